Source: an optimization exercise on an open RTL-to-GDS flow (aim: small area). Production flows keep margins and buffers that such runs may drop. RTL that was checked went through simulation tests only; none was proved equivalent to the original. Order is by start time. A run may have started before the one above it ended, and the first run may already hold edits. Some runs may be left out. An edit can pass the tests and still lose a function that they never use. For runs 2 to 5 and 7, only the layout was checked, not whether the RTL still works. In runs 7 to 11 the design's own scripts or RTL, not TritonCTS, make the clock network. The clock input has no modelled driver; a real chip could not lean on it and would need a root buffer or a full tree. Power is estimated from default activity; no workload was simulated.

**flow/run.sh**
```bash
#!/bin/bash
# synth_recipe.tcl (not shown) runs the flow's synth.tcl, then flattens the netlist and writes it again
# the make line also repeats each setting of config.mk as NAME=value (left out here)
make -C /OpenROAD-flow-scripts/flow DESIGN_CONFIG=/design/flow/config.mk WORK_HOME=/design/flow/orfs CLKGATE_MAP_FILE= SYNTH_SCRIPT=/design/flow/synth_recipe.tcl finish
```
**flow/config.mk**
```make
export PLATFORM = sky130hd
export DESIGN_NAME = parking_system
export DESIGN_NICKNAME = parking_system
export VERILOG_FILES = /design/flow/design.v
export SDC_FILE = /design/flow/constraint.sdc
export NUM_CORES = 4
export LEC_CHECK = 0
export CAP_MARGIN = 20
export CORE_MARGIN = 2
export CORE_UTILIZATION = 40
export SLEW_MARGIN = 20
```
**flow/constraint.sdc**
```tcl
create_clock -name core_clock -period 10.0 [get_ports {clk}]
set_input_delay 2.0000 -clock core_clock [delete_from_list [all_inputs] [get_ports {clk}]]
set_output_delay 2.0000 -clock core_clock [all_outputs]
set_load 0.01 [all_outputs]
```
**flow/design.v**
```verilog
`timescale 1ns / 1ps
module parking_system( 
  input clk,reset_n,
  input sensor_entrance, sensor_exit, 
  input pushbutton_0,input pushbutton_1,
  output reg [3:0] digit_out,
  output reg GREEN_LED,output reg RED_LED,output reg IDLE_LED
);
parameter IDLE = 3'b000, WAIT_PASSWORD = 3'b001, WRONG_PASS = 3'b010, RIGHT_PASS = 3'b011,STOP = 3'b100;
parameter WAIT_EXIT_PASSWORD = 3'b101, RIGHT_EXIT_PASS = 3'b111;
parameter pass1=4'b1100, pass2=4'b1001, pass3=4'b1010, pass4=4'b0101;  
parameter CAPACITY=4;
parameter GATE_DELAY=11'd1935, SHOW_DELAY=15'd1935;
parameter TICK_01=15'd8079, TICK_23=15'd1935;
reg[2:0] current_state;
reg red_tmp,green_tmp,idle_temp;
reg[4:0] num_cars;
reg [3:0] password_temp;
reg button_old_0;
reg button_old_1;
reg [3:0] temp_counter;
reg [10:0] delay;
reg [3:0] flag;
reg [3:0] change_flag;
reg [3:0]counter[0:3];
reg [14:0]delays[0:3];
reg [14:0]show_delay;
always @(posedge clk)
begin
  if(reset_n==1)
  begin
    current_state<=IDLE;
    red_tmp<=1'b0;
    green_tmp<=1'b0;
    idle_temp<=1'b0;
    RED_LED<=1'b0;
    GREEN_LED<=1'b0;
    IDLE_LED<=1'b0;
    num_cars<=0;
    password_temp<=0;
    button_old_0<=0;
    button_old_1<=0;
    temp_counter<=0;
    delay<=0;
    flag<=0;
    change_flag<=0;
    counter[0]<=0; counter[1]<=0; counter[2]<=0; counter[3]<=0;
    delays[0]<=0; delays[1]<=0; delays[2]<=0; delays[3]<=0;
    show_delay<=0;
    digit_out<=0;
  end
  else
  begin
    if(current_state==WAIT_PASSWORD || current_state==WAIT_EXIT_PASSWORD)
    begin
        if (pushbutton_0 == 1'b1 && button_old_0 == 0)
        begin
            password_temp<=password_temp*2;
            temp_counter<=temp_counter+1;  
            button_old_0<=1;
        end
        else if (pushbutton_0 == 1'b0 && button_old_0 == 1)
        begin
          button_old_0<=0;
        end   
      if (pushbutton_1 == 1'b1 && button_old_1 == 0)
        begin
            password_temp<=password_temp*2+1;  
            temp_counter<=temp_counter+1;
            button_old_1<=1;
        end
      else if (pushbutton_1 == 1'b0 && button_old_1 == 1)
        begin
          button_old_1<=0;
        end
    end
    case(current_state)
    IDLE: 
      begin
          temp_counter <= 3'b000;
          password_temp <= 4'b0000;
          if(sensor_entrance == 1 && num_cars < CAPACITY)
              current_state <= WAIT_PASSWORD;
          else if(sensor_exit == 1 && num_cars > 0)
              current_state <= WAIT_EXIT_PASSWORD;
          else
              current_state <= IDLE;
      end
    WAIT_PASSWORD: 
      begin
        if((temp_counter==4)&&((password_temp==pass1)||(password_temp==pass2)||(password_temp==pass3)||(password_temp==pass4)))
        begin
             if(password_temp==pass1)
                flag[0]<=1;
             else if(password_temp==pass2)
                flag[1]<=1;
             else if(password_temp==pass3)
                flag[2]<=1;
             else if(password_temp==pass4)
                flag[3]<=1;   
             current_state <= RIGHT_PASS;
             temp_counter<=0;
             password_temp<=4'b0000;
             num_cars<=num_cars+1;
        end
        else if((temp_counter==4)&&(password_temp!=pass1)&&(password_temp!=pass2)&&(password_temp!=pass3)&&(password_temp!=pass4))
        begin
            current_state <= IDLE;
            temp_counter<=0;
            password_temp<=4'b0000;
        end
        else
            current_state<=WAIT_PASSWORD;
      end
    WAIT_EXIT_PASSWORD: 
      begin
        if((temp_counter==4)&&((password_temp==pass1)||(password_temp==pass2)||(password_temp==pass3)||(password_temp==pass4)))
        begin
             if(password_temp==pass1)
             begin
                flag[0]<=0;
                change_flag[0]<=1;
             end   
             else if(password_temp==pass2)
             begin
                flag[1]<=0;
                change_flag[1]<=1;
             end   
             else if(password_temp==pass3)
             begin
                flag[2]<=0;
                change_flag[2]<=1;
             end   
             else if(password_temp==pass4)
             begin
                flag[3]<=0;
                change_flag[3]<=1;
             end      
             current_state <= RIGHT_EXIT_PASS;
             temp_counter<=0;
             password_temp<=4'b0000;
             num_cars<=num_cars-1;
        end
        else if((temp_counter==4)&&(password_temp!=pass1)&&(password_temp!=pass2)&&(password_temp!=pass3)&&(password_temp!=pass4))
        begin
            current_state <= IDLE;
            temp_counter<=0;
            password_temp<=4'b0000;
        end
        else
            current_state<=WAIT_EXIT_PASSWORD;
      end
    RIGHT_PASS: 
    begin
      delay <= delay+1;
      if(delay==GATE_DELAY)  
      begin
          delay <= 0;
          current_state <= IDLE;
      end
      else
        current_state<=RIGHT_PASS;
    end
    RIGHT_EXIT_PASS: 
    begin
      delay <= delay+1;
      if(delay==GATE_DELAY)
      begin
          delay <= 0;
          current_state <= IDLE;
      end
      else
        current_state<=RIGHT_EXIT_PASS;
    end
    default: 
      current_state <= IDLE;
    endcase
    case(current_state)
       IDLE: 
       begin
         idle_temp<=1'b1;
         red_tmp <= 1'b0;
         green_tmp <= 1'b0;
       end
       WAIT_PASSWORD: 
       begin
         idle_temp<=1'b0;
         red_tmp <= 1'b1;
         green_tmp <= 1'b1;
       end
       WAIT_EXIT_PASSWORD: 
       begin
         idle_temp<=1'b1;
         red_tmp <= 1'b1;
         green_tmp <= 1'b1;
       end
       RIGHT_EXIT_PASS: 
       begin
         idle_temp<=1'b1;
         red_tmp <= 1'b0;
         green_tmp <= 1'b1;
       end
       RIGHT_PASS: 
       begin
         idle_temp<=1'b0;
         red_tmp <= 1'b0;
         green_tmp <= 1'b1;
       end
       default: ;
    endcase
    RED_LED <=red_tmp;
    GREEN_LED <= green_tmp;
    IDLE_LED <= idle_temp;
    if(flag[0]==1)
    begin
      delays[0]<=delays[0]+1;
      if(delays[0]==TICK_01)
      begin
        delays[0]<=0;
        counter[0]<=counter[0]+1;
      end
    end
    if(flag[1]==1)
    begin
      delays[1]<=delays[1]+1;
      if(delays[1]==TICK_01)
      begin
        delays[1]<=0;
        counter[1]<=counter[1]+1;
      end
    end
    if(flag[2]==1)
    begin
      delays[2]<=delays[2]+1;
      if(delays[2]==TICK_23)
      begin
        delays[2]<=0;
        counter[2]<=counter[2]+1;
      end
    end
    if(flag[3]==1)
    begin
      delays[3]<=delays[3]+1;
      if(delays[3]==TICK_23)
      begin
        delays[3]<=0;
        counter[3]<=counter[3]+1;
      end
    end 
    if(change_flag[0]==1)
    begin
      if(show_delay==SHOW_DELAY)
      begin
        digit_out<=num_cars;
        show_delay<=0;
        change_flag[0]<=0;
        delays[0]<=0;
        counter[0]<=0;
      end  
      else
      begin
        digit_out<=(counter[0]/5);
        show_delay<=show_delay+1;      
      end
    end
    else if(change_flag[1]==1)
    begin
      if(show_delay==SHOW_DELAY)
      begin
        digit_out<=num_cars;
        show_delay<=0;
        change_flag[1]<=0;
        delays[1]<=0;
        counter[1]<=0;
      end  
      else
      begin
        digit_out<=(counter[1]/5);
        show_delay<=show_delay+1;      
      end
    end  
    else if(change_flag[2]==1)
    begin
      if(show_delay==SHOW_DELAY)
      begin
        digit_out<=num_cars;
        show_delay<=0;
        change_flag[2]<=0;
        delays[2]<=0;
        counter[2]<=0;
      end  
      else
      begin
        digit_out<=(counter[2]/5);
        show_delay<=show_delay+1;      
      end
    end  
    else if(change_flag[3]==1)
    begin
      if(show_delay==SHOW_DELAY)
      begin
        digit_out<=num_cars;
        show_delay<=0;
        change_flag[3]<=0;
        delays[3]<=0;
        counter[3]<=0;
      end  
      else
      begin
        digit_out<=counter[3]/5;
        show_delay<=show_delay+1;      
      end
    end    
    else
        digit_out<=num_cars;
  end
end
endmodule
```
==> results of run 1 <==
[layout make-up]
class | count | area [um2]
fill | 1640 | 8910
inverter | 33 | 124
clock inverter | 12 | 198
sequential | 138 | 2760
clock buffer | 19 | 443
multi-input combinational | 605 | 3860
tap | 220 | 275
timing repair buffer | 13 | 128
[worst register-to-register path: stages (launching register included)]
cell      delay, ps
dfxtp_1         590
nand2b_1        390
nor2_1          370
inv_1           140
fa_1            410
nor2b_1         110
o21ai_0         100
a21o_1          190
nand3_1          80
mux2_2          330
[flip-flops by register name, summed over array words and instances (netlist names), 3 cells and up]
signal         cells
digit_out          4
current_state      3
show_delay        15
flag               4
counter           16
num_cars           5
temp_counter       4
delays            60
delay             11
password_temp      4
change_flag        4
[final timing paths]
path	startpoint	slack (ps)	depth (start not counted)	end
setup / recovery	reset_n	6630	5	delays[0][7]
setup reg to reg	current_state[0]	7150	9	num_cars[4]
hold reg to reg	green_tmp	460	1	GREEN_LED
hold / removal	green_tmp	460	1	GREEN_LED
[cell families (layout without fill, tap and decap cells)]
| kind of cell | count (synthesis) | count (layout) |
|---|---|---|
| fa+ha+maj | 38 | 38 |
| mux | 6 | 6 |
| xor+xnor | 86 | 86 |
| compound gates | 101 | 101 |
| buf+inv | 58 | 77 |
| flops | 138 | 138 |
| simple gates | 374 | 374 |
[synth_stat cells (5+ instances only)]
cell       number
nand2b_1       12
nor2_1        139
or3_1           9
a31oi_1         5
and3_1         16
a211oi_1        8
ha_1           37
dfxtp_1       138
xnor2_1        41
o21ai_0        19
nor2b_1         8
inv_1          33
a21o_1          6
mux2i_1         5
nand4_1        33
clkbuf_1       11
nand3_1        25
nand2_1        65
nor3_1         16
nor4_1          6
nor3b_1         6
nand4bb_1       5
xor2_1         45
o21a_1          5
nand3b_1        6
a21oi_1        40
[per-layer routing]
metal,part of all wire,wire [um],GRT usage
met4,0.012,148,0.0590
met3,0.020,253,0.0382
met5,0,0,0
met2,0.43,5520,0.231
met1,0.53,6770,0.202
[through the flow]
stage / setup WS (ps) / utilization / power, mW / instances / hold slack, ps
4_1_cts: 6620 / 0.466 / 1.28 / 1040 / 466
2_1_floorplan: 6910 / - / 0.585 / 801 / 438
3_5_place_dp: 6180 / 0.428 / 0.591 / 1009 / 457
5_1_grt: 6490 / 0.466 / 1.31 / 1040 / 475
6_report: 6630 / 0.466 / 1.26 / 1040 / 463
3_3_place_gp: 6220 / 0.428 / 0.591 / 1009 / 458
[where the power goes]
| group | total, mW | internal (mW) | switching, mW |
|---|---|---|---|
| Sequential | 0.554 | 0.552 | 0.00214 |
| Clock | 0.681 | 0.447 | 0.235 |
| Combinational | 0.0241 | 0.00841 | 0.0157 |
==> reports/results.txt, run 1 <==
Initial antenna violation count - 0
Crit path cell chain - clkdlybuf4s50_1, buf_4, a21o_1, or2_1, nor2_1
IR Drop Worst-Case VDD - 0.121 mV
Synthesis Warnings - 3
Total CTS buffers - 17
Post-synthesis adder-cell area fraction - 0.0702
Resized cells post-CTS - 0
Tmin final - 3370 ps
Final hold violations - 0
WP data arrival - 3660 ps
Multiplexer share of the synthesized area - 0.00891
Layout Nets - 852
Die boundary width - 135 um
Final setup skew - 5.85 ps
Layout cells sized above 1 - 0.0598
Core Region - 16700 um2
DRT antenna net count - 0
IO Port Bufs - 12
Iteration-0 DRC count of the detailed router - 197
Least-Margin Pin Slew - 927 ps
Yosys top cell area share - 0.401
CP delay by family, top - buffers and inverters
CTS sink cnt - 138
Hpwl dp - 8690 um
Clock root buffer - clkbuf_16
Hold_buf cts - 0
Clk latency of the worst-skew pair - 420 ps
Die area - 18300 um2
Critical path class - in -> reg
Design Area, Final - 7790 um2
Crit path max-delay cell type - clkdlybuf4s50_1
GR Util All Layers - 0.150
Distinct cells, synth - 57
CTS tree - built
Largest net degree at the start of global routing - 40
Final GP Congestion - 0.739
Top_reg_cell synth - dfxtp_1
Seq cells post-synth - 138
Vias - 5177
Syn Area/Cell - 8.59 um2
Slowest stage delay, CP - 470 ps
Initial Util - 0.412
XOR/XNOR Fraction of Synth Area - 0.109
Final setup fails - 0
Vias in the first global route - 4900
Pre-Repair DR Iteration Count - 4
Max-slew violations - 0
Top Ports - 13
Ranking of synthesized cells by area - dfxtp_1 40%, nor2_1 7.6%, ha_1 6.7%, xor2_1 5.7%, xnor2_1 5.2%
WP buf/inv - 2
Worst Path Required - 10290 ps
RSZ-0062 raised after global routing - no
Pleak - 2.80 nW
Max Freq - 297 MHz
Antenna diode count - 0
Post-Synth Simple-Gate Area - 0.278
CP Capture Type - register
Max Cap Violations - 0
Post-Syn Area - 6880 um2
First-pass GRT wire length - 22500 um
DR vias/cell - 4.98
Setup TNS - 0 ps
Post-CTS Setup Bufs - 0
Tcrit/Tclk final - 0.337
H-Tree Level Count - 4
Total power per unit cell area - 162 nW/um2
Post-synthesis async set-or-reset flop share - 0
Commonest cells after routing, fill and taps aside - 139 x nor2_1, 138 x dfxtp_1, 65 x nand2_1, 45 x xor2_1, 41 x xnor2_1
Post-synth EDFFs - 0
Crit Path Max Fanout - 39
Routed WL - 12700 um
Die height - 135 um
DR WL/cell - 12.2 um
P&R area growth vs syn - 13.2%
Clk slew on worst S/H paths - 60 ps
Max clock buf depth - 2
Register area share after synthesis - 0.401
Overflow after GRT - 0
Most common cell after layout, fill and taps aside - nor2_1
Max_slew headroom - 0.380
Post-synth top area cell - dfxtp_1
Outcome - finished clean
Synth Area in Compound Gates - 0.0933
Number of remaining DRC errors - 0
Syn nets - 845
CP Launch Type - input port
Placement-stage cell area - 7150 um2
Post-synthesis cell count - 801
Worst min-delay path category - reg -> reg
Site row count - 47
Largest family of logic cells by synthesized area - simple AND/OR/NAND/NOR gates
==> run 2, diff against run 1 <==
==> flow/design.v (replaced) <==
`timescale 1ns / 1ps
module parking_system(
  input clk,reset_n,
  input sensor_entrance, sensor_exit,
  input pushbutton_0,input pushbutton_1,
  output [3:0] digit_out,
  output reg GREEN_LED,output reg RED_LED,output reg IDLE_LED
);
localparam [2:0] S_IDLE = 3'b100, S_WP = 3'b011, S_WEP = 3'b111,
                 S_RP = 3'b001, S_REP = 3'b101;
localparam [10:0] L11_END = 11'd1837;
localparam [12:0] L13_END = 13'd2280;
localparam [10:0] G_END = L11_END;
function [10:0] l11;   
  input [10:0] s;
  l11 = {s[9:0], ~(s[10] ^ s[8])};
endfunction
function [12:0] l13;   
  input [12:0] s;
  l13 = {s[11:0], ~(s[12] ^ s[1] ^ s[0])};
endfunction
reg [2:0] st;
reg [2:0] led_tmp;
reg [2:0] num_cars;
reg [4:0] sh;             
reg old0, old1;
reg [3:0] flag;
reg [3:0] cflag;
reg [3:0] cnt0, cnt1, cnt2, cnt3;
reg [12:0] d0, d1;
reg [10:0] d2, d3;
reg [10:0] show;
reg [10:0] gate;
reg [2:0] dig;
assign digit_out = {1'b0, dig};
wire is_idle  = ~st[0];
wire is_wait  = st[1];
wire is_right = st[0] & ~st[1];
wire exit_dir = st[2];
wire r0 = is_wait & pushbutton_0 & ~old0;
wire r1 = is_wait & pushbutton_1 & ~old1;
wire [3:0] pw = sh[3:0];
wire check = is_wait & sh[4];
wire v0 = pw == 4'b1100;
wire v1 = pw == 4'b1001;
wire v2 = pw == 4'b1010;
wire v3 = pw == 4'b0101;
wire valid = v0 | v1 | v2 | v3;
wire ok = check & valid;
wire [3:0] vs = {v3, v2, v1, v0};
wire gate_end = gate == G_END;
wire show_end = show == G_END;
wire pending = |cflag;
wire [3:0] sel = cflag[0] ? 4'b0001 : cflag[1] ? 4'b0010 : cflag[2] ? 4'b0100 :
                 cflag[3] ? 4'b1000 : 4'b0000;
wire [3:0] csel = cflag[0] ? cnt0 : cflag[1] ? cnt1 : cflag[2] ? cnt2 : cnt3;
wire [3:0] dclr = sel & {4{show_end}};
wire e0 = d0 == L13_END;
wire e1 = d1 == L13_END;
wire e2 = d2 == L11_END;
wire e3 = d3 == L11_END;
always @(posedge clk) begin
  if (reset_n) begin
    st <= S_IDLE;
    led_tmp <= 3'b000;
    {IDLE_LED, RED_LED, GREEN_LED} <= 3'b000;
    num_cars <= 0;
    old0 <= 0; old1 <= 0;
    flag <= 0; cflag <= 0;
    cnt0 <= 0; cnt1 <= 0; cnt2 <= 0; cnt3 <= 0;
    d0 <= 0; d1 <= 0; d2 <= 0; d3 <= 0;
    dig <= 0;
  end else begin
    led_tmp <= st;
    {IDLE_LED, RED_LED, GREEN_LED} <= led_tmp;
    if (is_wait) begin
      old0 <= pushbutton_0;
      old1 <= pushbutton_1;
    end
    if (is_idle) begin
      if (sensor_entrance && !num_cars[2]) st <= S_WP;
      else if (sensor_exit && num_cars != 0) st <= S_WEP;
    end else if (is_wait) begin
      if (check) st <= valid ? {exit_dir, 2'b01} : S_IDLE;
    end else begin
      if (gate_end) st <= S_IDLE;
    end
    if (ok) begin
      if (exit_dir) begin
        num_cars <= num_cars - 1'b1;
        flag <= flag & ~vs;
      end else begin
        num_cars <= num_cars + 1'b1;
        flag <= flag | vs;
      end
    end
    cflag <= (cflag | (vs & {4{ok & exit_dir}})) & ~dclr;
    if (flag[0]) begin d0 <= e0 ? 13'd0 : l13(d0); if (e0) cnt0 <= cnt0 + 1'b1; end
    if (flag[1]) begin d1 <= e1 ? 13'd0 : l13(d1); if (e1) cnt1 <= cnt1 + 1'b1; end
    if (flag[2]) begin d2 <= e2 ? 11'd0 : l11(d2); if (e2) cnt2 <= cnt2 + 1'b1; end
    if (flag[3]) begin d3 <= e3 ? 11'd0 : l11(d3); if (e3) cnt3 <= cnt3 + 1'b1; end
    if (dclr[0]) begin d0 <= 0; cnt0 <= 0; end
    if (dclr[1]) begin d1 <= 0; cnt1 <= 0; end
    if (dclr[2]) begin d2 <= 0; cnt2 <= 0; end
    if (dclr[3]) begin d3 <= 0; cnt3 <= 0; end
    if (pending && !show_end) dig <= csel / 3'd5;
    else dig <= num_cars;
  end
end
always @(posedge clk) begin
  if (!is_wait || sh[4]) sh <= 5'b00001;
  else if (r1) sh <= {sh[3:0], 1'b1};
  else if (r0) sh <= {sh[3:0], 1'b0};
  gate <= (is_right && !gate_end) ? l11(gate) : 11'd0;
  show <= (pending && !show_end) ? l11(show) : 11'd0;
end
endmodule
==> run 2 against run 1 <==
  * Die area shrank 29%
  * Global-route usage shrank 0.58 points
  * Register-to-register slack gained 590 ps
  * Worst setup slack lost 75 ps
  * Final cell count shrank 34%
  * Design area shrank 28%
  * Still clean
  * Critical path depth shrank 2
==> reports/results.txt, run 2 <==
Max_slew headroom - 0.389
Distinct cells, synth - 62
Most frequent cell after synthesis - dfxtp_1
Clk slew on worst S/H paths - 50 ps
Site row count - 40
Clock root buffer - clkbuf_16
Internal power - 875 uW
Most common cell after layout, fill and taps aside - dfxtp_1
R2R setup slack - 7740 ps
CTS sink cnt - 116
Vias - 3408
Register area share after synthesis - 0.482
Ranking of synthesized cells by area - dfxtp_1 48%, mux2i_1 6.2%, nor2_1 6.1%, nor2b_1 4.7%, a21oi_1 4.2%
Final hold slack - 432 ps
Layout Nets - 535
Max clock buf depth - 2
Max Cap Violations - 0
Hpwl dp - 5590 um
Resized cells post-CTS - 0
DRT antenna net count - 0
Layout cells sized above 1 - 0.0935
Hold-critical path endpoint - RED_LED
Yosys top cell area share - 0.482
DR vias/cell - 5.00
Pre-Repair DR Iteration Count - 5
Clk latency of the worst-skew pair - 410 ps
IR Drop Worst-Case VDD - 0.0990 mV
Critical path class - in -> reg
Syn Area/Cell - 9.38 um2
Reg2reg start - cflag[0]
Largest net degree at the start of global routing - 26
Post-synthesis async set-or-reset flop share - 0
Least-Margin Pin Slew - 916 ps
DR WL/cell - 12.2 um
Post-Syn Area - 4820 um2
Die boundary width - 114 um
Post-synth top area cell - dfxtp_1
Post-synth EDFFs - 0
Pleak - 2.06 nW
Clock share of power - 0.559
Initial antenna violation count - 0
Total CTS buffers - 17
Antenna diode count - 0
Outcome - finished clean
H-Tree Level Count - 4
Crit Path Max Fanout - 25
Tmin final - 3440 ps
Worst Path Required - 10270 ps
Hold_buf cts - 0
Initial Util - 0.405
Logic pwr share - 0.018
WHS Path Cells - 1
P_sw - 235 uW
Highest metal used - met4
GR Util All Layers - 0.144
Setup TNS - 0 ps
Total power per unit cell area - 198 nW/um2
Routed WL - 8310 um
Number of remaining DRC errors - 0
Tcrit/Tclk final - 0.344
Routed wire length on met2 - 3650 um
Seq cells post-synth - 116
Max-slew violations - 0
CTS tree - built
WL met1 - 4190 um
Met3 WL - 282 um
P&R area growth vs syn - 16.5%
RSZ-0062 raised after global routing - no
Top Ports - 13
Final setup skew - 7.40 ps
Largest registers - d0 (13), d1 (13)
Synthesis Warnings - 1
IO Port Bufs - 11
Post-synthesis cell count - 514
Commonest cells in the netlist - 116 x dfxtp_1, 79 x nor2_1, 40 x a21oi_1, 36 x nor2b_1, 30 x mux2i_1
CP Capture Type - register
CP Launch Type - input port
Vias in the first global route - 3297
Top_reg_cell synth - dfxtp_1
R2R depth - 6
Final setup fails - 0
Die height - 114 um
Max Freq - 290 MHz
RR Endpoint - dig[0]
Syn nets - 527
First-pass GRT wire length - 14900 um
WP data arrival - 3710 ps
Iteration-0 DRC count of the detailed router - 188
Worst min-delay path category - reg -> reg
Commonest cells after routing, fill and taps aside - 116 x dfxtp_1, 79 x nor2_1, 40 x a21oi_1, 36 x nor2b_1, 30 x mux2i_1
Final GP Congestion - 0.738
Core Region - 11900 um2
Overflow after GRT - 0
Overall power - 1.11 mW
Die area - 12900 um2
Switching share of power - 0.212
Post-CTS Setup Bufs - 0
Seq pwr share - 0.423
Worst hold start - led_tmp[1]
Final hold violations - 0
-- run 2: changes by cell type after synthesis, moves of 18 or more --
cell,delta
dfxtp_1,-22
ha_1,-31
inv_1,-18
mux2i_1,+25
nand2_1,-43
nand4_1,-30
nor2_1,-60
nor2b_1,+28
xnor2_1,-32
xor2_1,-33
-- run 2: final cells by class --
| class | instances | area (um2) |
|---|---|---|
| Inverter | 15 | 56.3 |
| Timing Repair Buffer | 11 | 110 |
| Clock inverter | 14 | 178 |
| Tap cell | 147 | 184 |
| Multi-Input combinational cell | 361 | 2330 |
| Fill cell | 1143 | 6290 |
| Clock buffer | 18 | 439 |
| Sequential cell | 116 | 2320 |
-- run 2: per-stage QoR --
stage / util / setup slack (ps) / instance area [um2] / cells
2_1_floorplan: - / 7200 / 4820 / 514
3_3_place_gp: 0.420 / 6180 / 5000 / 650
3_5_place_dp: 0.420 / 6150 / 5000 / 650
4_1_cts: 0.472 / 6560 / 5620 / 682
5_1_grt: 0.472 / 6340 / 5620 / 682
6_report: 0.472 / 6560 / 5620 / 682
-- run 2: how the worst max path moves through the flow --
stage | startpoint | end | slack [ps]
finish | reset_n | d0[6] | 6560
global route | reset_n | d0[6] | 6340
global placement | reset_n | cnt0[1] | 6180
floorplan | pushbutton_1 | sh[2] | 7200
CTS | reset_n | d0[6] | 6560
detailed placement | reset_n | d0[6] | 6150
-- run 2: kinds of logic (layout without fill, tap and decap cells) --
group	after synthesis	in the layout	share of synthesized area
xor+xnor	21	21	0.0381
mux	31	31	0.0646
simple gates	231	231	0.268
other cells	1	1	0.000778
fa+ha+maj	7	7	0.0197
compound gates	70	70	0.0919
flops	116	116	0.482
buf+inv	37	58	0.0355
-- run 2: power groups by stage --
stage | sequential, mW | combinational, mW | clock, mW
2_1_floorplan | 0.478 | 0.0167 | 0
3_3_place_gp | 0.480 | 0.0194 | 0
5_1_grt | 0.471 | 0.0226 | 0.657
3_5_place_dp | 0.480 | 0.0198 | 0
4_1_cts | 0.470 | 0.0199 | 0.635
6_report | 0.470 | 0.0196 | 0.621
-- run 2: routing by layer --
metal	global-route usage	up-vias
met3	0.0558	16
met4	0.0618	0
li1	-	1771
met2	0.212	36
met1	0.189	1585
met5	0	-
-- run 2: worst max-delay path, stage by stage --
cell and delay [ps]:
clkdlybuf4s50_1 1060, a21o_1 520, nor2_1 130
==> run 3, diff against run 2 <==
--- a/flow/config.mk
+++ b/flow/config.mk
@@ -8,4 +8,7 @@
 export CAP_MARGIN = 20
 export CORE_MARGIN = 2
 export CORE_UTILIZATION = 40
+export CTS_BUF_LIST = sky130_fd_sc_hd__clkbuf_4
+export CTS_CLUSTER_DIAMETER = 150
+export CTS_CLUSTER_SIZE = 40
 export SLEW_MARGIN = 20
==> run 3 against run 2 <==
  * First-iteration DRC count down 6.4%
  * Design area down 5.4%
  * Highest routed layer unchanged
  * Sequential share of layout area up 2.4 points
  * Clock-buffer cell count down 1
  * Fmax up 1.6%
  * Critical path type is now reg -> out
  * Critical path depth down 2
  * Synthesized cell count unchanged
  * Final cell count up 0.15%
  * Utilization down 2.6 points
  * Register-to-register slack worse by 20 ps
  * Area after synthesis unchanged
==> reports/results.txt, run 3 <==
CP Capture Point - digit_out[1]
Ranking of synthesized cells by area - dfxtp_1 48%, mux2i_1 6.2%, nor2_1 6.1%, nor2b_1 4.7%, a21oi_1 4.2%
Pleak - 1.92 nW
DRT antenna net count - 0
Yosys top cell area share - 0.482
Commonest cells after routing, fill and taps aside - 116 x dfxtp_1, 79 x nor2_1, 40 x a21oi_1, 36 x nor2b_1, 30 x mux2i_1
GR Util All Layers - 0.143
Post-synth EDFFs - 0
Routed WL - 8290 um
Number of remaining DRC errors - 0
Least-Margin Pin Slew - 922 ps
CP delay by family, top - buffers and inverters
Crit path max-delay cell type - clkdlybuf4s50_1
WHS Path Cells - 1
P&R area growth vs syn - 10.2%
RR Endpoint - dig[0]
Syn Area/Cell - 9.38 um2
Tmin final - 3390 ps
Register area share after synthesis - 0.482
Vias - 3399
Most frequent cell after synthesis - dfxtp_1
Hpwl dp - 5590 um
Post-Syn Area - 4820 um2
Register area - 2320 um2
Final GP Congestion - 0.738
Most common cell after layout, fill and taps aside - dfxtp_1
RSZ-0062 raised after global routing - no
# fillers - 1186
Max-slew violations - 0
Max Cap Violations - 0
CP Capture Type - primary output
Site row count - 40
Syn nets - 527
Iteration-0 DRC count of the detailed router - 176
Outcome - finished clean
Worst Path Required - 8000 ps
Hold_buf cts - 0
Crit path cell chain - clkdlybuf4s50_1
Largest registers - d0 (13), d1 (13)
CTS sink cnt - 116
Final setup fails - 0
Synthesis Warnings - 1
Die area - 12900 um2
Clk slew on worst S/H paths - 110 ps
WP buf/inv - 1
Overall power - 852 uW
Seq cells post-synth - 116
Top_reg_cell synth - dfxtp_1
Reg2reg start - cflag[0]
Vias in the first global route - 3278
Overflow after GRT - 0
Crit Path Max Fanout - 1
Slowest stage delay, CP - 530 ps
Max_slew headroom - 0.383
Post-synth top area cell - dfxtp_1
Total power per unit cell area - 160 nW/um2
Total CTS buffers - 17
Final hold violations - 0
Initial antenna violation count - 1
Max Freq - 295 MHz
Worst min-delay path category - reg -> reg
Clk latency of the worst-skew pair - 520 ps
Distinct cells, synth - 62
Launch point of the worst path - dig[1]
DR WL/cell - 12.1 um
Top Ports - 13
Core Region - 11900 um2
WP data arrival - 1390 ps
Pre-Repair DR Iteration Count - 4
Resized cells post-CTS - 0
Die boundary width - 114 um
Layout Nets - 535
Worst hold start - led_tmp[1]
R2R setup slack - 7720 ps
Die height - 114 um
Post-synthesis async set-or-reset flop share - 0
Clock root buffer - clkbuf_4
R2R depth - 6
Crit path depth - 1
Max clock buf depth - 2
Largest net degree at the start of global routing - 26
Post-CTS Setup Bufs - 0
Setup TNS - 0 ps
Layout cells sized above 1 - 0.0916
Initial Util - 0.405
DR vias/cell - 4.98
Final setup skew - 17.0 ps
H-Tree Level Count - 4
First-pass GRT wire length - 14900 um
Commonest cells in the netlist - 116 x dfxtp_1, 79 x nor2_1, 40 x a21oi_1, 36 x nor2b_1, 30 x mux2i_1
Tcrit/Tclk final - 0.339
Critical path class - reg -> out
CTS tree - built
Post-synthesis cell count - 514
IR Drop Worst-Case VDD - 0.102 mV
Multi-input combinational cell area - 2330 um2
IO Port Bufs - 11
CP Launch Type - register
run 3: changes by cell type in the layout (fill, tap and decap cells not counted), sizes merged:
cell	change
diode	+1
clkbuf	-1
clkinv	+1
run 3: logic make-up after synthesis:
| group | share of synthesized area |
|---|---|
| compound gates | 0.0919 |
| xor+xnor | 0.0381 |
| buf+inv | 0.0355 |
| flops | 0.482 |
| simple gates | 0.268 |
| fa+ha+maj | 0.0197 |
| mux | 0.0646 |
| other cells | 0.000778 |
run 3: report_power, final:
group	total (mW)	leakage [nW]	internal [mW]	switching, mW
registers	0.470	0.937	0.466	0.00390
logic	0.0196	0.830	0.00775	0.0119
clock network	0.363	0.158	0.175	0.187
total	0.852	1.92	0.649	0.203
run 3: area by class of cell:
class                           count  share of cell area
Inverter                           15              0.0106
Antenna cell                        1            0.000471
Tap cell                          147              0.0346
Multi-Input combinational cell    361               0.438
Clock inverter                     15              0.0341
Timing Repair Buffer               11              0.0207
Clock buffer                       17              0.0240
Sequential cell                   116               0.437
run 3: metal layers:
layer,part of all wire,GRT usage,vias up
met5,0,0,-
met4,0.0094,0.0602,0
met3,0.029,0.0542,6
met2,0.46,0.214,26
met1,0.51,0.187,1593
li1,-,-,1774
run 3: through the flow:
step	util	setup slack (ps)	instances	instance area, um2	hold WS [ps]
after floorplan	-	7200	514	4820	414
after global placement	0.420	6180	650	5000	420
after detailed placement	0.420	6150	650	5000	424
after CTS	0.446	6560	682	5310	452
after global routing	0.446	6500	683	5310	471
final	0.446	6610	683	5310	445
run 3: worst min path at each step:
stage | end | slack [ps]
3_5_place_dp | RED_LED | 420
4_1_cts | RED_LED | 450
6_report | RED_LED | 450
5_1_grt | GREEN_LED | 470
3_3_place_gp | RED_LED | 420
2_1_floorplan | GREEN_LED | 410
==> run 4, diff against run 3 <==
--- a/flow/config.mk
+++ b/flow/config.mk
@@ -7,8 +7,8 @@
 export LEC_CHECK = 0
 export CAP_MARGIN = 20
 export CORE_MARGIN = 2
-export CORE_UTILIZATION = 40
-export CTS_BUF_LIST = sky130_fd_sc_hd__clkbuf_4
-export CTS_CLUSTER_DIAMETER = 150
-export CTS_CLUSTER_SIZE = 40
+export CORE_UTILIZATION = 70
+export CTS_BUF_LIST = sky130_fd_sc_hd__clkbuf_8
+export CTS_CLUSTER_DIAMETER = 300
+export CTS_CLUSTER_SIZE = 60
 export SLEW_MARGIN = 20
==> run 4 against run 3 <==
  * Still clean
  * Combinational power about the same
  * Fmax decreased by 1.1%
  * Register-to-register slack got worse by 90 ps
  * Routed wire length increased by 1.1%
  * Sequential power about the same
  * Clock power increased by 28%
  * Hold slack got worse by 9.1 ps
  * Synthesized cell count unchanged
  * Flip-flop and latch count unchanged
  * Global-route usage increased by 9.5 points
  * Largest power group unchanged
==> reports/results.txt, run 4 <==
Outcome - finished clean
Site row count - 30
Tcrit/Tclk final - 0.343
Post-synth top area cell - dfxtp_1
Top_reg_cell synth - dfxtp_1
CP delay by family, top - buffers and inverters
Initial Util - 0.718
Routed wire length on met2 - 3990 um
Worst hold start - led_tmp[0]
Slowest stage delay, CP - 1040 ps
Final setup skew - 7.66 ps
Clk latency of the worst-skew pair - 420 ps
P_sw - 194 uW
IR Drop Worst-Case VDD - 0.124 mV
WL met1 - 4000 um
CTS tree - built
Max_slew headroom - 0.418
Placement-stage cell area - 4920 um2
Die boundary width - 87 um
WP buf/inv - 1
RSZ-0062 raised after global routing - no
Switching share of power - 0.203
Seq cells post-synth - 116
Highest metal used - met4
Total CTS buffers - 17
Resized cells post-CTS - 0
Final hold violations - 0
Design Area, Final - 5350 um2
Worst min-delay path category - reg -> reg
Antenna diode count - 0
Initial antenna violation count - 0
Critical path class - in -> reg
Number of remaining DRC errors - 0
Internal power - 761 uW
GR Util All Layers - 0.238
Vias - 3452
RR Endpoint - dig[0]
DRT antenna net count - 0
Hold_buf cts - 0
Commonest cells after routing, fill and taps aside - 116 x dfxtp_1, 79 x nor2_1, 40 x a21oi_1, 36 x nor2b_1, 30 x mux2i_1
CP Launch Type - input port
Max Freq - 292 MHz
# fillers - 446
Clock root buffer - clkbuf_8
Clk slew on worst S/H paths - 70 ps
Reg2reg start - cflag[0]
Least-Margin Pin Slew - 870 ps
Post-CTS Setup Bufs - 0
Routed WL - 8380 um
Register area share after synthesis - 0.482
Synthesis Warnings - 1
Met3 WL - 228 um
Worst Path Required - 10280 ps
CP Capture Type - register
Top Ports - 13
WP data arrival - 3710 ps
Hold-critical path endpoint - GREEN_LED
Ranking of synthesized cells by area - dfxtp_1 48%, mux2i_1 6.2%, nor2_1 6.1%, nor2b_1 4.7%, a21oi_1 4.2%
Most frequent cell after synthesis - dfxtp_1
Max Cap Violations - 0
Logic pwr share - 0.021
R2R setup slack - 7630 ps
Distinct cells, synth - 62
Clock share of power - 0.487
Post-Syn Area - 4820 um2
Post-synthesis cell count - 514
Crit path max-delay cell type - clkdlybuf4s50_1
Pleak - 1.99 nW
Final GP Congestion - 0.785
Max clock buf depth - 2
Overflow after GRT - 0
Die area - 7570 um2
Commonest cells in the netlist - 116 x dfxtp_1, 79 x nor2_1, 40 x a21oi_1, 36 x nor2b_1, 30 x mux2i_1
Pre-Repair DR Iteration Count - 5
H-Tree Level Count - 4
IO Port Bufs - 11
Layout Nets - 535
WHS Path Cells - 1
Layout cells sized above 1 - 0.0879
Total power per unit cell area - 178 nW/um2
Yosys top cell area share - 0.482
First-pass GRT wire length - 14200 um
R2R depth - 6
Vias in the first global route - 3188
Largest net degree at the start of global routing - 26
Post-synthesis async set-or-reset flop share - 0
Seq pwr share - 0.492
CTS sink cnt - 116
Setup TNS - 0 ps
Tmin final - 3430 ps
Die height - 87 um
P&R area growth vs syn - 11.0%
Final setup fails - 0
Largest registers - d0 (13), d1 (13)
Iteration-0 DRC count of the detailed router - 135
Post-synth EDFFs - 0
Crit path cell chain - clkdlybuf4s50_1, a21o_1, nor2_1
DR WL/cell - 13.6 um
DR vias/cell - 5.61
Hpwl dp - 5520 um
Syn Area/Cell - 9.38 um2
Core Region - 6720 um2
Final core utilization - 0.797
Crit Path Max Fanout - 25
Syn nets - 527
Most common cell after layout, fill and taps aside - dfxtp_1
Max-slew violations - 0
## run 4: cell counts after synthesis
Identical to the previous run, type by type.
## run 4: cells by family (layout without fill, tap and decap cells)
family / after synthesis / in the layout / share of synthesized area
AO/OA/AOI/OAI: 70 / 70 / 0.0919
XOR/XNOR: 21 / 21 / 0.0381
adder cells (fa/ha/maj): 7 / 7 / 0.0197
buffers and inverters: 37 / 58 / 0.0355
flip-flops: 116 / 116 / 0.482
multiplexers: 31 / 31 / 0.0646
other: 1 / 1 / 0.000778
AND/OR/NAND/NOR: 231 / 231 / 0.268
## run 4: power groups by stage
stage	clock network [mW]	logic, mW	registers [mW]
2_1_floorplan	0	0.0167	0.478
3_3_place_gp	0	0.0191	0.480
3_5_place_dp	0	0.0195	0.480
4_1_cts	0.472	0.0197	0.470
5_1_grt	0.491	0.0218	0.470
6_report	0.466	0.0197	0.470
## run 4: layer usage
| metal | vias to the layer above | GRT usage |
|---|---|---|
| li1 | 1771 | - |
| met1 | 1629 | 0.304 |
| met2 | 37 | 0.378 |
| met3 | 15 | 0.0768 |
| met4 | 0 | 0.0895 |
| met5 | - | 0 |
## run 4: area by class of cell
type / instances / area, um2 / area share
inverter: 15 / 56.3 / 0.0105
multi-input combinational: 361 / 2330 / 0.435
sequential: 116 / 2320 / 0.434
clock inverter: 12 / 161 / 0.0301
clock buffer: 20 / 275 / 0.0514
tap: 80 / 100 / 0.0187
timing repair buffer: 11 / 110 / 0.0206
## run 4: how the worst max path moves through the flow
stage	start	to	slack (ps)	cells past startpoint
floorplan	pushbutton_1	sh[2]	7200	4
global placement	reset_n	cnt0[2]	6220	3
detailed placement	reset_n	d0[3]	6170	3
CTS	reset_n	d0[8]	6610	3
global route	reset_n	d0[10]	6480	3
finish	reset_n	d0[3]	6570	3
## run 4: worst reg2reg max path: cells and delay by family, from the launching register on
family | cells | cell delay (ps)
and+or+nand+nor | 2 | 340
AOI/OAI and AO/OA | 3 | 1010
DFF | 1 | 640
adders and majority gates | 1 | 280
## run 4: metrics by stage
step                      setup slack, ps  power, mW  hold slack [ps]  instances
after floorplan                      7200      0.495              414        514
after global placement               6220      0.499              427        583
after detailed placement             6170      0.500              423        583
after CTS                            6610      0.962              438        615
after global routing                 6480      0.983              460        615
final                                6570      0.955              436        615
==> run 5, diff against run 4 <==
==> flow/design.v (replaced) <==
`timescale 1ns / 1ps
module parking_system(
  input clk,reset_n,
  input sensor_entrance, sensor_exit,
  input pushbutton_0,input pushbutton_1,
  output [3:0] digit_out,
  output reg GREEN_LED,output reg RED_LED,output reg IDLE_LED
);
localparam [2:0] S_IDLE = 3'b100, S_WP = 3'b011, S_WEP = 3'b111,
                 S_RP = 3'b001, S_REP = 3'b101;
localparam [10:0] G_START = 11'd1490;
localparam [12:0] A_START = 13'd1322;
localparam [10:0] B_START = 11'd1490;
function [10:0] lg;
  input [10:0] s;
  lg = {s[9:0], ~(s[10] ^ s[1])};
endfunction
function [12:0] la;
  input [12:0] s;
  la = {s[11:0], ~(s[12] ^ s[0] ^ s[1])};
endfunction
function [10:0] lb;
  input [10:0] s;
  lb = {s[9:0], ~(s[10] ^ s[1])};
endfunction
reg [2:0] st;
reg [2:0] led_tmp;       
reg [2:0] ncd;           
reg [4:0] sh;
reg old0, old1;
reg [3:0] flag;
reg [3:0] cnt0, cnt1, cnt2, cnt3;
reg [12:0] d0, d1;
reg [10:0] d2, d3;
reg [10:0] gate;
wire is_idle  = ~st[0];
wire is_wait  = st[1];
wire is_right = st[0] & ~st[1];
wire exit_dir = st[2];
wire is_rep   = is_right & exit_dir;
wire first    = is_right & led_tmp[1];    
wire r0 = is_wait & pushbutton_0 & ~old0;
wire r1 = is_wait & pushbutton_1 & ~old1;
wire [3:0] pw = sh[3:0];
wire check = is_wait & sh[4];
wire v0 = pw == 4'b1100;
wire v1 = pw == 4'b1001;
wire v2 = pw == 4'b1010;
wire v3 = pw == 4'b0101;
wire valid = v0 | v1 | v2 | v3;
wire ok = check & valid;
wire [3:0] vs = {v3, v2, v1, v0};
wire gate_end = &{gate[9], ~gate[8], ~gate[7], gate[6], ~gate[5], ~gate[4], gate[3], gate[1], ~gate[0]};
wire e0 = &{~d0[12], ~d0[11], d0[10], ~d0[9], d0[8], ~d0[7], d0[6], d0[5], d0[3], ~d0[2], d0[1], ~d0[0]};
wire e1 = &{~d1[12], ~d1[11], d1[10], ~d1[9], d1[8], ~d1[7], d1[6], d1[5], d1[3], ~d1[2], d1[1], ~d1[0]};
wire e2 = &{d2[9], ~d2[8], ~d2[7], d2[6], ~d2[5], ~d2[4], d2[3], d2[1], ~d2[0]};
wire e3 = &{d3[9], ~d3[8], ~d3[7], d3[6], ~d3[5], ~d3[4], d3[3], d3[1], ~d3[0]};
wire [3:0] tend = {e3, e2, e1, e0};
wire show = is_rep & ~first;
wire [3:0] csel = ({4{v0}} & cnt0) | ({4{v1}} & cnt1) | ({4{v2}} & cnt2) | ({4{v3}} & cnt3);
wire [1:0] q5 = csel / 3'd5;
assign digit_out = show ? {2'b00, q5} : {1'b0, ncd};
always @(posedge clk) begin
  if (reset_n) begin
    st <= S_IDLE;
    led_tmp <= 3'b000;
    {IDLE_LED, RED_LED, GREEN_LED} <= 3'b000;
    ncd <= 0;
    old0 <= 0; old1 <= 0;
    flag <= 0;
  end else begin
    led_tmp <= st;
    {IDLE_LED, RED_LED, GREEN_LED} <= led_tmp;
    if (is_wait) begin
      old0 <= pushbutton_0;
      old1 <= pushbutton_1;
    end
    if (is_idle) begin
      if (sensor_entrance && !ncd[2]) st <= S_WP;
      else if (sensor_exit && ncd != 0) st <= S_WEP;
    end else if (is_wait) begin
      if (check) st <= valid ? {exit_dir, 2'b01} : S_IDLE;
    end else begin
      if (gate_end) st <= S_IDLE;
    end
    if (first) ncd <= exit_dir ? ncd - 1'b1 : ncd + 1'b1;
    if (ok) flag <= exit_dir ? flag & ~vs : flag | vs;
  end
end
always @(posedge clk) begin
  if (is_idle) sh <= 5'b00001;
  else if (is_wait && !sh[4]) begin
    if (r1) sh <= {sh[3:0], 1'b1};
    else if (r0) sh <= {sh[3:0], 1'b0};
  end
  gate <= (is_right && !gate_end) ? lg(gate) : G_START;
  d0 <= (flag[0] && !e0) ? la(d0) : A_START;
  d1 <= (flag[1] && !e1) ? la(d1) : A_START;
  d2 <= (flag[2] && !e2) ? lb(d2) : B_START;
  d3 <= (flag[3] && !e3) ? lb(d3) : B_START;
  if (flag[0]) cnt0 <= cnt0 + e0; else if (!(is_rep && v0 && !gate_end)) cnt0 <= 0;
  if (flag[1]) cnt1 <= cnt1 + e1; else if (!(is_rep && v1 && !gate_end)) cnt1 <= 0;
  if (flag[2]) cnt2 <= cnt2 + e2; else if (!(is_rep && v2 && !gate_end)) cnt2 <= 0;
  if (flag[3]) cnt3 <= cnt3 + e3; else if (!(is_rep && v3 && !gate_end)) cnt3 <= 0;
end
endmodule
--- a/flow/config.mk
+++ b/flow/config.mk
@@ -7,8 +7,6 @@
 export LEC_CHECK = 0
 export CAP_MARGIN = 20
 export CORE_MARGIN = 2
-export CORE_UTILIZATION = 70
-export CTS_BUF_LIST = sky130_fd_sc_hd__clkbuf_8
-export CTS_CLUSTER_DIAMETER = 300
-export CTS_CLUSTER_SIZE = 60
+export CORE_UTILIZATION = 40
+export CTS_BUF_LIST = sky130_fd_sc_hd__clkbuf_4 sky130_fd_sc_hd__clkbuf_8
 export SLEW_MARGIN = 20
==> run 5 against run 4 <==
  * Sequential share of layout area grew 5.9 points
  * Via count shrank 29%
  * Clock power shrank 43%
  * Non-clock buffer count is the same
  * First-iteration DRC count shrank 43%
  * Register-to-register slack lost 190 ps
  * Final cell count shrank 17%
  * Highest routed layer unchanged
  * Utilization shrank 34 points
  * Critical path type is now reg -> out
==> reports/results.txt, run 5 <==
Logic pwr share - 0.043
Die area - 10500 um2
Placement-stage cell area - 4100 um2
Max Freq - 195 MHz
Seq cells post-synth - 98
Syn nets - 385
Post-synth EDFFs - 16
Resized cells post-CTS - 0
WP data arrival - 3120 ps
Max clock buf depth - 2
Initial antenna violation count - 0
Seq pwr share - 0.585
Final hold violations - 0
CP Capture Type - primary output
Least-Margin Pin Slew - 801 ps
P_sw - 168 uW
Fin worst setup slack - 4880 ps
Clk slew on worst S/H paths - 100 ps
Outcome - finished clean
Switching share of power - 0.236
Largest net degree at the start of global routing - 19
Overall power - 711 uW
Core Region - 9330 um2
Ranking of synthesized cells by area - dfxtp_1 42%, edfxtp_1 12%, and2_1 4.8%, nand2b_1 4.7%, and3_1 3.4%
Crit path max-delay cell type - nor2b_1
First-pass GRT wire length - 11300 um
Die boundary width - 103 um
CP Launch Type - register
Initial Util - 0.417
IO Port Bufs - 11
Total power per unit cell area - 165 nW/um2
Iteration-0 DRC count of the detailed router - 77
Multi-input combinational cell area - 1660 um2
Post-Syn Area - 3890 um2
Setup TNS - 0 ps
Tmin final - 5120 ps
Layout Nets - 393
Worst min-delay path category - reg -> reg
RSZ-0062 raised after global routing - no
DR vias/cell - 4.83
Register area share after synthesis - 0.546
Site row count - 35
Synthesis Warnings - 1
Total CTS buffers - 9
Critical path class - reg -> out
# fillers - 883
Commonest cells in the netlist - 82 x dfxtp_1, 30 x and2_1, 29 x nand2b_1, 21 x and3_1
Hold_buf cts - 0
Busiest grt layer - met2
Max_slew headroom - 0.465
Final setup skew - 12.6 ps
WP buf/inv - 1
Most frequent cell after synthesis - dfxtp_1
Most common cell after layout, fill and taps aside - dfxtp_1
Yosys top cell area share - 0.422
Final GP Congestion - 0.826
Clock root buffer - clkbuf_8
Design Area, Final - 4310 um2
Register area - 2120 um2
GR Layer Usage met2 - 0.218
Pre-CTS setup slack - 5270 ps
Vias - 2461
Post-synthesis cell count - 368
Routed WL - 6600 um
Pre-Repair DR Iteration Count - 6
Top Ports - 13
Tcrit/Tclk final - 0.512
P&R area growth vs syn - 10.8%
Top_reg_cell synth - dfxtp_1
Clk latency of the worst-skew pair - 370 ps
Antenna diode count - 0
DRT antenna net count - 0
Met1 Use GR - 0.181
Max-slew violations - 0
Internal power - 543 uW
CTS sink cnt - 98
Layout cells sized above 1 - 0.0919
Slowest stage delay, CP - 700 ps
GR Util All Layers - 0.141
Hpwl dp - 4600 um
Post-CTS Setup Bufs - 0
Overflow after GRT - 0
Largest registers - d0 (13), d1 (13)
CP delay by family, top - simple AND/OR/NAND/NOR gates
Crit path cell chain - nor2b_1, nand3b_1, and2_1, a311oi_2, a211o_1, clkdlybuf4s50_1
Post-synth top area cell - dfxtp_1
Die height - 103 um
CTS tree - built
Max Cap Violations - 0
Worst Path Required - 8000 ps
Grt met3 use - 0.0386
Post-synthesis async set-or-reset flop share - 0
H-Tree Level Count - 3
DR WL/cell - 12.9 um
Number of remaining DRC errors - 0
Distinct cells, synth - 51
Syn Area/Cell - 10.6 um2
IR Drop Worst-Case VDD - 0.0779 mV
Pleak - 1.72 nW
Vias in the first global route - 2425
Commonest cells after routing, fill and taps aside - 82 x dfxtp_1, 30 x and2_1, 29 x nand2b_1, 21 x and3_1
Final setup fails - 0
Crit Path Max Fanout - 14
Clock share of power - 0.372
run 5: changes by cell type after synthesis, moves of 6 or more:
cell / previous run / this run
dfxtp_1: 116 / 82
edfxtp_1: 0 / 16
inv_1: 15 / 9
nand3b_1: 1 / 12
and2_1: 18 / 30
nor2_1: 79 / 13
nand2b_1: 9 / 29
nand3_1: 17 / 6
a21oi_1: 40 / 16
nor2b_1: 36 / 11
and3_1: 4 / 21
mux2i_1: 30 / 5
nand2_1: 22 / 11
run 5: worst reg2reg max path, cell delays in order (launching register included):
cell and delay [ps]:
dfxtp_1 520, nor2b_1 700, and2_1 340, nand2_1 170
or4_1 550
run 5: worst paths after layout:
path              cells after the start            to  slack [ps]  startpoint
setup / recovery                      6  digit_out[0]        4880       st[0]
setup reg to reg                      4       cnt1[2]        7440       st[0]
hold reg to reg                       1         d0[5]         420       d0[4]
hold / removal                        1         d0[5]         420       d0[4]
run 5: area by class of cell:
| cell class | count | area share |
|---|---|---|
| clock buffers | 9 | 0.0288 |
| repair buffers | 11 | 0.0256 |
| well taps | 129 | 0.0375 |
| multi-input cells | 244 | 0.385 |
| flip-flops and latches | 98 | 0.493 |
| inverters | 12 | 0.0105 |
| clock inverters | 7 | 0.0198 |
run 5: logic make-up (layout without fill, tap and decap cells):
logic type	after synthesis	in the layout	share of synthesized area
AOI/OAI and AO/OA	42	42	0.0747
xor gates and xnor gates	18	18	0.0406
adders and majority gates	11	11	0.0373
buffers and inverters	26	39	0.0270
DFF	98	98	0.546
muxes	5	5	0.0129
other	1	1	0.000965
and+or+nand+nor	167	167	0.260
run 5: power groups by stage:
| stage | Combinational (mW) | Sequential [mW] | Clock [mW] |
|---|---|---|---|
| finish | 0.0303 | 0.416 | 0.265 |
| global route | 0.0334 | 0.418 | 0.295 |
| CTS | 0.0307 | 0.416 | 0.278 |
| detailed placement | 0.0306 | 0.425 | 0 |
| global placement | 0.0304 | 0.425 | 0 |
| floorplan | 0.0252 | 0.420 | 0 |
run 5: metal layers:
metal	vias up	wire length (um)
met3	11	138
met1	1157	3330
met4	0	138
met2	16	2990
met5	-	0
li1	1277	-
run 5: per-stage QoR:
step | hold WS, ps | cells | utilization
floorplan | 386 | 368 | -
global placement | 394 | 494 | 0.439
detailed placement | 401 | 494 | 0.439
CTS | 426 | 510 | 0.462
global route | 449 | 510 | 0.462
finish | 417 | 510 | 0.462
==> run 6, diff against run 5 <==
--- a/flow/design.v
+++ b/flow/design.v
@@ -8,20 +8,32 @@
 );
 localparam [2:0] S_IDLE = 3'b100, S_WP = 3'b011, S_WEP = 3'b111,
                  S_RP = 3'b001, S_REP = 3'b101;
-localparam [10:0] G_START = 11'd1490;
-localparam [12:0] A_START = 13'd1322;
-localparam [10:0] B_START = 11'd1490;
-function [10:0] lg;
+localparam [10:0] G_START = 11'd1912;
+localparam [12:0] A_START = 13'd3968;
+localparam [10:0] B_START = 11'd1912;
+function [10:0] lg;   
   input [10:0] s;
-  lg = {s[9:0], ~(s[10] ^ s[1])};
+  reg [10:0] v;
+  begin
+    v = s ^ 11'd682;
+    lg = {v[9:0], ~(v[10] ^ v[1])} ^ 11'd682;
+  end
 endfunction
-function [12:0] la;
+function [12:0] la;   
   input [12:0] s;
-  la = {s[11:0], ~(s[12] ^ s[0] ^ s[1])};
+  reg [12:0] v;
+  begin
+    v = s ^ 13'd2730;
+    la = {v[11:0], ~(v[12] ^ v[0] ^ v[1])} ^ 13'd2730;
+  end
 endfunction
-function [10:0] lb;
+function [10:0] lb;   
   input [10:0] s;
-  lb = {s[9:0], ~(s[10] ^ s[1])};
+  reg [10:0] v;
+  begin
+    v = s ^ 11'd682;
+    lb = {v[9:0], ~(v[10] ^ v[1])} ^ 11'd682;
+  end
 endfunction
 reg [2:0] st;
 reg [2:0] led_tmp;       
@@ -50,11 +62,11 @@
 wire valid = v0 | v1 | v2 | v3;
 wire ok = check & valid;
 wire [3:0] vs = {v3, v2, v1, v0};
-wire gate_end = &{gate[9], ~gate[8], ~gate[7], gate[6], ~gate[5], ~gate[4], gate[3], gate[1], ~gate[0]};
-wire e0 = &{~d0[12], ~d0[11], d0[10], ~d0[9], d0[8], ~d0[7], d0[6], d0[5], d0[3], ~d0[2], d0[1], ~d0[0]};
-wire e1 = &{~d1[12], ~d1[11], d1[10], ~d1[9], d1[8], ~d1[7], d1[6], d1[5], d1[3], ~d1[2], d1[1], ~d1[0]};
-wire e2 = &{d2[9], ~d2[8], ~d2[7], d2[6], ~d2[5], ~d2[4], d2[3], d2[1], ~d2[0]};
-wire e3 = &{d3[9], ~d3[8], ~d3[7], d3[6], ~d3[5], ~d3[4], d3[3], d3[1], ~d3[0]};
+wire gate_end = &{~gate[9], ~gate[8], gate[7], gate[6], gate[5], ~gate[4], ~gate[3], ~gate[1], ~gate[0]};
+wire e0 = &{~d0[12], d0[11], d0[10], d0[9], d0[8], d0[7], d0[6], ~d0[5], ~d0[3], ~d0[2], ~d0[1], ~d0[0]};
+wire e1 = &{~d1[12], d1[11], d1[10], d1[9], d1[8], d1[7], d1[6], ~d1[5], ~d1[3], ~d1[2], ~d1[1], ~d1[0]};
+wire e2 = &{~d2[9], ~d2[8], d2[7], d2[6], d2[5], ~d2[4], ~d2[3], ~d2[1], ~d2[0]};
+wire e3 = &{~d3[9], ~d3[8], d3[7], d3[6], d3[5], ~d3[4], ~d3[3], ~d3[1], ~d3[0]};
 wire [3:0] tend = {e3, e2, e1, e0};
 wire show = is_rep & ~first;
 wire [3:0] csel = ({4{v0}} & cnt0) | ({4{v1}} & cnt1) | ({4{v2}} & cnt2) | ({4{v3}} & cnt3);
==> flow/flow/run.sh (new file) <==
#!/bin/bash
set -e
export BUFFER_PORTS_ARGS="-buffer_cell sky130_fd_sc_hd__buf_1"
export CTS_ARGS="-sink_clustering_enable -repair_clock_nets -buf_list sky130_fd_sc_hd__clkbuf_8 -dont_use_dummy_load"
bash standard.sh > standard.log 2>&1
==> flow/standard.sh (new file) <==
#!/bin/bash
# synth_recipe.tcl (not shown) runs the flow's synth.tcl, then flattens the netlist and writes it again
# the make line also repeats each setting of config.mk as NAME=value (left out here)
make -C /OpenROAD-flow-scripts/flow DESIGN_CONFIG=/design/flow/config.mk WORK_HOME=/design/flow/orfs CLKGATE_MAP_FILE= SYNTH_SCRIPT=/design/flow/synth_recipe.tcl "${@:-finish}"
--- a/flow/config.mk
+++ b/flow/config.mk
@@ -8,5 +8,5 @@
 export CAP_MARGIN = 20
 export CORE_MARGIN = 2
 export CORE_UTILIZATION = 40
-export CTS_BUF_LIST = sky130_fd_sc_hd__clkbuf_4 sky130_fd_sc_hd__clkbuf_8
+export CTS_BUF_LIST = sky130_fd_sc_hd__clkbuf_8
 export SLEW_MARGIN = 20
removed: flow/run.sh
==> run 6 against run 5 <==
  * Still clean
  * Fmax up 0.23%
  * Clock skew up 11 ps
  * Clock-buffer cell count unchanged
  * Critical path depth up 3
  * Area after synthesis down 3.7%
  * First-iteration DRC count up 82%
  * Register-to-register slack better by 340 ps
  * Via count up 0.61%
  * Global-route usage down 0.27 points
  * Worst setup slack better by 12 ps
  * Non-clock buffer count unchanged
  * Critical endpoint unchanged
  * Largest power group unchanged
==> reports/results.txt, run 6 <==
Pre-Repair DR Iteration Count - 6
Vias in the first global route - 2387
Total power per unit cell area - 160 nW/um2
Routed WL - 6370 um
CP Launch Type - register
Total CTS buffers - 9
Clock share of power - 0.304
Ranking of synthesized cells by area - dfxtp_1 44%, edfxtp_1 13%, nand2_1 4.8%, nor2_1 4.2%, and2_1 3.5%
Die boundary width - 101 um
Setup TNS - 0 ps
Worst Path Required - 8000 ps
First-pass GRT wire length - 11100 um
Hold_buf cts - 0
Clk slew on worst S/H paths - 90 ps
Max-slew violations - 0
Largest net degree at the start of global routing - 19
Syn Area/Cell - 10.2 um2
Commonest cells in the netlist - 82 x dfxtp_1, 48 x nand2_1, 42 x nor2_1, 21 x and2_1, 16 x edfxtp_1
IO Port Bufs - 11
Critical path class - reg -> out
H-Tree Level Count - 3
CTS sink cnt - 98
Final setup skew - 23.4 ps
Final setup fails - 0
DR WL/cell - 13.1 um
Post-Syn Area - 3740 um2
Distinct cells, synth - 50
Layout cells sized above 1 - 0.0400
Iteration-0 DRC count of the detailed router - 140
Site row count - 35
Worst min-delay path category - reg -> reg
Outcome - finished clean
Largest registers - d0 (13), d1 (13)
Seq pwr share - 0.654
CTS tree - built
Final hold violations - 0
GR Util All Layers - 0.138
Switching share of power - 0.216
Post-synthesis cell count - 368
Final GP Congestion - 0.831
P_sw - 137 uW
Core Region - 9150 um2
Post-CTS Setup Bufs - 0
Syn nets - 385
Final core utilization - 0.436
DR vias/cell - 5.09
Post-synth EDFFs - 16
Design Area, Final - 3990 um2
Overflow after GRT - 0
Antenna diode count - 0
DRT antenna net count - 0
Max Cap Violations - 0
Top Ports - 13
Tcrit/Tclk final - 0.511
Number of remaining DRC errors - 0
Tmin final - 5110 ps
Initial Util - 0.409
Top_reg_cell synth - dfxtp_1
P&R area growth vs syn - 6.48%
Post-synthesis async set-or-reset flop share - 0
Resized cells post-CTS - 0
Logic pwr share - 0.042
Pleak - 1.59 nW
Post-synth top area cell - dfxtp_1
Vias - 2476
Max_slew headroom - 0.449
Clk latency of the worst-skew pair - 340 ps
IR Drop Worst-Case VDD - 0.101 mV
RSZ-0062 raised after global routing - no
Initial antenna violation count - 0
Least-Margin Pin Slew - 826 ps
Clock root buffer - clkbuf_8
Register area share after synthesis - 0.567
Most frequent cell after synthesis - dfxtp_1
Placement-stage cell area - 3860 um2
Synthesis Warnings - 1
Yosys top cell area share - 0.439
Hpwl dp - 4630 um
Commonest cells after routing, fill and taps aside - 82 x dfxtp_1, 48 x nand2_1, 42 x nor2_1, 21 x and2_1, 16 x edfxtp_1
Internal power - 499 uW
Most common cell after layout, fill and taps aside - dfxtp_1
Die area - 10100 um2
Die height - 101 um
Max clock buf depth - 2
Crit Path Max Fanout - 17
CP Capture Type - primary output
Layout Nets - 394
WP data arrival - 3110 ps
Seq cells post-synth - 98
Max Freq - 196 MHz
## run 6: changes by cell type after synthesis, sizes merged, moves of 8 or more
cell    previous run  this run
and2              30        22
and3              21         0
nand2b            29         6
nor2              13        43
nand2             11        48
## run 6: final cells by class
cell class,count,area (um2)
fill,875,5170
sequential,98,2120
timing repair buffer,11,41.3
multi-input combinational,244,1510
inverter,13,48.8
clock buffer,9,124
tap,111,139
## run 6: metal layers
metal	share of wire	GRT usage	up-vias
li1	-	-	1259
met1	0.49	0.178	1170
met2	0.47	0.222	35
met3	0.027	0.0347	12
met4	0.020	0.0537	0
met5	0	0	-
## run 6: power groups by stage
stage	clock network, mW	logic, mW	registers [mW]
final	0.194	0.0267	0.416
after global routing	0.217	0.0305	0.417
after CTS	0.204	0.0269	0.416
after detailed placement	0	0.0268	0.425
after global placement	0	0.0264	0.425
after floorplan	0	0.0243	0.421
## run 6: logic make-up after synthesis
group	Yosys count	share of synthesized area
simple gates	172	0.239
compound gates	35	0.0638
flops	98	0.567
other cells	1	0.00100
mux	7	0.0187
fa+ha+maj	11	0.0388
xor+xnor	18	0.0421
buf+inv	26	0.0294
## run 6: final timing paths
check            endpoint  startpoint  slack (ps)  cells after the start
max          digit_out[0]       sh[0]        4890                      9
min                 d2[3]       d2[2]         370                      1
max reg2reg       cnt1[3]       st[0]        7780                      5
min reg2reg         d2[3]       d2[2]         370                      1
## run 6: metrics by stage
step | cells | total power, mW | setup WS (ps) | hold WS [ps]
floorplan | 368 | 0.445 | 5830 | 343
finish | 486 | 0.636 | 4890 | 367
CTS | 486 | 0.647 | 4980 | 374
global route | 486 | 0.665 | 4630 | 391
global placement | 477 | 0.451 | 5520 | 350
detailed placement | 477 | 0.452 | 5380 | 355
## run 6: critical path, cell delays in order (launching register included)
cell       delay [ps]
dfxtp_1           620
and4bb_1          300
a22o_1            270
or2_2             300
ha_1              290
inv_1              80
o31ai_1            80
a2111oi_0         540
a311oi_1          110
buf_1             160
==> run 7, diff against run 6 <==
--- a/flow/design.v
+++ b/flow/design.v
@@ -35,6 +35,49 @@
     lb = {v[9:0], ~(v[10] ^ v[1])} ^ 11'd682;
   end
 endfunction
+function [3:0] cstep;
+  input [3:0] s;
+  cstep = {s[3] ^ (s[2] & s[1] & s[0]), s[2] ^ (s[1] & s[0]), s[1] ^ s[0], ~s[0]};
+endfunction
+function [1:0] cq5;
+  input [3:0] s;
+  begin
+    case (s)
+      4'd0: cq5 = 2'd0;
+      4'd1: cq5 = 2'd0;
+      4'd2: cq5 = 2'd0;
+      4'd3: cq5 = 2'd0;
+      4'd4: cq5 = 2'd0;
+      4'd5: cq5 = 2'd1;
+      4'd6: cq5 = 2'd1;
+      4'd7: cq5 = 2'd1;
+      4'd8: cq5 = 2'd1;
+      4'd9: cq5 = 2'd1;
+      4'd10: cq5 = 2'd2;
+      4'd11: cq5 = 2'd2;
+      4'd12: cq5 = 2'd2;
+      4'd13: cq5 = 2'd2;
+      4'd14: cq5 = 2'd2;
+      4'd15: cq5 = 2'd3;
+      default: cq5 = 2'd0;
+    endcase
+  end
+endfunction
+function [2:0] ncd_step;
+  input [2:0] n;
+  input down;
+  case ({down, n})
+    4'b0000: ncd_step = 3'd1;
+    4'b0001: ncd_step = 3'd2;
+    4'b0010: ncd_step = 3'd3;
+    4'b0011: ncd_step = 3'd4;
+    4'b1001: ncd_step = 3'd0;
+    4'b1010: ncd_step = 3'd1;
+    4'b1011: ncd_step = 3'd2;
+    4'b1100: ncd_step = 3'd3;
+    default: ncd_step = 3'd0;   
+  endcase
+endfunction
 reg [2:0] st;
 reg [2:0] led_tmp;       
 reg [2:0] ncd;           
@@ -70,7 +113,7 @@
 wire [3:0] tend = {e3, e2, e1, e0};
 wire show = is_rep & ~first;
 wire [3:0] csel = ({4{v0}} & cnt0) | ({4{v1}} & cnt1) | ({4{v2}} & cnt2) | ({4{v3}} & cnt3);
-wire [1:0] q5 = csel / 3'd5;
+wire [1:0] q5 = cq5(csel);
 assign digit_out = show ? {2'b00, q5} : {1'b0, ncd};
 always @(posedge clk) begin
   if (reset_n) begin
@@ -96,7 +139,10 @@
       if (gate_end) st <= S_IDLE;
     end
     if (first) ncd <= exit_dir ? ncd - 1'b1 : ncd + 1'b1;
-    if (ok) flag <= exit_dir ? flag & ~vs : flag | vs;
+    if (ok && v0) flag[0] <= ~exit_dir;
+    if (ok && v1) flag[1] <= ~exit_dir;
+    if (ok && v2) flag[2] <= ~exit_dir;
+    if (ok && v3) flag[3] <= ~exit_dir;
   end
 end
 always @(posedge clk) begin
@@ -110,9 +156,9 @@
   d1 <= (flag[1] && !e1) ? la(d1) : A_START;
   d2 <= (flag[2] && !e2) ? lb(d2) : B_START;
   d3 <= (flag[3] && !e3) ? lb(d3) : B_START;
-  if (flag[0]) cnt0 <= cnt0 + e0; else if (!(is_rep && v0 && !gate_end)) cnt0 <= 0;
-  if (flag[1]) cnt1 <= cnt1 + e1; else if (!(is_rep && v1 && !gate_end)) cnt1 <= 0;
-  if (flag[2]) cnt2 <= cnt2 + e2; else if (!(is_rep && v2 && !gate_end)) cnt2 <= 0;
-  if (flag[3]) cnt3 <= cnt3 + e3; else if (!(is_rep && v3 && !gate_end)) cnt3 <= 0;
+  if (flag[0]) begin if (e0) cnt0 <= cstep(cnt0); end else if (!(is_rep && v0 && !gate_end)) cnt0 <= 0;
+  if (flag[1]) begin if (e1) cnt1 <= cstep(cnt1); end else if (!(is_rep && v1 && !gate_end)) cnt1 <= 0;
+  if (flag[2]) begin if (e2) cnt2 <= cstep(cnt2); end else if (!(is_rep && v2 && !gate_end)) cnt2 <= 0;
+  if (flag[3]) begin if (e3) cnt3 <= cstep(cnt3); end else if (!(is_rep && v3 && !gate_end)) cnt3 <= 0;
 end
 endmodule
==> flow/flow/run.sh (replaced) <==
#!/bin/bash
# The standard layout (standard.sh) with these changes:
# * synthesis is synth_recipe.tcl with an area-oriented abc script
#   (flow/synth_area.tcl, flow/area.abc); registers are untouched;
# * the port buffers are the smallest buffer (buf_1);
# * the clock tree is made by flow/cts_manual.tcl: four buffers, each
#   driving the flip-flops of one quarter of the layout, fed by the clock port.
# Each tool's output goes to a log file in this folder.
set -euo pipefail
W=$(pwd)
R=$W/orfs/results/sky130hd/parking_system/base
export AREA_ABC_SCRIPT=$W/flow/area.abc
export BUFFER_PORTS_ARGS="-buffer_cell sky130_fd_sc_hd__buf_1"
# synthesis: standard.sh's own make command, with our synthesis script
grep '^make ' standard.sh \
  | sed -e "s#SYNTH_SCRIPT=[^ ]*#SYNTH_SCRIPT=$W/flow/synth_area.tcl#" \
        -e 's#"${@:-finish}"#synth#' > synth_cmd.sh
bash synth_cmd.sh > synth.log 2>&1
# floorplan and placement, standard
bash standard.sh place > place.log 2>&1
# clock tree
RESULTS=$R CTS_NX=2 CTS_NY=2 CTS_BUF=sky130_fd_sc_hd__buf_12 \
  openroad -no_init -exit $W/flow/cts_manual.tcl > cts.log 2>&1
cp cts.log $W/orfs/logs/sky130hd/parking_system/base/4_1_cts.log
# routing and the rest, standard
bash standard.sh finish > finish.log 2>&1
==> flow/flow/area.abc (new file) <==
&get -n
&deepsyn -T 60
&put
strash
ifraig
dc2
dch -f
amap
==> flow/flow/cts_manual.tcl (new file) <==
set plat $::env(FLOW_HOME)/platforms/sky130hd
read_lef $plat/lef/sky130_fd_sc_hd.tlef
read_lef $plat/lef/sky130_fd_sc_hd_merged.lef
read_liberty $plat/lib/sky130_fd_sc_hd__tt_025C_1v80.lib
read_db $::env(RESULTS)/3_place.odb
read_sdc $::env(RESULTS)/3_place.sdc
source $plat/setRC.tcl
set_dont_use [list sky130_fd_sc_hd__probe_p_8 sky130_fd_sc_hd__probec_p_8 sky130_fd_sc_hd__lpflow_*]

set nx $::env(CTS_NX)
set ny $::env(CTS_NY)
set pl {}
foreach p [get_pins -of_objects [get_nets clk]] {
  if { [get_property $p direction] ne "input" } { continue }
  set inst [[sta::sta_to_db_pin $p] getInst]
  set loc [$inst getLocation]
  lappend pl [list [get_full_name $p] [lindex $loc 0] [lindex $loc 1]]
}
puts "clock sinks: [llength $pl]"
set pl [lsort -integer -index 1 $pl]
set n [llength $pl]
set k 0
for {set i 0} {$i < $nx} {incr i} {
  set col [lrange $pl [expr {$i * $n / $nx}] [expr {($i + 1) * $n / $nx - 1}]]
  set col [lsort -integer -index 2 $col]
  set m [llength $col]
  for {set j 0} {$j < $ny} {incr j} {
    set g [lrange $col [expr {$j * $m / $ny}] [expr {($j + 1) * $m / $ny - 1}]]
    set lp {}
    set sx 0
    set sy 0
    foreach e $g {
      lappend lp [get_pins [lindex $e 0]]
      set sx [expr {$sx + [lindex $e 1]}]
      set sy [expr {$sy + [lindex $e 2]}]
    }
    set cx [expr {$sx / [llength $g] / 1000.0}]
    set cy [expr {$sy / [llength $g] / 1000.0}]
    insert_buffer -buffer_cell $::env(CTS_BUF) -net clk -load_pins $lp \
      -location [list $cx $cy] -buffer_name clkbuf_leaf_$k -net_name clknet_leaf_$k
    puts "group $k: [llength $g] sinks, buffer at $cx $cy"
    incr k
  }
}
foreach net [[ord::get_db_block] getNets] {
  if { [string match clknet_leaf_* [$net getName]] || [$net getName] eq "clk" } {
    $net setSigType CLOCK
  }
}
detailed_placement
check_placement -verbose
set_propagated_clock [all_clocks]
estimate_parasitics -placement
report_clock_skew
report_clock_min_period
report_tns
report_wns
report_worst_slack -min
repair_timing -hold -hold_margin 0.05
report_worst_slack -min
foreach pin [get_pins -of_objects [get_nets clknet_leaf_*]] { report_slews $pin }
write_db $::env(RESULTS)/4_1_cts.odb
write_sdc $::env(RESULTS)/4_cts.sdc
==> flow/flow/synth_area.tcl (new file) <==
# synth_recipe.tcl with one change: the final abc technology mapping uses the
# area-oriented script flow/area.abc instead of ORFS's speed script. Every
# other step (and so every register, its name and its cell) is the same.
proc synth {args} { yosys synth -nofsm -noshare {*}$args }
proc abc {args} {
  set i [lsearch -exact $args -script]
  if { $i >= 0 } { lset args [expr {$i + 1}] $::env(AREA_ABC_SCRIPT) }
  yosys abc {*}$args
}
source $::env(SCRIPTS_DIR)/synth.tcl
# left out here: clear keep_hierarchy, flatten, clean up, hide names made inside functions, write 1_2_yosys.v
--- a/flow/config.mk
+++ b/flow/config.mk
@@ -7,6 +7,5 @@
 export LEC_CHECK = 0
 export CAP_MARGIN = 20
 export CORE_MARGIN = 2
-export CORE_UTILIZATION = 40
-export CTS_BUF_LIST = sky130_fd_sc_hd__clkbuf_8
+export CORE_UTILIZATION = 60
 export SLEW_MARGIN = 20
==> run 7 against run 6 <==
  * Still clean
  * Clock power is about 20% lower
  * Sequential share of layout area is 6.7 points higher
  * Flip-flop and latch count stayed put
  * Utilization is 22 points higher
  * First-iteration DRC count is 9.3% lower
  * Combinational power is 67% higher
  * Fmax is 9.7% higher
  * Critical path depth stayed put
  * Non-clock buffer count stayed put
  * Design area is 11% lower
==> reports/results.txt, run 7 <==
Outcome - finished clean
Max Freq - 215 MHz
Overflow after GRT - 0
Yosys top cell area share - 0.492
Least-Margin Pin Slew - 937 ps
Largest net degree at the start of global routing - 26
Commonest cells in the netlist - 82 x dfxtp_1, 52 x nor2_1, 39 x nand2_1, 33 x clkinv_1, 16 x edfxtp_1
Post-synthesis cell count - 331
Register area share after synthesis - 0.636
First-pass GRT wire length - 9850 um
Layout Nets - 358
Distinct cells, synth - 33
IO Port Bufs - 11
Met3 WL - 178 um
Final setup fails - 0
Max-slew violations - 0
Largest registers - d0 (13), d1 (13)
Die area - 6170 um2
Tmin final - 4660 ps
Most common cell after layout, fill and taps aside - dfxtp_1
Clk slew on worst S/H paths - 90 ps
Tcrit/Tclk final - 0.466
Seq pwr share - 0.682
Antenna diode count - 0
IR Drop Worst-Case VDD - 0.143 mV
Initial antenna violation count - 0
Final hold slack - 371 ps
Site row count - 27
R2R depth - 5
Worst hold start - d2[2]
WL met1 - 2750 um
Worst min-delay path category - reg -> reg
Synthesis Warnings - 1
Seq cells post-synth - 98
Initial Util - 0.614
Pre-Repair DR Iteration Count - 4
Hold-critical path endpoint - d2[3]
Max Cap Violations - 0
RR Endpoint - cnt2[0]
Switching share of power - 0.211
Die height - 78.6 um
Syn Area/Cell - 10.1 um2
Routed WL - 5640 um
Clk latency of the worst-skew pair - 130 ps
Die boundary width - 78.6 um
GR Util All Layers - 0.191
Post-synth EDFFs - 16
Post-Syn Area - 3340 um2
Hpwl dp - 4220 um
P&R area growth vs syn - 6.11%
Ranking of synthesized cells by area - dfxtp_1 49%, edfxtp_1 14%, nor2_1 5.8%, nand2_1 4.4%, clkinv_1 3.7%
Total power per unit cell area - 178 nW/um2
Syn nets - 342
Crit Path Max Fanout - 6
RSZ-0062 raised after global routing - no
Final setup skew - 5.95 ps
Iteration-0 DRC count of the detailed router - 127
Vias in the first global route - 2221
DR WL/cell - 13.5 um
DR vias/cell - 5.61
Logic pwr share - 0.071
R2R setup slack - 7490 ps
Core Region - 5440 um2
Commonest cells after routing, fill and taps aside - 82 x dfxtp_1, 52 x nor2_1, 39 x nand2_1, 33 x clkinv_1, 16 x edfxtp_1
Final GP Congestion - 0.768
CP Capture Type - primary output
Post-synthesis async set-or-reset flop share - 0
Max_slew headroom - 0.370
Pleak - 1.31 nW
Worst Path Required - 8000 ps
Layout cells sized above 1 - 0.0116
Clock share of power - 0.248
Top_reg_cell synth - dfxtp_1
Vias - 2339
WP data arrival - 2660 ps
WHS Path Cells - 1
CP Launch Type - register
Critical path class - reg -> out
Number of remaining DRC errors - 0
Setup TNS - 0 ps
Reg2reg start - d2[1]
Final hold violations - 0
Internal power - 497 uW
Post-synth top area cell - dfxtp_1
Routed wire length on met2 - 2650 um
Highest metal used - met4
Top Ports - 13
Most frequent cell after synthesis - dfxtp_1
DRT antenna net count - 0
Hold_buf cts - 0
P_sw - 133 uW
## run 7: changes by cell type in the layout (fill, tap and decap cells not counted), sizes merged, moves of 12 or more
cell    change
clkinv     +33
inv        -13
and2       -22
xnor2      -12
## run 7: critical path, cell delays in order (launching register included)
cell	delay (ps)
dfxtp_1	360
clkinv_1	130
nor4_1	820
a222oi_1	250
o21ai_0	200
nand2_1	110
o21ai_0	240
a31o_1	160
o21a_1	120
buf_1	140
## run 7: worst max-delay path by stage
stage                     startpoint           end  slack [ps]  cells after the start
after floorplan                sh[2]  digit_out[0]        6000                      8
after global placement         sh[2]  digit_out[0]        5630                      9
after detailed placement       sh[2]  digit_out[0]        5510                      9
after global routing           sh[2]  digit_out[0]        5110                      9
final                          sh[2]  digit_out[0]        5340                      9
## run 7: kinds of logic (layout without fill, tap and decap cells)
group,count (synthesis),count (layout),share of synthesized area
flip-flops,98,98,0.636
adder cells (fa/ha/maj),5,5,0.0210
AO/OA/AOI/OAI,66,66,0.133
AND/OR/NAND/NOR,127,127,0.169
buffers and inverters,34,48,0.0394
other,1,1,0.00112
## run 7: cell type report
| class | count | area [um2] |
|---|---|---|
| flip-flops and latches | 98 | 2120 |
| fillers | 439 | 1900 |
| multi-input cells | 199 | 1080 |
| inverters | 33 | 124 |
| well taps | 72 | 90.1 |
| clock buffers | 4 | 80.1 |
| repair buffers | 11 | 41.3 |
## run 7: per-stage QoR
stage | instance area [um2] | utilization | total power [mW] | setup slack [ps] | cells
2_1_floorplan | 3340 | - | 0.468 | 6000 | 331
3_3_place_gp | 3460 | 0.636 | 0.481 | 5630 | 413
3_5_place_dp | 3460 | 0.636 | 0.482 | 5510 | 413
5_1_grt | 3540 | 0.651 | 0.654 | 5110 | 417
6_report | 3540 | 0.651 | 0.630 | 5340 | 417
## run 7: power by group through the flow
stage	sequential, mW	clock, mW	combinational [mW]
detailed placement	0.438	0	0.0447
global placement	0.438	0	0.0434
global route	0.431	0.172	0.0514
floorplan	0.435	0	0.0331
finish	0.429	0.156	0.0446
## run 7: layer usage
metal / GRT usage / vias up
li1: - / 1189
met1: 0.270 / 1103
met2: 0.324 / 41
met3: 0.0172 / 6
met4: 0.0368 / 0
met5: 0 / -
==> run 8, diff against run 7 <==
--- a/flow/design.v
+++ b/flow/design.v
@@ -62,21 +62,6 @@
       default: cq5 = 2'd0;
     endcase
   end
-endfunction
-function [2:0] ncd_step;
-  input [2:0] n;
-  input down;
-  case ({down, n})
-    4'b0000: ncd_step = 3'd1;
-    4'b0001: ncd_step = 3'd2;
-    4'b0010: ncd_step = 3'd3;
-    4'b0011: ncd_step = 3'd4;
-    4'b1001: ncd_step = 3'd0;
-    4'b1010: ncd_step = 3'd1;
-    4'b1011: ncd_step = 3'd2;
-    4'b1100: ncd_step = 3'd3;
-    default: ncd_step = 3'd0;   
-  endcase
 endfunction
 reg [2:0] st;
 reg [2:0] led_tmp;       
==> run 8 against run 7 <==
  * Clock-buffer cell count did not move
  * Still clean
  * Hold slack is the same
  * Clock power about the same
  * Highest routed layer unchanged
  * Non-clock buffer count is the same
==> reports/results.txt, run 8 <==
Outcome - finished clean
Crit Path Max Fanout - 6
Seq cells post-synth - 98
Total power per unit cell area - 178 nW/um2
Hold_buf cts - 0
Syn Area/Cell - 10.1 um2
Post-Syn Area - 3340 um2
Final hold slack - 371 ps
Register area share after synthesis - 0.636
Ranking of synthesized cells by area - dfxtp_1 49%, edfxtp_1 14%, nor2_1 5.8%, nand2_1 4.4%, clkinv_1 3.7%
Routed wire length on met2 - 2650 um
GR Util All Layers - 0.191
Pleak - 1.31 nW
WL met1 - 2750 um
Most frequent cell after synthesis - dfxtp_1
P&R area growth vs syn - 6.11%
Post-synth EDFFs - 16
Post-synthesis cell count - 331
Post-Layout Cell Count - 417
Final setup fails - 0
Die boundary width - 78.6 um
R2R setup slack - 7490 ps
Max_slew headroom - 0.370
Met3 WL - 178 um
CP Capture Type - primary output
Most common cell after layout, fill and taps aside - dfxtp_1
Final core utilization - 0.651
Commonest cells after routing, fill and taps aside - 82 x dfxtp_1, 52 x nor2_1, 39 x nand2_1, 33 x clkinv_1, 16 x edfxtp_1
Least-Margin Pin Slew - 937 ps
Top Ports - 13
RSZ-0062 raised after global routing - no
Tmin final - 4660 ps
# fillers - 439
Layout Nets - 358
Iteration-0 DRC count of the detailed router - 127
Setup TNS - 0 ps
Syn nets - 342
Highest metal used - met4
Crit path cell chain - clkinv_1, nor4_1, a222oi_1, o21ai_0, nand2_1, o21ai_0, a31o_1, o21a_1, buf_1
Slowest stage delay, CP - 820 ps
Worst min-delay path category - reg -> reg
Initial antenna violation count - 0
Commonest cells in the netlist - 82 x dfxtp_1, 52 x nor2_1, 39 x nand2_1, 33 x clkinv_1, 16 x edfxtp_1
Max Freq - 215 MHz
Clk slew on worst S/H paths - 90 ps
Final GP Congestion - 0.768
Layout cells sized above 1 - 0.0116
Distinct cells, synth - 33
Fin worst setup slack - 5340 ps
Max Cap Violations - 0
Routed WL - 5640 um
CP Launch Type - register
First-pass GRT wire length - 9850 um
Worst Path Required - 8000 ps
Yosys top cell area share - 0.492
Final setup skew - 5.95 ps
Top_reg_cell synth - dfxtp_1
Hpwl dp - 4220 um
Post-synth top area cell - dfxtp_1
Critical path class - reg -> out
Placement-stage cell area - 3460 um2
Vias - 2339
IO Port Bufs - 11
DR WL/cell - 13.5 um
Max-slew violations - 0
Antenna diode count - 0
Core Region - 5440 um2
Largest net degree at the start of global routing - 26
Synthesis Warnings - 1
Number of remaining DRC errors - 0
Overflow after GRT - 0
Post-synthesis async set-or-reset flop share - 0
Site row count - 27
Initial Util - 0.614
Pre-CTS setup slack - 5510 ps
Die area - 6170 um2
Die height - 78.6 um
Overall power - 630 uW
DR vias/cell - 5.61
Vias in the first global route - 2221
Clk latency of the worst-skew pair - 130 ps
Largest registers - d0 (13), d1 (13)
DRT antenna net count - 0
Crit path max-delay cell type - nor4_1
CP most frequent cell - o21ai_0
Pre-Repair DR Iteration Count - 4
WP data arrival - 2660 ps
Tcrit/Tclk final - 0.466
Final hold violations - 0
Placed Cells - 413
IR Drop Worst-Case VDD - 0.143 mV
Design Area, Final - 3540 um2
-- run 8: final cells by class --
cell class	count	area (um2)	share of cell area
Multi-Input combinational cell	199	1080	0.306
Inverter	33	124	0.0350
Tap cell	72	90.1	0.0254
Clock buffer	4	80.1	0.0226
Timing Repair Buffer	11	41.3	0.0117
Sequential cell	98	2120	0.599
-- run 8: critical path: cells and delay by family, from the launching register on --
family,cells,cell delay (ps)
buf+inv,2,270
compound gates,5,970
flops,1,360
simple gates,2,930
-- run 8: worst paths after layout --
path	cells past startpoint	from	endpoint
setup / recovery	9	sh[2]	digit_out[0]
hold / removal	1	d2[2]	d2[3]
setup reg to reg	5	d2[1]	cnt2[0]
hold reg to reg	1	d2[2]	d2[3]
-- run 8: metal layers --
layer  global-route usage  vias up
met3               0.0172        6
met1                0.270     1103
met5                    0        -
met4               0.0368        0
met2                0.324       41
li1                     -     1189
-- run 8: cell families (layout without fill, tap and decap cells) --
group / after synthesis / count (layout) / synth area share
flip-flops: 98 / 98 / 0.636
buffers and inverters: 34 / 48 / 0.0394
AO/OA/AOI/OAI: 66 / 66 / 0.133
AND/OR/NAND/NOR: 127 / 127 / 0.169
other: 1 / 1 / 0.00112
adder cells (fa/ha/maj): 5 / 5 / 0.0210
-- run 8: where the power goes --
| part | internal, mW | switching, mW | leakage, nW |
|---|---|---|---|
| combinational | 0.0150 | 0.0296 | 0.404 |
| sequential | 0.417 | 0.0125 | 0.864 |
| clock | 0.0651 | 0.0908 | 0.0376 |
| total | 0.497 | 0.133 | 1.31 |
==> run 9, diff against run 8 <==
--- a/flow/design.v
+++ b/flow/design.v
@@ -8,7 +8,7 @@
 );
 localparam [2:0] S_IDLE = 3'b100, S_WP = 3'b011, S_WEP = 3'b111,
                  S_RP = 3'b001, S_REP = 3'b101;
-localparam [10:0] G_START = 11'd1912;
+localparam [10:0] G_START = 11'd1505;
 localparam [12:0] A_START = 13'd3968;
 localparam [10:0] B_START = 11'd1912;
 function [10:0] lg;   
@@ -66,7 +66,6 @@
 reg [2:0] st;
 reg [2:0] led_tmp;       
 reg [2:0] ncd;           
-reg [4:0] sh;
 reg old0, old1;
 reg [3:0] flag;
 reg [3:0] cnt0, cnt1, cnt2, cnt3;
@@ -81,8 +80,8 @@
 wire first    = is_right & led_tmp[1];    
 wire r0 = is_wait & pushbutton_0 & ~old0;
 wire r1 = is_wait & pushbutton_1 & ~old1;
-wire [3:0] pw = sh[3:0];
-wire check = is_wait & sh[4];
+wire [3:0] pw = gate[3:0];
+wire check = is_wait & gate[4];
 wire v0 = pw == 4'b1100;
 wire v1 = pw == 4'b1001;
 wire v2 = pw == 4'b1010;
@@ -90,14 +89,14 @@
 wire valid = v0 | v1 | v2 | v3;
 wire ok = check & valid;
 wire [3:0] vs = {v3, v2, v1, v0};
-wire gate_end = &{~gate[9], ~gate[8], gate[7], gate[6], gate[5], ~gate[4], ~gate[3], ~gate[1], ~gate[0]};
+wire gate_end = &{~gate[10], gate[9], gate[8], gate[7], ~gate[6], ~gate[5], ~gate[3], ~gate[2], ~gate[0]};
 wire e0 = &{~d0[12], d0[11], d0[10], d0[9], d0[8], d0[7], d0[6], ~d0[5], ~d0[3], ~d0[2], ~d0[1], ~d0[0]};
 wire e1 = &{~d1[12], d1[11], d1[10], d1[9], d1[8], d1[7], d1[6], ~d1[5], ~d1[3], ~d1[2], ~d1[1], ~d1[0]};
 wire e2 = &{~d2[9], ~d2[8], d2[7], d2[6], d2[5], ~d2[4], ~d2[3], ~d2[1], ~d2[0]};
 wire e3 = &{~d3[9], ~d3[8], d3[7], d3[6], d3[5], ~d3[4], ~d3[3], ~d3[1], ~d3[0]};
 wire [3:0] tend = {e3, e2, e1, e0};
 wire show = is_rep & ~first;
-wire [3:0] csel = ({4{v0}} & cnt0) | ({4{v1}} & cnt1) | ({4{v2}} & cnt2) | ({4{v3}} & cnt3);
+wire [3:0] csel = ({4{~flag[0]}} & cnt0) | ({4{~flag[1]}} & cnt1) | ({4{~flag[2]}} & cnt2) | ({4{~flag[3]}} & cnt3);
 wire [1:0] q5 = cq5(csel);
 assign digit_out = show ? {2'b00, q5} : {1'b0, ncd};
 always @(posedge clk) begin
@@ -131,19 +130,16 @@
   end
 end
 always @(posedge clk) begin
-  if (is_idle) sh <= 5'b00001;
-  else if (is_wait && !sh[4]) begin
-    if (r1) sh <= {sh[3:0], 1'b1};
-    else if (r0) sh <= {sh[3:0], 1'b0};
-  end
-  gate <= (is_right && !gate_end) ? lg(gate) : G_START;
+  if (is_right && !gate_end) gate <= lg(gate);
+  else if (check || !is_wait) gate <= G_START;
+  else gate <= {G_START[10:5], r1 ? {gate[3:0], 1'b1} : r0 ? {gate[3:0], 1'b0} : gate[4:0]};
   d0 <= (flag[0] && !e0) ? la(d0) : A_START;
   d1 <= (flag[1] && !e1) ? la(d1) : A_START;
   d2 <= (flag[2] && !e2) ? lb(d2) : B_START;
   d3 <= (flag[3] && !e3) ? lb(d3) : B_START;
-  if (flag[0]) begin if (e0) cnt0 <= cstep(cnt0); end else if (!(is_rep && v0 && !gate_end)) cnt0 <= 0;
-  if (flag[1]) begin if (e1) cnt1 <= cstep(cnt1); end else if (!(is_rep && v1 && !gate_end)) cnt1 <= 0;
-  if (flag[2]) begin if (e2) cnt2 <= cstep(cnt2); end else if (!(is_rep && v2 && !gate_end)) cnt2 <= 0;
-  if (flag[3]) begin if (e3) cnt3 <= cstep(cnt3); end else if (!(is_rep && v3 && !gate_end)) cnt3 <= 0;
+  if (flag[0]) begin if (e0) cnt0 <= cstep(cnt0); end else if (!(is_rep && !gate_end)) cnt0 <= 0;
+  if (flag[1]) begin if (e1) cnt1 <= cstep(cnt1); end else if (!(is_rep && !gate_end)) cnt1 <= 0;
+  if (flag[2]) begin if (e2) cnt2 <= cstep(cnt2); end else if (!(is_rep && !gate_end)) cnt2 <= 0;
+  if (flag[3]) begin if (e3) cnt3 <= cstep(cnt3); end else if (!(is_rep && !gate_end)) cnt3 <= 0;
 end
 endmodule
--- a/flow/flow/run.sh
+++ b/flow/flow/run.sh
@@ -19,7 +19,7 @@
 # floorplan and placement, standard
 bash standard.sh place > place.log 2>&1
 # clock tree
-RESULTS=$R CTS_NX=2 CTS_NY=2 CTS_BUF=sky130_fd_sc_hd__buf_12 \
+RESULTS=$R CTS_NX=2 CTS_NY=2 CTS_BUF=sky130_fd_sc_hd__buf_8 \
   openroad -no_init -exit $W/flow/cts_manual.tcl > cts.log 2>&1
 cp cts.log $W/orfs/logs/sky130hd/parking_system/base/4_1_cts.log
 # routing and the rest, standard
--- a/flow/config.mk
+++ b/flow/config.mk
@@ -7,5 +7,5 @@
 export LEC_CHECK = 0
 export CAP_MARGIN = 20
 export CORE_MARGIN = 2
-export CORE_UTILIZATION = 60
+export CORE_UTILIZATION = 70
 export SLEW_MARGIN = 20
==> run 9 against run 8 <==
  * Still clean on timing, DRC and antenna
  * Clock power is 15% lower
  * Utilization up 12 points
  * Register-to-register slack worse by 30 ps
  * Power up 16%
  * Critical path type unchanged
==> reports/results.txt, run 9 <==
Iteration-0 DRC count of the detailed router - 163
Crit path depth - 7
Clk slew on worst S/H paths - 110 ps
Pre-Repair DR Iteration Count - 4
Routed WL - 5570 um
Final GP Congestion - 0.885
Largest net degree at the start of global routing - 25
Yosys top cell area share - 0.442
Crit Path Max Fanout - 10
Tmin final - 4020 ps
Worst min-delay path category - reg -> reg
Final hold slack - 374 ps
Site row count - 24
Ranking of synthesized cells by area - dfxtp_1 44%, edfxtp_1 19%, nor2_1 6.6%, nand2_1 4.0%, clkinv_1 3.6%
Setup TNS - 0 ps
Hold_buf cts - 0
Antenna diode count - 0
Commonest cells in the netlist - 72 x dfxtp_1, 57 x nor2_1, 35 x nand2_1, 31 x clkinv_1, 21 x edfxtp_1
Outcome - finished clean
Final hold violations - 0
WP data arrival - 2020 ps
Register area - 2070 um2
Commonest cells after routing, fill and taps aside - 72 x dfxtp_1, 57 x nor2_1, 35 x nand2_1, 31 x clkinv_1, 21 x edfxtp_1
Design Area, Final - 3420 um2
Least-Margin Pin Slew - 767 ps
CP Launch Type - register
R2R depth - 5
Post-synthesis async set-or-reset flop share - 0
Most frequent cell after synthesis - dfxtp_1
WP buf/inv - 2
Post-synth top area cell - dfxtp_1
Syn nets - 332
Seq cells post-synth - 93
Post-Syn Area - 3260 um2
Launch point of the worst path - flag[2]
Slowest stage delay, CP - 390 ps
Clk latency of the worst-skew pair - 150 ps
Number of remaining DRC errors - 0
First-pass GRT wire length - 9690 um
Placement-stage cell area - 3360 um2
Initial Util - 0.739
Register area share after synthesis - 0.635
Final setup skew - 12.2 ps
Crit path cell chain - clkinv_1, a222oi_1, o21ai_0, nand2_1, o21ai_0, o22ai_1, buf_1
Initial antenna violation count - 0
RR Endpoint - cnt3[2]
Multi-input combinational cell area - 1060 um2
Most common cell after layout, fill and taps aside - dfxtp_1
Hpwl dp - 4150 um
Die height - 72.3 um
IR Drop Worst-Case VDD - 0.171 mV
Overall power - 731 uW
Max-slew violations - 0
Top Ports - 13
Total power per unit cell area - 214 nW/um2
CP Capture Point - digit_out[1]
Largest registers - d0 (13), d1 (13)
Die area - 5220 um2
Pleak - 1.25 nW
CP Capture Type - primary output
Max Freq - 249 MHz
Max_slew headroom - 0.487
GR Util All Layers - 0.225
Layout Nets - 348
# fillers - 314
Vias in the first global route - 2243
Post-synth EDFFs - 21
R2R setup slack - 7460 ps
Top_reg_cell synth - dfxtp_1
Final setup fails - 0
DR vias/cell - 5.89
CP delay by family, top - compound AO/OA/AOI/OAI gates
DR WL/cell - 14.4 um
Critical path class - reg -> out
RSZ-0062 raised after global routing - no
Tcrit/Tclk final - 0.402
Synthesis Warnings - 1
Die boundary width - 72.3 um
IO Port Bufs - 11
P&R area growth vs syn - 4.87%
Vias - 2281
Layout cells sized above 1 - 0.0119
Worst Path Required - 8000 ps
DRT antenna net count - 0
Distinct cells, synth - 37
CP most frequent cell - o21ai_0
Max Cap Violations - 0
Reg2reg start - d3[1]
Syn Area/Cell - 10.2 um2
Crit path max-delay cell type - dfxtp_1
Post-synthesis cell count - 321
Overflow after GRT - 0
Core Region - 4410 um2
-- run 9: cell types whose count changed after synthesis, sizes merged, moves of 5 or more --
cell / change
nor2: +5
dfxtp: -10
edfxtp: +5
nand3: -7
o21ai: -5
-- run 9: metrics by stage --
stage                     std cells  setup slack, ps  utilization
after floorplan                 321             6510            -
after global placement          383             6260        0.761
final                           387             5980        0.775
after detailed placement        383             6190        0.761
after global routing            387             5710        0.775
-- run 9: cell type report --
class / count / area share
multi-input cells: 196 / 0.311
clock buffers: 4 / 0.0176
repair buffers: 11 / 0.0121
flip-flops and latches: 93 / 0.606
well taps: 52 / 0.0190
inverters: 31 / 0.0340
-- run 9: report_power, final --
part           switching [mW]  total (mW)  internal [mW]
sequential             0.0405       0.476          0.436
clock                  0.0861       0.132         0.0460
combinational          0.0772       0.123         0.0456
total                   0.204       0.731          0.527
-- run 9: worst register-to-register path: stages, from the launching register on --
cell	delay (ps)
dfxtp_1	350
nor4b_1	280
nand3_1	110
o41ai_1	570
clkinv_1	400
a31oi_1	480
-- run 9: cell families (layout without fill, tap and decap cells) --
logic type	Yosys count	in the layout	share of synthesized area
AO/OA/AOI/OAI	63	63	0.134
other	1	1	0.00115
buffers and inverters	32	46	0.0380
AND/OR/NAND/NOR	127	127	0.170
adder cells (fa/ha/maj)	5	5	0.0215
flip-flops	93	93	0.635
-- run 9: worst min-delay path by stage --
| stage | start | end | slack, ps | depth (start not counted) |
|---|---|---|---|---|
| final | d3[2] | d3[3] | 370 | 1 |
| after global placement | d2[2] | d2[3] | 350 | 1 |
| after floorplan | d2[2] | d2[3] | 340 | 1 |
| after global routing | d0[6] | d0[7] | 400 | 1 |
| after detailed placement | d3[2] | d3[3] | 350 | 1 |
-- run 9: layer usage --
metal	vias to the layer above	wire length, um	GRT usage
met5	-	0	0
met4	0	125	0.0482
met3	14	261	0.0208
met2	56	2590	0.398
met1	1049	2590	0.302
li1	1162	-	-
==> run 10, diff against run 9 <==
--- a/flow/flow/run.sh
+++ b/flow/flow/run.sh
@@ -19,7 +19,7 @@
 # floorplan and placement, standard
 bash standard.sh place > place.log 2>&1
 # clock tree
-RESULTS=$R CTS_NX=2 CTS_NY=2 CTS_BUF=sky130_fd_sc_hd__buf_8 \
+RESULTS=$R CTS_NX=2 CTS_NY=2 CTS_BUF=sky130_fd_sc_hd__buf_12 \
   openroad -no_init -exit $W/flow/cts_manual.tcl > cts.log 2>&1
 cp cts.log $W/orfs/logs/sky130hd/parking_system/base/4_1_cts.log
 # routing and the rest, standard
--- a/flow/config.mk
+++ b/flow/config.mk
@@ -7,5 +7,5 @@
 export LEC_CHECK = 0
 export CAP_MARGIN = 20
 export CORE_MARGIN = 2
-export CORE_UTILIZATION = 70
+export CORE_UTILIZATION = 60
 export SLEW_MARGIN = 20
==> run 10 against run 9 <==
  * Still clean
  * Critical path depth is 1 higher
  * Hold slack gained 0.82 ps
  * Sequential power about the same
  * Register-to-register slack better by 20 ps
  * Clock skew down 1.8 ps
  * Via count is 2.2% lower
  * Largest cell class unchanged
  * Highest routed layer unchanged
==> reports/results.txt, run 10 <==
Outcome - finished clean
WP data arrival - 2120 ps
Pre-Repair DR Iteration Count - 5
Iteration-0 DRC count of the detailed router - 138
Routed WL - 5320 um
Vias - 2231
Post-synthesis cell count - 322
Post-synthesis async set-or-reset flop share - 0
Max Cap Violations - 0
Post-synth top area cell - dfxtp_1
First-pass GRT wire length - 9230 um
Max-slew violations - 0
Most frequent cell after synthesis - dfxtp_1
Least-Margin Pin Slew - 734 ps
Final setup fails - 0
Worst min-delay path category - reg -> reg
GR Util All Layers - 0.181
Post-synth EDFFs - 21
Clk slew on worst S/H paths - 90 ps
Most common cell after layout, fill and taps aside - dfxtp_1
CP Capture Type - primary output
Hold_buf cts - 0
Largest net degree at the start of global routing - 25
Yosys top cell area share - 0.443
Syn nets - 333
Crit Path Max Fanout - 9
Slowest stage delay, CP - 400 ps
Tcrit/Tclk final - 0.412
Max Freq - 243 MHz
Die height - 77.6 um
Commonest cells in the netlist - 72 x dfxtp_1, 56 x nor2_1, 36 x nand2_1, 28 x clkinv_1, 21 x edfxtp_1
Overflow after GRT - 0
Initial antenna violation count - 0
Layout cells sized above 1 - 0.0119
Final setup skew - 10.3 ps
Distinct cells, synth - 34
Crit path max-delay cell type - dfxtp_1
RSZ-0062 raised after global routing - no
Top Ports - 13
Largest registers - d0 (13), d1 (13)
Post-Syn Area - 3250 um2
DR vias/cell - 5.50
Die boundary width - 77.6 um
Initial Util - 0.629
# fillers - 407
Clk latency of the worst-skew pair - 130 ps
Synthesis Warnings - 1
Layout Nets - 349
P&R area growth vs syn - 6.19%
Overall power - 754 uW
Number of remaining DRC errors - 0
Antenna diode count - 0
Syn Area/Cell - 10.1 um2
Max_slew headroom - 0.511
Die area - 6020 um2
Top_reg_cell synth - dfxtp_1
Ranking of synthesized cells by area - dfxtp_1 44%, edfxtp_1 19%, nor2_1 6.5%, nand2_1 4.2%, a211oi_1 3.2%
DR WL/cell - 13.1 um
Vias in the first global route - 2085
IR Drop Worst-Case VDD - 0.157 mV
Core Region - 5170 um2
Tmin final - 4120 ps
Seq cells post-synth - 93
Site row count - 26
Commonest cells after routing, fill and taps aside - 72 x dfxtp_1, 56 x nor2_1, 36 x nand2_1, 28 x clkinv_1, 21 x edfxtp_1
Crit path cell chain - clkinv_1, a22o_1, a221oi_1, nand2_1, o21ai_0, a31o_1, o21a_1, buf_1
Final GP Congestion - 0.772
Critical path class - reg -> out
CP Launch Type - register
DRT antenna net count - 0
Setup TNS - 0 ps
Register area share after synthesis - 0.637
Worst Path Required - 8000 ps
IO Port Bufs - 11
Final hold violations - 0
Pleak - 1.26 nW
Hpwl dp - 3970 um
Total power per unit cell area - 218 nW/um2
==> run 10: power by group <==
| group | leakage (nW) | total [mW] | internal, mW | switching [mW] |
|---|---|---|---|---|
| clock | 0.0376 | 0.154 | 0.0651 | 0.0888 |
| sequential | 0.822 | 0.477 | 0.438 | 0.0394 |
| combinational | 0.400 | 0.123 | 0.0458 | 0.0768 |
==> run 10: routing by layer <==
| metal | vias up | GRT usage | share of wire |
|---|---|---|---|
| li1 | 1169 | - | - |
| met1 | 1031 | 0.262 | 0.49 |
| met2 | 23 | 0.305 | 0.47 |
| met3 | 8 | 0.0151 | 0.022 |
| met4 | 0 | 0.0250 | 0.014 |
| met5 | - | 0 | 0 |
==> run 10: area by class of cell <==
| class | instances | area [um2] | share of cell area |
|---|---|---|---|
| clock buffer | 4 | 80.1 | 0.0232 |
| inverter | 28 | 105 | 0.0304 |
| multi-input combinational | 200 | 1070 | 0.309 |
| tap | 70 | 87.6 | 0.0254 |
| timing repair buffer | 11 | 41.3 | 0.0120 |
| sequential | 93 | 2070 | 0.600 |
==> run 10: kinds of logic after synthesis <==
family | count (synthesis) | share of synthesized area
and+or+nand+nor | 128 | 0.170
buffers and inverters | 29 | 0.0346
other | 1 | 0.00115
DFF | 93 | 0.637
AOI/OAI and AO/OA | 66 | 0.135
adders and majority gates | 5 | 0.0215
==> run 10: critical path: cells and delay by family, from the launching register on <==
| kind | cells | cell delay [ps] |
|---|---|---|
| AND/OR/NAND/NOR | 1 | 120 |
| flip-flops | 1 | 400 |
| AO/OA/AOI/OAI | 5 | 1070 |
| buffers and inverters | 2 | 420 |
==> run 10: per-stage QoR <==
stage / setup slack [ps] / hold slack [ps] / instances / instance area [um2] / util
finish: 5880 / 375 / 406 / 3450 / 0.668
global route: 5670 / 387 / 406 / 3450 / 0.668
detailed placement: 6060 / 358 / 402 / 3370 / 0.652
global placement: 6140 / 344 / 402 / 3370 / 0.652
floorplan: 6400 / 343 / 322 / 3250 / -
==> run 10: worst paths after layout <==
kind / cells after the start / slack (ps) / startpoint / end
min: 1 / 380 / d3[2] / d3[3]
max reg2reg: 5 / 7480 / d3[1] / cnt3[1]
min reg2reg: 1 / 380 / d3[2] / d3[3]
max: 8 / 5880 / flag[3] / digit_out[0]
==> run 11, diff against run 10 <==
--- a/flow/flow/run.sh
+++ b/flow/flow/run.sh
@@ -19,7 +19,7 @@
 # floorplan and placement, standard
 bash standard.sh place > place.log 2>&1
 # clock tree
-RESULTS=$R CTS_NX=2 CTS_NY=2 CTS_BUF=sky130_fd_sc_hd__buf_12 \
+RESULTS=$R CTS_NX=2 CTS_NY=2 CTS_BUF=sky130_fd_sc_hd__buf_8 \
   openroad -no_init -exit $W/flow/cts_manual.tcl > cts.log 2>&1
 cp cts.log $W/orfs/logs/sky130hd/parking_system/base/4_1_cts.log
 # routing and the rest, standard
--- a/flow/config.mk
+++ b/flow/config.mk
@@ -7,5 +7,5 @@
 export LEC_CHECK = 0
 export CAP_MARGIN = 20
 export CORE_MARGIN = 2
-export CORE_UTILIZATION = 60
+export CORE_UTILIZATION = 80
 export SLEW_MARGIN = 20
==> run 11 against run 10 <==
  * Still clean on timing, DRC and antenna
  * Fmax increased by 0.25%
  * Sequential share of layout area rose by 0.64 points
  * First-iteration DRC count is 36% higher
  * Clock-buffer cell count unchanged
==> reports/results.txt, run 11 <==
Outcome - finished clean
Largest net degree at the start of global routing - 25
Antenna diode count - 0
Final hold violations - 0
Die area - 4600 um2
Least-Margin Pin Slew - 760 ps
WL met1 - 2620 um
Hpwl dp - 4590 um
Tcrit/Tclk final - 0.411
Internal power - 528 uW
Clock share of power - 0.177
CP delay by family, top - compound AO/OA/AOI/OAI gates
Routed wire length on met2 - 3180 um
Hold_buf cts - 0
Post-synthesis cell count - 321
Fin worst setup slack - 5890 ps
Slowest stage delay, CP - 410 ps
IR Drop Worst-Case VDD - 0.202 mV
DR WL/cell - 16.3 um
Critical path class - reg -> out
Total power per unit cell area - 216 nW/um2
RR Endpoint - cnt3[2]
Max Cap Violations - 0
Max Freq - 243 MHz
Top_reg_cell synth - dfxtp_1
Vias in the first global route - 2216
Commonest cells after routing, fill and taps aside - 72 x dfxtp_1, 57 x nor2_1, 35 x nand2_1, 31 x clkinv_1, 21 x edfxtp_1
Die height - 67.8 um
Crit path cell chain - clkinv_1, a222oi_1, o21ai_0, nor2_1, o311a_1, o22a_1, buf_1
Site row count - 23
Yosys top cell area share - 0.442
Max-slew violations - 0
CP Capture Point - digit_out[0]
Met3 WL - 357 um
Post-synth EDFFs - 21
GR Util All Layers - 0.287
Crit path depth - 7
Launch point of the worst path - flag[2]
Distinct cells, synth - 37
Die boundary width - 67.8 um
First-pass GRT wire length - 10100 um
Iteration-0 DRC count of the detailed router - 188
WP buf/inv - 2
Seq cells post-synth - 93
Number of remaining DRC errors - 0
Vias - 2352
CP Launch Type - register
Setup TNS - 0 ps
Ranking of synthesized cells by area - dfxtp_1 44%, edfxtp_1 19%, nor2_1 6.6%, nand2_1 4.0%, clkinv_1 3.6%
Syn Area/Cell - 10.2 um2
R2R setup slack - 7350 ps
Final core utilization - 0.860
Pre-Repair DR Iteration Count - 5
Overflow after GRT - 0
DR vias/cell - 6.11
P&R area growth vs syn - 4.80%
Syn nets - 332
Final setup fails - 0
Most common cell after layout, fill and taps aside - dfxtp_1
Layout cells sized above 1 - 0.0119
Core Region - 3970 um2
Post-synthesis async set-or-reset flop share - 0
WP data arrival - 2110 ps
Seq pwr share - 0.648
Layout Nets - 348
Reg2reg start - d3[1]
Highest metal used - met4
Most frequent cell after synthesis - dfxtp_1
Top Ports - 13
Final GP Congestion - 0.924
Initial antenna violation count - 0
RSZ-0062 raised after global routing - no
P_sw - 209 uW
Crit Path Max Fanout - 10
Post-synth top area cell - dfxtp_1
Worst Path Required - 8000 ps
Pre-CTS setup slack - 6100 ps
Worst min-delay path category - reg -> reg
Placed Cells - 381
Tmin final - 4110 ps
Max_slew headroom - 0.487
CP Capture Type - primary output
Routed WL - 6260 um
Register area share after synthesis - 0.635
Clk latency of the worst-skew pair - 140 ps
Initial Util - 0.821
Largest registers - d0 (13), d1 (13)
Synthesis Warnings - 1
Switching share of power - 0.284
DRT antenna net count - 0
Crit path max-delay cell type - dfxtp_1
Post-Layout Cell Count - 385
Commonest cells in the netlist - 72 x dfxtp_1, 57 x nor2_1, 35 x nand2_1, 31 x clkinv_1, 21 x edfxtp_1
Logic pwr share - 0.175
R2R depth - 5
Post-Syn Area - 3260 um2
IO Port Bufs - 11
Clk slew on worst S/H paths - 110 ps
Final setup skew - 6.01 ps
Pleak - 1.25 nW
-- run 11: cell types whose count changed after synthesis, moves of 2 or more --
cell and delta:
a21oi_1 -2, a31oi_1 -2, clkinv_1 +3, nand3_1 -5, nor2b_1 +2, o21ai_0 -3
-- run 11: power groups by stage --
stage	clock, mW	sequential [mW]	combinational, mW
2_1_floorplan	0	0.472	0.0941
3_3_place_gp	0	0.481	0.113
3_5_place_dp	0	0.485	0.125
5_1_grt	0.140	0.484	0.143
6_report	0.131	0.478	0.129
-- run 11: worst min path at each step --
stage	cells after the start	to	slack, ps	start
after floorplan	1	d2[3]	340	d2[2]
after global placement	1	d2[3]	350	d2[2]
after global routing	1	d2[3]	400	d2[2]
after detailed placement	1	d2[3]	350	d2[2]
final	1	d2[3]	370	d2[2]
-- run 11: routing by layer --
layer  vias up  global-route usage
met5         -                   0
met4         0              0.0375
met2        88               0.527
li1       1159                   -
met1      1096               0.382
met3         9              0.0263
-- run 11: layout make-up --
class / count / area (um2)
flip-flops and latches: 93 / 2070
fillers: 232 / 554
multi-input cells: 196 / 1060
clock buffers: 4 / 60.1
inverters: 31 / 116
repair buffers: 11 / 41.3
well taps: 50 / 62.6
-- run 11: per-stage QoR --
stage               power, mW  hold WS, ps  area (um2)
finish                  0.737          375        3420
global route            0.767          397        3420
detailed placement      0.610          349        3360
global placement        0.595          346        3360
floorplan               0.566          343        3260
-- run 11: cell families after synthesis --
group | Yosys count | synth area share
and+or+nand+nor | 127 | 0.170
DFF | 93 | 0.635
adders and majority gates | 5 | 0.0215
other | 1 | 0.00115
buffers and inverters | 32 | 0.0380
AOI/OAI and AO/OA | 63 | 0.134

==> re-timing with driven ports <==
How much do the figures lean on ideal ports? The routed layouts below were timed once more, with nothing changed but the port constraints. Step 1: set_driving_cell puts a clkbuf_16 on clk and a buf_2 on each other input, an assumption about the parent block. Step 2, shift: input delay + t, output delay - t, t = (earliest + latest rising clock arrival at the registers) / 2. This alone moves slack from input paths to output paths. Three values: ideal, step 1, step 2; two values: the first two.
run	t (ns)	setup WS [ns]	hold slack, ns	cell pins on the clock port's net
run 1	0.460	6.630 / 6.651 / 6.191	0.463 / 0.463 / 0.463	1
run 2	0.446	6.555 / 6.570 / 6.124	0.432 / 0.432 / 0.432	1
run 3	0.540	6.609 / 6.579 / 6.142	0.445 / 0.445 / 0.445	1
run 4	0.446	6.570 / 6.581 / 6.135	0.436 / 0.436 / 0.436	1
run 5	0.398	4.880 / 4.849 / 5.247	0.417 / 0.417 / 0.417	1
run 6	0.360	4.892 / 4.863 / 5.223	0.367 / 0.367 / 0.367	1
run 7	0.205	5.344 / 5.265 / 5.470	0.371 / 0.371 / 0.371	4
run 8	0.205	5.344 / 5.265 / 5.470	0.371 / 0.371 / 0.371	4
run 9	0.211	5.984 / 5.912 / 6.123	0.374 / 0.374 / 0.374	4
run 10	0.204	5.881 / 5.802 / 6.005	0.375 / 0.375 / 0.375	4
run 11	0.208	5.891 / 5.818 / 6.026	0.375 / 0.375 / 0.375	4
After both steps setup and hold are still met in every run listed. For run 3, which loses most, drivers alone change the setup slack by -0.030 ns; drivers and shift together by -0.467 ns.
